Source: an optimization exercise on an open RTL-to-GDS flow (aim: small area). Production flows keep margins and buffers that such runs may drop.
RTL that was checked went through simulation tests only; none was proved equivalent to the original.
The runs stand in the order in which they began. Some may have run side by side, so a run need not build on the results above it, and the first need not be the original design.
Some runs may be left out. An edit can pass the tests and still lose a function that they never use.
Only the layout flow was run in runs 1 to 3; the RTL was not checked for function there.

==> flow/design.v <==
module fir_filter(
    input               		clk,
    input               		n_rst,
    input  		signed	[7:0] 	din,    
    output reg 	signed 	[7:0] 	dout 
);
localparam signed B0 = -24;
localparam signed B1 = -21;
localparam signed B2 =   0;
localparam signed B3 =  37;
localparam signed B4 =  80;
localparam signed B5 = 114;
localparam signed B6 = 127;
reg signed [7:0] din_d;
reg signed [7:0] din_d1;
reg signed [7:0] din_d2;
reg signed [7:0] din_d3;
reg signed [7:0] din_d4;
reg signed [7:0] din_d5;
reg signed [7:0] din_d6;
reg signed [7:0] din_d7;
reg signed [7:0] din_d8;
reg signed [7:0] din_d9;
reg signed [7:0] din_d10;
reg signed [7:0] din_d11;
reg signed [7:0] din_d12;
wire signed [8:0] sum_w0;
wire signed [8:0] sum_w1;
wire signed [8:0] sum_w2;
wire signed [8:0] sum_w3;
wire signed [8:0] sum_w4;
wire signed [8:0] sum_w5;
wire signed [8:0] sum_w6;
wire signed [16:0] mul_0;
wire signed [16:0] mul_1;
wire signed [16:0] mul_2;
wire signed [16:0] mul_3;
wire signed [16:0] mul_4;
wire signed [16:0] mul_5;
wire signed [16:0] mul_6;
reg signed [16:0] mul_0d;
reg signed [16:0] mul_1d;
reg signed [16:0] mul_2d;
reg signed [16:0] mul_3d;
reg signed [16:0] mul_4d;
reg signed [16:0] mul_5d;
reg signed [16:0] mul_6d;
wire signed [17:0] sum_w00;
wire signed [17:0] sum_w01;
wire signed [17:0] sum_w02;
wire signed [17:0] sum_w03;
reg signed [17:0] sum_w00d;
reg signed [17:0] sum_w01d;
reg signed [17:0] sum_w02d;
reg signed [17:0] sum_w03d;
wire signed [18:0] sum_w000;
wire signed [18:0] sum_w001;
wire signed [19:0] sum_all;
wire signed [7:0] sum_finish;
always @(posedge clk or negedge n_rst) begin
	if (!n_rst) begin 
		din_d <= 8'h0;
	end
	else begin 
		din_d <= din;
	end
end
always @(posedge clk or negedge n_rst) begin
    if (!n_rst) begin 
        dout <= 8'sd0;
	end
    else begin 
        dout <= sum_finish;
	end
end
always @(posedge clk or negedge n_rst) begin
    if (!n_rst) begin
        din_d1  <= 8'sd0; 
        din_d2  <= 8'sd0; 
        din_d3  <= 8'sd0; 
        din_d4  <= 8'sd0;
        din_d5  <= 8'sd0; 
        din_d6  <= 8'sd0; 
        din_d7  <= 8'sd0; 
        din_d8  <= 8'sd0;
        din_d9  <= 8'sd0; 
        din_d10 <= 8'sd0; 
        din_d11 <= 8'sd0; 
        din_d12 <= 8'sd0;
    end else begin
        din_d1  <= din_d;
        din_d2  <= din_d1;
        din_d3  <= din_d2;
        din_d4  <= din_d3;
        din_d5  <= din_d4;
        din_d6  <= din_d5;
        din_d7  <= din_d6;
        din_d8  <= din_d7;
        din_d9  <= din_d8;
        din_d10 <= din_d9;
        din_d11 <= din_d10;
        din_d12 <= din_d11;
    end
end
assign sum_w0 = $signed(din_d) + $signed(din_d12);
assign sum_w1 = $signed(din_d1) + $signed(din_d11);
assign sum_w2 = $signed(din_d2) + $signed(din_d10);
assign sum_w3 = $signed(din_d3) + $signed(din_d9);
assign sum_w4 = $signed(din_d4) + $signed(din_d8);
assign sum_w5 = $signed(din_d5) + $signed(din_d7);
assign sum_w6 = {din_d6[7], din_d6};   
assign mul_0 = $signed(B0) * $signed(sum_w0);
assign mul_1 = $signed(B1) * $signed(sum_w1);
assign mul_2 = $signed(B2) * $signed(sum_w2);
assign mul_3 = $signed(B3) * $signed(sum_w3);
assign mul_4 = $signed(B4) * $signed(sum_w4);
assign mul_5 = $signed(B5) * $signed(sum_w5);
assign mul_6 = $signed(B6) * $signed(sum_w6);
always @(posedge clk or negedge n_rst) begin
    if (!n_rst) begin 
        mul_0d <= 17'sd0;
        mul_1d <= 17'sd0;
        mul_2d <= 17'sd0;
        mul_3d <= 17'sd0;
        mul_4d <= 17'sd0;
        mul_5d <= 17'sd0;
        mul_6d <= 17'sd0;
    end 
	else begin 
        mul_0d <= mul_0;
        mul_1d <= mul_1;
        mul_2d <= mul_2;
        mul_3d <= mul_3;
        mul_4d <= mul_4;
        mul_5d <= mul_5;
        mul_6d <= mul_6;
    end
end
assign sum_w00 = $signed(mul_0d) + $signed(mul_1d); 
assign sum_w01 = $signed(mul_2d) + $signed(mul_3d); 
assign sum_w02 = $signed(mul_4d) + $signed(mul_5d);
assign sum_w03 = $signed(mul_6d);
always @(posedge clk or negedge n_rst) begin
    if (!n_rst) begin
        sum_w00d <= 18'sd0;
        sum_w01d <= 18'sd0;
        sum_w02d <= 18'sd0;
        sum_w03d <= 18'sd0;
    end 
	else begin
        sum_w00d <= sum_w00;
        sum_w01d <= sum_w01;
        sum_w02d <= sum_w02;
        sum_w03d <= sum_w03;
    end
end
assign sum_w000 = $signed(sum_w00d) + $signed(sum_w01d); 
assign sum_w001 = $signed(sum_w02d) + $signed(sum_w03d);
assign sum_all = $signed(sum_w000) + $signed(sum_w001);
assign sum_finish =	((sum_all[19]) && (sum_all[18:16] != 3'b111))? 8'h81 : 
 					((!sum_all[19]) && (sum_all[18:16] != 3'b000))? 8'h7F : sum_all[16:9];
endmodule
==> flow/run.sh <==
#!/bin/bash
# synth_recipe.tcl (not shown) runs the flow's synth.tcl, then flattens the netlist and writes it again
# the make line also repeats each setting of config.mk as NAME=value (left out here)
make -C /OpenROAD-flow-scripts/flow DESIGN_CONFIG=/design/flow/config.mk WORK_HOME=/design/flow/orfs CLKGATE_MAP_FILE= SYNTH_SCRIPT=/design/flow/synth_recipe.tcl finish
==> flow/config.mk <==
export PLATFORM = sky130hd
export DESIGN_NAME = fir_filter
export DESIGN_NICKNAME = fir_filter
export VERILOG_FILES = /design/flow/design.v
export SDC_FILE = /design/flow/constraint.sdc
export NUM_CORES = 4
export LEC_CHECK = 0
export CAP_MARGIN = 20
export CORE_MARGIN = 2
export CORE_UTILIZATION = 40
export SLEW_MARGIN = 20
==> flow/constraint.sdc <==
create_clock -name core_clock -period 6.0 [get_ports {clk}]
set_input_delay 1.2000 -clock core_clock [delete_from_list [all_inputs] [get_ports {clk}]]
set_output_delay 1.2000 -clock core_clock [all_outputs]
set_load 0.01 [all_outputs]
==> run notes, run 1 <==
Total Nets Final=1805; area of placed instances=0.0169 mm^2; vias per cell=4.62; Ports=18; clock period minus worst slack=5.46 ns; Resized cells post-CTS=0; headroom to the max-slew limit=0.397; GRT Util Overall=0.142; DRC Markers=0; max cap viols=0; cts hold-fix bufs=0; RSZ-0062 raised after global routing=false; total negative setup slack=0 ns; Die X=204 um; die area=0.0417 mm^2; Initial Utilization=0.405; Worst-Margin Slew=0.904 ns; Worst R2R Path Depth=22; sequential area share after synthesis=0.410; Synth cell types=47; CP max FO=4; Worst Skew=0.0117 ns; worst r2r dst=mul_1d[14]; Hold WC Path Type=register to register; most frequent cells in the layout=ha_1 (277), dfrtp_1 (263), inv_1 (255), xnor2_1 (91), a21oi_1 (86); clock latency (worst-skew pair)=0.56 ns; number of port buffers=17; DRT Pass-1 Iters=4; Core ar.=0.0396 mm^2; synthesized flop and latch total=263; Area Overhead vs Synth=12.3%; H-tree levels=1; largest net degree at the start of global routing=142; Worst-path clk slew=0.06 ns; FF-to-FF Start=din_d1[0]; share of cells above drive strength 1=0.0474; Setup Crit Path Kind=register to register; post-route cell area=0.0180 mm^2; post-layout util=0.455; Async S/R FF share, synth=1.00; global placement routability congestion=0.820; Post-synth EDFFs=0; Max clock buf depth=3; DR WL/cell=13.9 um; Final Cycle Share=0.910; first-pass GRT wire length=47.7 mm; top_reg_cell synth=dfrtp_1; final setup vio count=0; # rows=73; clock sinks=263; Syn Area/Cell=11.6 um^2; status=no timing/DRC/antenna violations; Gate Count Post-Synth=1382; die height=204 um; vias in the first global route=9897; Yosys top cell area share=0.410; Startpoint Class=register; most common cell after layout, fill and taps aside=ha_1; final-report max-slew violation count=0; Arr. time, crit path=5.92 ns; Min Hold Slack=0.342 ns; Vias=9147; Root Buffer=clkbuf_16; dpl hpwl=22.2 mm; YS warnings=1; post-route ant nets=0; initial antenna violation count=0; post-CTS setup buffer count=0; CTS tree=yes; 1st-iter DRT viols=231; hold path endpoint=din_d11[5]; Achievable Freq=0.183 GHz; CP required=6.47 ns; main area contributors after synthesis=dfrtp_1 (41%), ha_1 (22%), fa_1 (10%); fillers=3620; TritonCTS buffer count=29; total gr overflow=0; Hold Crit Depth=0; leading area contributor after synthesis=dfrtp_1; Post-Syn Area=0.0160 mm^2; Hold Vio Cnt, Final=0; Worst R2R Setup Slack=0.54 ns; final WL=27.5 mm; hold path startpoint=din_d10[5]; CP Capture Type=register; syn nets=1753
## logic make-up after synthesis
logic type / synth area share
and+or+nand+nor: 0.0424
adders and majority gates: 0.321
xor gates and xnor gates: 0.0677
muxes: 0.00226
buffers and inverters: 0.0597
DFF: 0.410
AOI/OAI and AO/OA: 0.0968
## area by class of cell
cell class                      instances  area, um^2  share of cell area
Timing Repair Buffer                   21         218              0.0121
Clock buffer                           35         788              0.0437
Multi-Input combinational cell        864        8500               0.472
Tap cell                              525         657              0.0365
Antenna cell                            1        2.50            0.000139
Sequential cell                       263        6580               0.365
Inverter                              255         957              0.0531
Clock inverter                         17         312              0.0173
## flip-flops by register name, summed over array words and instances (netlist names)
name      count
din_d         8
din_d1        8
din_d10       8
din_d11       8
din_d12       8
din_d2        8
din_d3        8
din_d4        8
din_d5        8
din_d6        8
din_d7        8
din_d8        8
din_d9        8
dout          8
mul_0d       12
mul_1d       15
mul_3d       16
mul_4d       13
mul_5d       16
mul_6d       15
sum_w00d     16
sum_w01d     16
sum_w02d     17
sum_w03d     15
## metrics by stage
step / setup WS (ns) / std cells
6_report: 0.543 / 1981
5_1_grt: 0.116 / 1980
4_1_cts: 0.549 / 1980
3_5_place_dp: 0.576 / 1928
3_3_place_gp: 0.724 / 1928
2_1_floorplan: 0.833 / 1382
## cell usage after synthesis (18+ instances only)
cell / count
dfrtp_1: 263
xnor2_1: 91
a21oi_1: 86
o21bai_1: 32
xor2_1: 33
inv_1: 255
a21o_1: 41
nor2_1: 42
nand2_1: 23
fa_1: 84
o21ai_0: 34
ha_1: 277
nor3_1: 18
## metal layers
| layer | up-vias | wire, um | global-route usage |
|---|---|---|---|
| met2 | 72 | 12500 | 0.239 |
| li1 | 4647 | - | - |
| met3 | 45 | 653 | 0.0164 |
| met1 | 4383 | 13600 | 0.192 |
| met5 | - | 0 | 0 |
| met4 | 0 | 771 | 0.0427 |
## critical path, stage by stage, from the launching register on
cell,delay (ns)
dfrtp_1,0.38
ha_1,0.24
fa_1,0.40
a21oi_1,0.17
nor2_1,0.05
nor2_1,0.16
o21bai_1,0.08
a21oi_1,0.21
xnor2_1,0.24
ha_1,0.32
fa_1,0.47
fa_1,0.49
ha_1,0.31
ha_1,0.34
a21o_1,0.19
a21oi_1,0.23
o21bai_1,0.10
a21oi_1,0.24
o21bai_1,0.10
a21oi_1,0.24
o21bai_1,0.09
a21oi_1,0.18
xnor2_1,0.15
## worst max-delay path by stage
| stage | startpoint | endpoint | slack, ns | depth (start not counted) |
|---|---|---|---|---|
| 2_1_floorplan | din_d3[0] | mul_3d[15] | 0.83 | 23 |
| 3_3_place_gp | din_d1[0] | mul_1d[14] | 0.72 | 22 |
| 3_5_place_dp | din_d1[0] | mul_1d[14] | 0.58 | 22 |
| 4_1_cts | din_d1[0] | mul_1d[14] | 0.55 | 22 |
| 5_1_grt | din_d1[0] | mul_1d[14] | 0.12 | 22 |
| 6_report | din_d1[0] | mul_1d[14] | 0.54 | 22 |
Power of run 1 is not shown: default switching activity piles up to over one toggle a cycle in this logic, so the estimate is an artifact.
==> run 2, diff against run 1 <==
==> flow/design.v (replaced) <==
module fir_filter(
    input              clk,
    input              n_rst,
    input  signed [7:0] din,
    output reg signed [7:0] dout
);
reg [7:0] d0;
reg [7:0] d1;
reg [7:0] d2;
reg [7:0] d3;
reg [7:0] d4;
reg [7:0] d5;
reg [7:0] d6;
reg [7:0] d7;
reg [7:0] d8;
reg [7:0] d9;
reg [7:0] d10;
reg [7:0] d11;
reg [7:0] d12;
reg [7:0] d13;
reg [7:0] d14;
always @(posedge clk or negedge n_rst) begin
    if (!n_rst) begin
        d0 <= 8'd0;
        d1 <= 8'd0;
        d2 <= 8'd0;
        d3 <= 8'd0;
        d4 <= 8'd0;
        d5 <= 8'd0;
        d6 <= 8'd0;
        d7 <= 8'd0;
        d8 <= 8'd0;
        d9 <= 8'd0;
        d10 <= 8'd0;
        d11 <= 8'd0;
        d12 <= 8'd0;
        d13 <= 8'd0;
        d14 <= 8'd0;
    end else begin
        d0 <= din;
        d1 <= d0;
        d2 <= d1;
        d3 <= d2;
        d4 <= d3;
        d5 <= d4;
        d6 <= d5;
        d7 <= d6;
        d8 <= d7;
        d9 <= d8;
        d10 <= d9;
        d11 <= d10;
        d12 <= d11;
        d13 <= d12;
        d14 <= d13;
    end
end
wire s1;
wire c2;
assign s1 = d2[0] ^ d14[0];
assign c2 = d2[0] & d14[0];
wire s3;
wire c4;
assign s3 = d2[1] ^ d14[1] ^ c2;
assign c4 = (d2[1] & d14[1]) | (c2 & (d2[1] ^ d14[1]));
wire s5;
wire c6;
assign s5 = d2[2] ^ d14[2] ^ c4;
assign c6 = (d2[2] & d14[2]) | (c4 & (d2[2] ^ d14[2]));
wire s7;
wire c8;
assign s7 = d2[3] ^ d14[3] ^ c6;
assign c8 = (d2[3] & d14[3]) | (c6 & (d2[3] ^ d14[3]));
wire s9;
wire c10;
assign s9 = d2[4] ^ d14[4] ^ c8;
assign c10 = (d2[4] & d14[4]) | (c8 & (d2[4] ^ d14[4]));
wire s11;
wire c12;
assign s11 = d2[5] ^ d14[5] ^ c10;
assign c12 = (d2[5] & d14[5]) | (c10 & (d2[5] ^ d14[5]));
wire s13;
wire c14;
assign s13 = d2[6] ^ d14[6] ^ c12;
assign c14 = (d2[6] & d14[6]) | (c12 & (d2[6] ^ d14[6]));
wire s15;
wire c16;
assign s15 = ~d2[7] ^ ~d14[7] ^ c14;
assign c16 = (~d2[7] & ~d14[7]) | (c14 & (~d2[7] ^ ~d14[7]));
wire s17;
wire c18;
assign s17 = d3[0] ^ d13[0];
assign c18 = d3[0] & d13[0];
wire s19;
wire c20;
assign s19 = d3[1] ^ d13[1] ^ c18;
assign c20 = (d3[1] & d13[1]) | (c18 & (d3[1] ^ d13[1]));
wire s21;
wire c22;
assign s21 = d3[2] ^ d13[2] ^ c20;
assign c22 = (d3[2] & d13[2]) | (c20 & (d3[2] ^ d13[2]));
wire s23;
wire c24;
assign s23 = d3[3] ^ d13[3] ^ c22;
assign c24 = (d3[3] & d13[3]) | (c22 & (d3[3] ^ d13[3]));
wire s25;
wire c26;
assign s25 = d3[4] ^ d13[4] ^ c24;
assign c26 = (d3[4] & d13[4]) | (c24 & (d3[4] ^ d13[4]));
wire s27;
wire c28;
assign s27 = d3[5] ^ d13[5] ^ c26;
assign c28 = (d3[5] & d13[5]) | (c26 & (d3[5] ^ d13[5]));
wire s29;
wire c30;
assign s29 = d3[6] ^ d13[6] ^ c28;
assign c30 = (d3[6] & d13[6]) | (c28 & (d3[6] ^ d13[6]));
wire s31;
wire c32;
assign s31 = ~d3[7] ^ ~d13[7] ^ c30;
assign c32 = (~d3[7] & ~d13[7]) | (c30 & (~d3[7] ^ ~d13[7]));
wire s33;
wire c34;
assign s33 = d5[0] ^ d11[0];
assign c34 = d5[0] & d11[0];
wire s35;
wire c36;
assign s35 = d5[1] ^ d11[1] ^ c34;
assign c36 = (d5[1] & d11[1]) | (c34 & (d5[1] ^ d11[1]));
wire s37;
wire c38;
assign s37 = d5[2] ^ d11[2] ^ c36;
assign c38 = (d5[2] & d11[2]) | (c36 & (d5[2] ^ d11[2]));
wire s39;
wire c40;
assign s39 = d5[3] ^ d11[3] ^ c38;
assign c40 = (d5[3] & d11[3]) | (c38 & (d5[3] ^ d11[3]));
wire s41;
wire c42;
assign s41 = d5[4] ^ d11[4] ^ c40;
assign c42 = (d5[4] & d11[4]) | (c40 & (d5[4] ^ d11[4]));
wire s43;
wire c44;
assign s43 = d5[5] ^ d11[5] ^ c42;
assign c44 = (d5[5] & d11[5]) | (c42 & (d5[5] ^ d11[5]));
wire s45;
wire c46;
assign s45 = d5[6] ^ d11[6] ^ c44;
assign c46 = (d5[6] & d11[6]) | (c44 & (d5[6] ^ d11[6]));
wire s47;
wire c48;
assign s47 = ~d5[7] ^ ~d11[7] ^ c46;
assign c48 = (~d5[7] & ~d11[7]) | (c46 & (~d5[7] ^ ~d11[7]));
wire s49;
wire c50;
assign s49 = d6[0] ^ d10[0];
assign c50 = d6[0] & d10[0];
wire s51;
wire c52;
assign s51 = d6[1] ^ d10[1] ^ c50;
assign c52 = (d6[1] & d10[1]) | (c50 & (d6[1] ^ d10[1]));
wire s53;
wire c54;
assign s53 = d6[2] ^ d10[2] ^ c52;
assign c54 = (d6[2] & d10[2]) | (c52 & (d6[2] ^ d10[2]));
wire s55;
wire c56;
assign s55 = d6[3] ^ d10[3] ^ c54;
assign c56 = (d6[3] & d10[3]) | (c54 & (d6[3] ^ d10[3]));
wire s57;
wire c58;
assign s57 = d6[4] ^ d10[4] ^ c56;
assign c58 = (d6[4] & d10[4]) | (c56 & (d6[4] ^ d10[4]));
wire s59;
wire c60;
assign s59 = d6[5] ^ d10[5] ^ c58;
assign c60 = (d6[5] & d10[5]) | (c58 & (d6[5] ^ d10[5]));
wire s61;
wire c62;
assign s61 = d6[6] ^ d10[6] ^ c60;
assign c62 = (d6[6] & d10[6]) | (c60 & (d6[6] ^ d10[6]));
wire s63;
wire c64;
assign s63 = ~d6[7] ^ ~d10[7] ^ c62;
assign c64 = (~d6[7] & ~d10[7]) | (c62 & (~d6[7] ^ ~d10[7]));
wire s65;
wire c66;
assign s65 = d7[0] ^ d9[0];
assign c66 = d7[0] & d9[0];
wire s67;
wire c68;
assign s67 = d7[1] ^ d9[1] ^ c66;
assign c68 = (d7[1] & d9[1]) | (c66 & (d7[1] ^ d9[1]));
wire s69;
wire c70;
assign s69 = d7[2] ^ d9[2] ^ c68;
assign c70 = (d7[2] & d9[2]) | (c68 & (d7[2] ^ d9[2]));
wire s71;
wire c72;
assign s71 = d7[3] ^ d9[3] ^ c70;
assign c72 = (d7[3] & d9[3]) | (c70 & (d7[3] ^ d9[3]));
wire s73;
wire c74;
assign s73 = d7[4] ^ d9[4] ^ c72;
assign c74 = (d7[4] & d9[4]) | (c72 & (d7[4] ^ d9[4]));
wire s75;
wire c76;
assign s75 = d7[5] ^ d9[5] ^ c74;
assign c76 = (d7[5] & d9[5]) | (c74 & (d7[5] ^ d9[5]));
wire s77;
wire c78;
assign s77 = d7[6] ^ d9[6] ^ c76;
assign c78 = (d7[6] & d9[6]) | (c76 & (d7[6] ^ d9[6]));
wire s79;
wire c80;
assign s79 = ~d7[7] ^ ~d9[7] ^ c78;
assign c80 = (~d7[7] & ~d9[7]) | (c78 & (~d7[7] ^ ~d9[7]));
wire s81;
wire c82;
assign s81 = ~d8[0] ^ ~s17 ^ s33;
assign c82 = (~d8[0] & ~s17) | (s33 & (~d8[0] ^ ~s17));
wire s83;
wire c84;
assign s83 = ~d8[1] ^ 1'b1 ^ s65;
assign c84 = (~d8[1] & 1'b1) | (s65 & (~d8[1] ^ 1'b1));
wire s85;
wire c86;
assign s85 = ~s19 ^ s35 ^ c82;
assign c86 = (~s19 & s35) | (c82 & (~s19 ^ s35));
wire s87;
wire c88;
assign s87 = s83 ^ s85;
assign c88 = s83 & s85;
wire s89;
wire c90;
assign s89 = ~d8[2] ^ 1'b1 ^ ~s17;
assign c90 = (~d8[2] & 1'b1) | (~s17 & (~d8[2] ^ 1'b1));
wire s91;
wire c92;
assign s91 = s33 ^ s67 ^ c84;
assign c92 = (s33 & s67) | (c84 & (s33 ^ s67));
wire s93;
wire c94;
assign s93 = s89 ^ ~s21 ^ s37;
assign c94 = (s89 & ~s21) | (s37 & (s89 ^ ~s21));
wire s95;
wire c96;
assign s95 = c86 ^ s91 ^ c88;
assign c96 = (c86 & s91) | (c88 & (c86 ^ s91));
wire s97;
wire c98;
assign s97 = s93 ^ s95;
assign c98 = s93 & s95;
wire s99;
wire c100;
assign s99 = ~d8[3] ^ s1 ^ ~s19;
assign c100 = (~d8[3] & s1) | (~s19 & (~d8[3] ^ s1));
wire s101;
wire c102;
assign s101 = s35 ^ c90 ^ s69;
assign c102 = (s35 & c90) | (s69 & (s35 ^ c90));
wire s103;
wire c104;
assign s103 = c92 ^ s99 ^ ~s23;
assign c104 = (c92 & s99) | (~s23 & (c92 ^ s99));
wire s105;
wire c106;
assign s105 = s39 ^ c94 ^ s101;
assign c106 = (s39 & c94) | (s101 & (s39 ^ c94));
wire s107;
wire c108;
assign s107 = c96 ^ s103 ^ s105;
assign c108 = (c96 & s103) | (s105 & (c96 ^ s103));
wire s109;
wire c110;
assign s109 = c98 ^ s107;
assign c110 = c98 & s107;
wire s111;
wire c112;
assign s111 = ~d8[4] ^ ~s17 ^ s49;
assign c112 = (~d8[4] & ~s17) | (s49 & (~d8[4] ^ ~s17));
wire s113;
wire c114;
assign s113 = ~s65 ^ s3 ^ s111;
assign c114 = (~s65 & s3) | (s111 & (~s65 ^ s3));
wire s115;
wire c116;
assign s115 = ~s21 ^ s37 ^ c100;
assign c116 = (~s21 & s37) | (c100 & (~s21 ^ s37));
wire s117;
wire c118;
assign s117 = s113 ^ s71 ^ c102;
assign c118 = (s113 & s71) | (c102 & (s113 ^ s71));
wire s119;
wire c120;
assign s119 = s115 ^ c104 ^ ~s25;
assign c120 = (s115 & c104) | (~s25 & (s115 ^ c104));
wire s121;
wire c122;
assign s121 = s41 ^ s117 ^ c106;
assign c122 = (s41 & s117) | (c106 & (s41 ^ s117));
wire s123;
wire c124;
assign s123 = s119 ^ c108 ^ s121;
assign c124 = (s119 & c108) | (s121 & (s119 ^ c108));
wire s125;
wire c126;
assign s125 = c110 ^ s123;
assign c126 = c110 & s123;
wire s127;
wire c128;
assign s127 = ~d8[5] ^ ~s1 ^ s33;
assign c128 = (~d8[5] & ~s1) | (s33 & (~d8[5] ^ ~s1));
wire s129;
wire c130;
assign s129 = ~s19 ^ s51 ^ ~s67;
assign c130 = (~s19 & s51) | (~s67 & (~s19 ^ s51));
wire s131;
wire c132;
assign s131 = c112 ^ s127 ^ s5;
assign c132 = (c112 & s127) | (s5 & (c112 ^ s127));
wire s133;
wire c134;
assign s133 = c114 ^ s129 ^ ~s23;
assign c134 = (c114 & s129) | (~s23 & (c114 ^ s129));
wire s135;
wire c136;
assign s135 = s39 ^ c116 ^ s131;
assign c136 = (s39 & c116) | (s131 & (s39 ^ c116));
wire s137;
wire c138;
assign s137 = c118 ^ s73 ^ s133;
assign c138 = (c118 & s73) | (s133 & (c118 ^ s73));
wire s139;
wire c140;
assign s139 = s135 ^ ~s27 ^ s43;
assign c140 = (s135 & ~s27) | (s43 & (s135 ^ ~s27));
wire s141;
wire c142;
assign s141 = c120 ^ c122 ^ s137;
assign c142 = (c120 & c122) | (s137 & (c120 ^ c122));
wire s143;
wire c144;
assign s143 = s139 ^ c124 ^ s141;
assign c144 = (s139 & c124) | (s141 & (s139 ^ c124));
wire s145;
wire c146;
assign s145 = c126 ^ s143;
assign c146 = c126 & s143;
wire s147;
wire c148;
assign s147 = ~d8[6] ^ 1'b1 ^ s49;
assign c148 = (~d8[6] & 1'b1) | (s49 & (~d8[6] ^ 1'b1));
wire s149;
wire c150;
assign s149 = ~s3 ^ s35 ^ c128;
assign c150 = (~s3 & s35) | (c128 & (~s3 ^ s35));
wire s151;
wire c152;
assign s151 = s147 ^ ~s21 ^ s53;
assign c152 = (s147 & ~s21) | (s53 & (s147 ^ ~s21));
wire s153;
wire c154;
assign s153 = ~s69 ^ c130 ^ s149;
assign c154 = (~s69 & c130) | (s149 & (~s69 ^ c130));
wire s155;
wire c156;
assign s155 = s7 ^ c132 ^ s151;
assign c156 = (s7 & c132) | (s151 & (s7 ^ c132));
wire s157;
wire c158;
assign s157 = s153 ^ c134 ^ ~s25;
assign c158 = (s153 & c134) | (~s25 & (s153 ^ c134));
wire s159;
wire c160;
assign s159 = s41 ^ c136 ^ s155;
assign c160 = (s41 & c136) | (s155 & (s41 ^ c136));
wire s161;
wire c162;
assign s161 = s75 ^ c138 ^ s157;
assign c162 = (s75 & c138) | (s157 & (s75 ^ c138));
wire s163;
wire c164;
assign s163 = s159 ^ ~s29 ^ s45;
assign c164 = (s159 & ~s29) | (s45 & (s159 ^ ~s29));
wire s165;
wire c166;
assign s165 = c140 ^ c142 ^ s161;
assign c166 = (c140 & c142) | (s161 & (c140 ^ c142));
wire s167;
wire c168;
assign s167 = s163 ^ c144 ^ s165;
assign c168 = (s163 & c144) | (s165 & (s163 ^ c144));
wire s169;
wire c170;
assign s169 = c146 ^ s167;
assign c170 = c146 & s167;
wire s171;
wire c172;
assign s171 = d8[0] ^ d8[7] ^ 1'b1;
assign c172 = (d8[0] & d8[7]) | (1'b1 & (d8[0] ^ d8[7]));
wire s173;
wire c174;
assign s173 = s65 ^ s171 ^ s51;
assign c174 = (s65 & s171) | (s51 & (s65 ^ s171));
wire s175;
wire c176;
assign s175 = c148 ^ ~s5 ^ s37;
assign c176 = (c148 & ~s5) | (s37 & (c148 ^ ~s5));
wire s177;
wire c178;
assign s177 = c150 ^ s173 ^ ~s23;
assign c178 = (c150 & s173) | (~s23 & (c150 ^ s173));
wire s179;
wire c180;
assign s179 = s55 ^ ~s71 ^ c152;
assign c180 = (s55 & ~s71) | (c152 & (s55 ^ ~s71));
wire s181;
wire c182;
assign s181 = c154 ^ s175 ^ s9;
assign c182 = (c154 & s175) | (s9 & (c154 ^ s175));
wire s183;
wire c184;
assign s183 = s177 ^ s179 ^ c156;
assign c184 = (s177 & s179) | (c156 & (s177 ^ s179));
wire s185;
wire c186;
assign s185 = ~s27 ^ s43 ^ c158;
assign c186 = (~s27 & s43) | (c158 & (~s27 ^ s43));
wire s187;
wire c188;
assign s187 = s181 ^ c160 ^ s183;
assign c188 = (s181 & c160) | (s183 & (s181 ^ c160));
wire s189;
wire c190;
assign s189 = s77 ^ c162 ^ s185;
assign c190 = (s77 & c162) | (s185 & (s77 ^ c162));
wire s191;
wire c192;
assign s191 = s187 ^ ~s31 ^ s47;
assign c192 = (s187 & ~s31) | (s47 & (s187 ^ ~s31));
wire s193;
wire c194;
assign s193 = c164 ^ c166 ^ s189;
assign c194 = (c164 & c166) | (s189 & (c164 ^ c166));
wire s195;
wire c196;
assign s195 = s191 ^ c168 ^ s193;
assign c196 = (s191 & c168) | (s193 & (s191 ^ c168));
wire s197;
wire c198;
assign s197 = c170 ^ s195;
assign c198 = c170 & s195;
wire s199;
wire c200;
assign s199 = d8[1] ^ 1'b1 ^ c172;
assign c200 = (d8[1] & 1'b1) | (c172 & (d8[1] ^ 1'b1));
wire s201;
wire c202;
assign s201 = s67 ^ s199 ^ s53;
assign c202 = (s67 & s199) | (s53 & (s67 ^ s199));
wire s203;
wire c204;
assign s203 = c174 ^ ~s7 ^ s39;
assign c204 = (c174 & ~s7) | (s39 & (c174 ^ ~s7));
wire s205;
wire c206;
assign s205 = c176 ^ s201 ^ c178;
assign c206 = (c176 & s201) | (c178 & (c176 ^ s201));
wire s207;
wire c208;
assign s207 = c180 ^ ~s25 ^ s57;
assign c208 = (c180 & ~s25) | (s57 & (c180 ^ ~s25));
wire s209;
wire c210;
assign s209 = ~s73 ^ s203 ^ s11;
assign c210 = (~s73 & s203) | (s11 & (~s73 ^ s203));
wire s211;
wire c212;
assign s211 = c182 ^ c184 ^ s205;
assign c212 = (c182 & c184) | (s205 & (c182 ^ c184));
wire s213;
wire c214;
assign s213 = s207 ^ ~s29 ^ s45;
assign c214 = (s207 & ~s29) | (s45 & (s207 ^ ~s29));
wire s215;
wire c216;
assign s215 = c186 ^ s209 ^ c188;
assign c216 = (c186 & s209) | (c188 & (c186 ^ s209));
wire s217;
wire c218;
assign s217 = s211 ^ ~c32 ^ c48;
assign c218 = (s211 & ~c32) | (c48 & (s211 ^ ~c32));
wire s219;
wire c220;
assign s219 = s79 ^ c190 ^ s213;
assign c220 = (s79 & c190) | (s213 & (s79 ^ c190));
wire s221;
wire c222;
assign s221 = s215 ^ c192 ^ s217;
assign c222 = (s215 & c192) | (s217 & (s215 ^ c192));
wire s223;
wire c224;
assign s223 = c194 ^ s219 ^ s221;
assign c224 = (c194 & s219) | (s221 & (c194 ^ s219));
wire s225;
wire c226;
assign s225 = c196 ^ c198 ^ s223;
assign c226 = (c196 & c198) | (s223 & (c196 ^ c198));
wire s227;
wire c228;
assign s227 = d8[2] ^ 1'b1 ^ c200;
assign c228 = (d8[2] & 1'b1) | (c200 & (d8[2] ^ 1'b1));
wire s229;
wire c230;
assign s229 = s69 ^ s227 ^ s55;
assign c230 = (s69 & s227) | (s55 & (s69 ^ s227));
wire s231;
wire c232;
assign s231 = c202 ^ c204 ^ ~s9;
assign c232 = (c202 & c204) | (~s9 & (c202 ^ c204));
wire s233;
wire c234;
assign s233 = s41 ^ s229 ^ c206;
assign c234 = (s41 & s229) | (c206 & (s41 ^ s229));
wire s235;
wire c236;
assign s235 = ~s27 ^ s59 ^ ~s75;
assign c236 = (~s27 & s59) | (~s75 & (~s27 ^ s59));
wire s237;
wire c238;
assign s237 = c208 ^ s231 ^ s13;
assign c238 = (c208 & s231) | (s13 & (c208 ^ s231));
wire s239;
wire c240;
assign s239 = c210 ^ c212 ^ s233;
assign c240 = (c210 & c212) | (s233 & (c210 ^ c212));
wire s241;
wire c242;
assign s241 = s235 ^ c80 ^ ~s31;
assign c242 = (s235 & c80) | (~s31 & (s235 ^ c80));
wire s243;
wire c244;
assign s243 = s47 ^ c214 ^ s237;
assign c244 = (s47 & c214) | (s237 & (s47 ^ c214));
wire s245;
wire c246;
assign s245 = c216 ^ s239 ^ c218;
assign c246 = (c216 & s239) | (c218 & (c216 ^ s239));
wire s247;
wire c248;
assign s247 = c220 ^ s241 ^ s243;
assign c248 = (c220 & s241) | (s243 & (c220 ^ s241));
wire s249;
wire c250;
assign s249 = c222 ^ s245 ^ s247;
assign c250 = (c222 & s245) | (s247 & (c222 ^ s245));
wire s251;
wire c252;
assign s251 = c224 ^ s249 ^ c226;
assign c252 = (c224 & s249) | (c226 & (c224 ^ s249));
wire s253;
wire c254;
assign s253 = d8[3] ^ c228 ^ s71;
assign c254 = (d8[3] & c228) | (s71 & (d8[3] ^ c228));
wire s255;
wire c256;
assign s255 = c230 ^ s57 ^ s253;
assign c256 = (c230 & s57) | (s253 & (c230 ^ s57));
wire s257;
wire c258;
assign s257 = ~s11 ^ s43 ^ c232;
assign c258 = (~s11 & s43) | (c232 & (~s11 ^ s43));
wire s259;
wire c260;
assign s259 = s255 ^ c234 ^ ~s29;
assign c260 = (s255 & c234) | (~s29 & (s255 ^ c234));
wire s261;
wire c262;
assign s261 = s61 ^ ~s77 ^ c236;
assign c262 = (s61 & ~s77) | (c236 & (s61 ^ ~s77));
wire s263;
wire c264;
assign s263 = s257 ^ ~c32 ^ c48;
assign c264 = (s257 & ~c32) | (c48 & (s257 ^ ~c32));
wire s265;
wire c266;
assign s265 = s15 ^ c238 ^ c240;
assign c266 = (s15 & c238) | (c240 & (s15 ^ c238));
wire s267;
wire c268;
assign s267 = s259 ^ s261 ^ c242;
assign c268 = (s259 & s261) | (c242 & (s259 ^ s261));
wire s269;
wire c270;
assign s269 = s263 ^ c244 ^ s265;
assign c270 = (s263 & c244) | (s265 & (s263 ^ c244));
wire s271;
wire c272;
assign s271 = c246 ^ s267 ^ c248;
assign c272 = (c246 & s267) | (c248 & (c246 ^ s267));
wire s273;
wire c274;
assign s273 = s269 ^ c250 ^ s271;
assign c274 = (s269 & c250) | (s271 & (s269 ^ c250));
wire s275;
wire c276;
assign s275 = c252 ^ s273;
assign c276 = c252 & s273;
wire s277;
wire c278;
assign s277 = d8[4] ^ 1'b1 ^ c254;
assign c278 = (d8[4] & 1'b1) | (c254 & (d8[4] ^ 1'b1));
wire s279;
wire c280;
assign s279 = s73 ^ s59 ^ c256;
assign c280 = (s73 & s59) | (c256 & (s73 ^ s59));
wire s281;
wire c282;
assign s281 = s277 ^ ~s13 ^ s45;
assign c282 = (s277 & ~s13) | (s45 & (s277 ^ ~s13));
wire s283;
wire c284;
assign s283 = c258 ^ s279 ^ c16;
assign c284 = (c258 & s279) | (c16 & (c258 ^ s279));
wire s285;
wire c286;
assign s285 = ~s31 ^ s63 ^ ~s79;
assign c286 = (~s31 & s63) | (~s79 & (~s31 ^ s63));
wire s287;
wire c288;
assign s287 = c260 ^ c262 ^ s281;
assign c288 = (c260 & c262) | (s281 & (c260 ^ c262));
wire s289;
wire c290;
assign s289 = c264 ^ s283 ^ c266;
assign c290 = (c264 & s283) | (c266 & (c264 ^ s283));
wire s291;
wire c292;
assign s291 = s285 ^ s287 ^ c268;
assign c292 = (s285 & s287) | (c268 & (s285 ^ s287));
wire s293;
wire c294;
assign s293 = c270 ^ s289 ^ s291;
assign c294 = (c270 & s289) | (s291 & (c270 ^ s289));
wire s295;
wire c296;
assign s295 = c272 ^ s293 ^ c274;
assign c296 = (c272 & s293) | (c274 & (c272 ^ s293));
wire s297;
wire c298;
assign s297 = c276 ^ s295;
assign c298 = c276 & s295;
wire s299;
wire c300;
assign s299 = d8[5] ^ 1'b1 ^ c278;
assign c300 = (d8[5] & 1'b1) | (c278 & (d8[5] ^ 1'b1));
wire s301;
wire c302;
assign s301 = s75 ^ s61 ^ c280;
assign c302 = (s75 & s61) | (c280 & (s75 ^ s61));
wire s303;
wire c304;
assign s303 = s299 ^ ~c32 ^ c64;
assign c304 = (s299 & ~c32) | (c64 & (s299 ^ ~c32));
wire s305;
wire c306;
assign s305 = ~c80 ^ ~s15 ^ s47;
assign c306 = (~c80 & ~s15) | (s47 & (~c80 ^ ~s15));
wire s307;
wire c308;
assign s307 = c282 ^ s301 ^ c284;
assign c308 = (c282 & s301) | (c284 & (c282 ^ s301));
wire s309;
wire c310;
assign s309 = c286 ^ s303 ^ c288;
assign c310 = (c286 & s303) | (c288 & (c286 ^ s303));
wire s311;
wire c312;
assign s311 = s305 ^ s307 ^ c290;
assign c312 = (s305 & s307) | (c290 & (s305 ^ s307));
wire s313;
wire c314;
assign s313 = s309 ^ c292 ^ s311;
assign c314 = (s309 & c292) | (s311 & (s309 ^ c292));
wire s315;
wire c316;
assign s315 = c294 ^ s313 ^ c296;
assign c316 = (c294 & s313) | (c296 & (c294 ^ s313));
wire s317;
wire c318;
assign s317 = c298 ^ s315;
assign c318 = c298 & s315;
wire s319;
wire c320;
assign s319 = d8[6] ^ 1'b1 ^ c300;
assign c320 = (d8[6] & 1'b1) | (c300 & (d8[6] ^ 1'b1));
wire s321;
wire c322;
assign s321 = s77 ^ ~c16 ^ c48;
assign c322 = (s77 & ~c16) | (c48 & (s77 ^ ~c16));
wire s323;
wire c324;
assign s323 = s63 ^ c302 ^ s319;
assign c324 = (s63 & c302) | (s319 & (s63 ^ c302));
wire s325;
wire c326;
assign s325 = c304 ^ c306 ^ s321;
assign c326 = (c304 & c306) | (s321 & (c304 ^ c306));
wire s327;
wire c328;
assign s327 = s323 ^ c308 ^ c310;
assign c328 = (s323 & c308) | (c310 & (s323 ^ c308));
wire s329;
wire c330;
assign s329 = s325 ^ c312 ^ s327;
assign c330 = (s325 & c312) | (s327 & (s325 ^ c312));
wire s331;
wire c332;
assign s331 = c314 ^ s329 ^ c316;
assign c332 = (c314 & s329) | (c316 & (c314 ^ s329));
wire s333;
wire c334;
assign s333 = c318 ^ s331;
assign c334 = c318 & s331;
wire s335;
wire c336;
assign s335 = ~d8[7] ^ 1'b1 ^ c64;
assign c336 = (~d8[7] & 1'b1) | (c64 & (~d8[7] ^ 1'b1));
wire s337;
wire c338;
assign s337 = c320 ^ s79 ^ c322;
assign c338 = (c320 & s79) | (c322 & (c320 ^ s79));
wire s339;
wire c340;
assign s339 = s335 ^ c324 ^ c326;
assign c340 = (s335 & c324) | (c326 & (s335 ^ c324));
wire s341;
wire c342;
assign s341 = s337 ^ s339 ^ c328;
assign c342 = (s337 & s339) | (c328 & (s337 ^ s339));
wire s343;
wire c344;
assign s343 = c330 ^ s341 ^ c332;
assign c344 = (c330 & s341) | (c332 & (c330 ^ s341));
wire s345;
wire c346;
assign s345 = c334 ^ s343;
assign c346 = c334 & s343;
wire s347;
wire c348;
assign s347 = c80 ^ c336 ^ c338;
assign c348 = (c80 & c336) | (c338 & (c80 ^ c336));
wire s349;
wire c350;
assign s349 = c340 ^ s347 ^ c342;
assign c350 = (c340 & s347) | (c342 & (c340 ^ s347));
wire s351;
wire c352;
assign s351 = s349 ^ c344 ^ c346;
assign c352 = (s349 & c344) | (c346 & (s349 ^ c344));
wire s353;
wire c354;
assign s353 = c348 ^ c350 ^ c352;
assign c354 = (c348 & c350) | (c352 & (c348 ^ c350));
wire s355;
wire c356;
assign s355 = 1'b1 ^ c354;
assign c356 = 1'b1 & c354;
wire [17:0] S = {s355, s353, s351, s345, s333, s317, s297, s275, s251, s225, s197, s169, s145, s125, s109, s97, s87, s81};
wire ovf = S[17] ^ S[16];
wire [7:0] sat = {S[17], ovf ? {6{~S[17]}} : S[15:10], ovf | S[9]};
always @(posedge clk or negedge n_rst) begin
    if (!n_rst) dout <= 8'sd0;
    else        dout <= sat;
end
endmodule
--- a/flow/config.mk
+++ b/flow/config.mk
@@ -5,6 +5,7 @@
 export SDC_FILE = /design/flow/constraint.sdc
 export NUM_CORES = 4
 export LEC_CHECK = 0
+export ABC_AREA = 1
 export CAP_MARGIN = 20
 export CORE_MARGIN = 2
 export CORE_UTILIZATION = 40
==> run 2 against run 1 <==
Now fails the layout checks on setup timing. Critical endpoint is now dout[6]. Worst hold slack improved by 0.0045 ns. Flip-flop and latch count decreased by 135. Largest cell class unchanged. Critical path type unchanged. Highest routed layer unchanged. Core utilization increased by 4.5 points. Routed wire length decreased by 54%. Global-route usage increased by 0.98 points.
==> run notes, run 2 <==
total gr overflow=0 (unchanged); clock latency (worst-skew pair)=0.42 ns (-0.14 ns); vias in the first global route=4360 (-56%); first-pass GRT wire length=22.0 mm (-54%); Die X=139 um (-32%); TritonCTS buffer count=17 (-41%); Total Nets Final=797 (-56%); leading area contributor after synthesis=dfrtp_1; Syn Area/Cell=14.2 um^2 (+22%); Post-Syn Area=0.00726 mm^2 (-55%); largest net degree at the start of global routing=70 (-51%); main area contributors after synthesis=dfrtp_1 (44%), fa_1 (41%), inv_1 (10%); cts hold-fix bufs=0 (unchanged); hold path startpoint=d1[2]; Achievable Freq=0.126 GHz (-31%); CP top delay family=adder cells; fillers=1554 (-57%); YS warnings=1 (unchanged); Root Buffer=clkbuf_16; DR WL/cell=14.6 um (+5.2%); Synth top cells by count=inv_1 (195), fa_1 (148), dfrtp_1 (128); antenna cells=0 (-1); Setup Crit Path Kind=register to register; Initial Utilization=0.406 (+0.000861); cell with the most instances after synthesis=inv_1; share of cells above drive strength 1=0.254 (+0.207); Max clock buf depth=2 (-1); Worst-path clk slew=0.06 ns (about the same); syn nets=691 (-61%); final setup vio count=8 (+8); Synth cell types=11 (-77%); headroom to the max-slew limit=0.440 (+0.0429); 1st-iter DRT viols=163 (-29%); worst r2r dst=dout[6]; post-route ant nets=0 (unchanged); number of port buffers=17 (unchanged); Worst-Margin Slew=0.839 ns (-0.0644 ns); Buf/Inv on CP=6 (+6); post-route cell area=0.00895 mm^2 (-50%); status=complete, but fails checks; CP max FO=7 (+3); clock period minus worst slack=7.92 ns (+2.47 ns); CP Capture Type=register; final-report max-slew violation count=0 (unchanged); # rows=49 (-33%); Violated Checks=setup timing; max cap viols=0 (unchanged); CTS tree=yes; Area Overhead vs Synth=23.2%; vias per cell=4.15 (-10%); most frequent cells in the layout=inv_1 (181), dfrtp_1 (128), fa_1 (115), buf_4 (71), fa_2 (33); CP required=6.30 ns (-0.17 ns); Placed Cells=823 (-57%); most common cell after layout, fill and taps aside=inv_1; top_reg_cell synth=dfrtp_1; CP dominant cell by count=fa_2; Gate Count Post-Synth=511 (-63%); Final Cycle Share=1.32 (+0.411); Hold Vio Cnt, Final=0 (unchanged); DRC Markers=0 (unchanged); Async S/R FF share, synth=1.00 (unchanged); Hold WC Path Type=register to register; Core ar.=0.0179 mm^2 (-55%); crit-path max cell delay=0.52 ns (+0.03 ns); Worst R2R Path Depth=26 (+18%); clock sinks=128 (-51%); dpl hpwl=10.5 mm (-53%); Ports=18 (unchanged); initial antenna violation count=0 (unchanged); Worst R2R Setup Slack=-1.92 ns (-2.47 ns); area of placed instances=0.00827 mm^2 (-51%); RSZ-0062 raised after global routing=true; Yosys top cell area share=0.441 (+0.0309); sequential area share after synthesis=0.441 (+0.0309); synthesized flop and latch total=128 (-51%); DRT Pass-1 Iters=4 (unchanged); Post-synth EDFFs=0 (unchanged); Arr. time, crit path=8.22 ns (+2.30 ns); Hold Crit Depth=0 (unchanged); hold path endpoint=d2[2]; Slowest cell on crit path=fa_2; GRT Util Overall=0.152 (+0.00984); global placement routability congestion=0.851 (+3.7%); Startpoint Class=register; slack of the critical path=-1.92 ns (-2.47 ns); FF-to-FF Start=d10[0]; Worst Skew=0.0101 ns (-0.00165 ns); final WL=12.6 mm (-54%); final cell count without fillers=859 (-57%); H-tree levels=4 (+3); die height=139 um (-32%); Vias=3563 (-61%); die area=0.0192 mm^2 (-54%)
run 2: cell types whose count changed after synthesis, moves of 16 or more:
| cell | before | now |
|---|---|---|
| xnor2_1 | 91 | 0 |
| dfrtp_1 | 263 | 128 |
| xor2_1 | 33 | 0 |
| ha_1 | 277 | 22 |
| a21oi_1 | 86 | 7 |
| nor2_1 | 42 | 4 |
| nor2b_1 | 16 | 0 |
| fa_1 | 84 | 148 |
| inv_1 | 255 | 195 |
| o21ai_0 | 34 | 0 |
| o21bai_1 | 32 | 0 |
| nand2_1 | 23 | 3 |
| a21o_1 | 41 | 1 |
| nor3_1 | 18 | 0 |
run 2: stage by stage:
step | util | worst slack [ns] | hold WS (ns) | setup TNS, ns
2_1_floorplan | - | -1.69 | 0.331 | -13.20
3_3_place_gp | 0.462 | -1.95 | 0.332 | -15.19
3_5_place_dp | 0.462 | -2.08 | 0.335 | -16.09
4_1_cts | 0.498 | -1.99 | 0.347 | -15.45
5_1_grt | 0.500 | -2.19 | 0.349 | -16.96
6_report | 0.500 | -1.92 | 0.346 | -14.88
run 2: worst max path at each step:
stage	start	end	slack, ns	cells past startpoint
floorplan	d3[0]	dout[1]	-1.69	26
global placement	d2[0]	dout[1]	-1.95	29
detailed placement	d2[0]	dout[1]	-2.08	29
CTS	d10[0]	dout[6]	-1.99	26
global route	d5[0]	dout[6]	-2.19	27
finish	d10[0]	dout[6]	-1.92	26
run 2: final cells by class:
type	instances	area, um^2	share of cell area
Clock buffer	17	425	0.0476
Clock inverter	15	160	0.0179
Inverter	195	732	0.0818
Multi-Input combinational cell	188	3450	0.385
Sequential cell	128	3200	0.358
Tap cell	229	287	0.0320
Timing Repair Buffer	87	693	0.0775
run 2: kinds of logic after synthesis:
family,Yosys count,share of synthesized area
buf+inv,195,0.101
fa+ha+maj,170,0.446
flops,128,0.441
simple gates,10,0.00603
compound gates,8,0.00586
run 2: what timing repair did:
item,CTS,global route
resized for setup,16,13
setup buffers,4,0
setup endpoints to repair,8,8
pin swaps,15,3
hold endpoints to repair,0,0
run 2: layer usage:
layer / wire length (um) / GRT usage
met1: 5880 / 0.213
met4: 269 / 0.0633
met3: 344 / 0.0376
met5: 0 / 0
met2: 6070 / 0.229
Power of run 2 is left out for the same reason.
==> run 3, diff against run 2 <==
--- a/flow/config.mk
+++ b/flow/config.mk
@@ -8,5 +8,6 @@
 export ABC_AREA = 1
 export CAP_MARGIN = 20
 export CORE_MARGIN = 2
-export CORE_UTILIZATION = 40
+export CORE_UTILIZATION = 60
+export CTS_BUF_LIST = sky130_fd_sc_hd__clkbuf_2 sky130_fd_sc_hd__clkbuf_4
 export SLEW_MARGIN = 20
==> run 3 against run 2 <==
Routed wire length fell by 1.4%. Synthesized cell count unchanged. Critical path depth stayed put. Worst hold slack barely moved. Flip-flop and latch count is the same. Fmax is 0.98% lower. Via count fell by 0.65%. Sequential share of layout area grew 2.0 points. The layout still fails its checks (setup timing). Largest cell class unchanged. Setup slack got worse by 0.079 ns. Core utilization is 21 points higher. Die area down 32%.
==> run notes, run 3 <==
status=complete, but fails checks; Violated Checks=setup timing; cell with the most instances after synthesis=inv_1; Post-Synth Simple-Gate Area=0.00603 (unchanged); area share of fa/ha/maj cells after synthesis=0.446 (unchanged); Achievable Freq=0.125 GHz (-0.98%); post-route ant nets=0 (unchanged); H-tree levels=4 (unchanged); DRC Markers=0 (unchanged); YS warnings=1 (unchanged); Area Overhead vs Synth=16.8%; hold path endpoint=d2[7]; clock period minus worst slack=8.00 ns (+0.0787 ns); Worst R2R Setup Slack=-2.00 ns (-0.08 ns); DRT Pass-1 Iters=4 (unchanged); Total Nets Final=792 (-0.63%); Gate Count Post-Synth=511 (unchanged); Syn Area/Cell=14.2 um^2 (unchanged); GRT Util Overall=0.223 (+0.0717); area of placed instances=0.00813 mm^2 (-1.8%); Yosys top cell area share=0.441 (unchanged); CTS tree=yes; post-route cell area=0.00848 mm^2 (-5.2%); global placement routability congestion=0.863 (+1.4%); Worst-Margin Slew=0.972 ns (+0.132 ns); share of cells above drive strength 1=0.230 (-0.0236); slack of the critical path=-2.00 ns (-0.0787 ns); Initial Utilization=0.609 (+0.204); multiplexer area fraction after synthesis=0 (unchanged); largest net degree at the start of global routing=77 (+10%); synthesized-area fraction occupied by xor and xnor cells=0 (unchanged); synthesized flop and latch total=128 (unchanged); RSZ-0062 raised after global routing=true; vias per cell=4.59 (+11%); Final Cycle Share=1.33 (+0.0131); Vias=3540 (-0.65%); main combinational cell family by area after synthesis=adder cells; die area=0.0130 mm^2 (-32%); CP dominant cell by count=fa_2; Synth top cells by count=inv_1 (195), fa_1 (148), dfrtp_1 (128); number of port buffers=17 (unchanged); main area contributors after synthesis=dfrtp_1 (44%), fa_1 (41%), inv_1 (10%); Synth cell types=11 (unchanged); max cap viols=0 (unchanged); die height=114 um (-18%); Post-synth EDFFs=0 (unchanged); Post-Syn Area=0.00726 mm^2 (unchanged); leading area contributor after synthesis=dfrtp_1; Hold Crit Depth=0 (unchanged); Die X=114 um (-18%); compound-gate portion of the synthesized area=0.00586 (unchanged); headroom to the max-slew limit=0.352 (-0.0883); most common cell after layout, fill and taps aside=inv_1; Async S/R FF share, synth=1.00 (unchanged); dpl hpwl=10.4 mm (-0.70%); Startpoint Class=register; first-pass GRT wire length=20.8 mm (-5.3%); Worst R2R Path Depth=26 (unchanged); CP Capture Type=register; cts hold-fix bufs=0 (unchanged); Hold WC Path Type=register to register; CP required=6.41 ns (+0.11 ns); crit-path max cell delay=0.56 ns (+0.04 ns); 1st-iter DRT viols=174 (+6.7%); initial antenna violation count=0 (unchanged); DR WL/cell=16.0 um (+9.7%); Max clock buf depth=2 (unchanged); final-report max-slew violation count=0 (unchanged); Root Buffer=clkbuf_4; Core ar.=0.0119 mm^2 (-33%); vias in the first global route=4071 (-6.6%); sequential area share after synthesis=0.441 (unchanged); Min Hold Slack=0.347 ns (+0.000197 ns); CP top delay family=adder cells; total gr overflow=0 (unchanged); Buf/Inv on CP=5 (-1); Hold Vio Cnt, Final=0 (unchanged); CP max FO=7 (unchanged); clock sinks=128 (unchanged); most frequent cells in the layout=inv_1 (183), dfrtp_1 (128), fa_1 (117), buf_4 (64), fa_2 (31); final WL=12.4 mm (-1.4%); TritonCTS buffer count=17 (unchanged); Worst Skew=0.0155 ns (+0.00542 ns); clock latency (worst-skew pair)=0.52 ns (+0.10 ns); Slowest cell on crit path=fa_2; Worst-path clk slew=0.11 ns (+0.05 ns); top_reg_cell synth=dfrtp_1; total negative setup slack=-15.66 ns (-0.785 ns); Arr. time, crit path=8.41 ns (+0.19 ns); hold path startpoint=d1[7]; worst r2r dst=dout[4]; Setup Crit Path Kind=register to register; # rows=40 (-18%); Ports=18 (unchanged); antenna cells=0 (unchanged); syn nets=691 (unchanged); FF-to-FF Start=d13[0]; final setup vio count=8 (unchanged)
run 3: cell counts after synthesis:
No cell type changed its count.
run 3: worst max path at each step:
| stage | startpoint | end | slack, ns | cells after the start |
|---|---|---|---|---|
| 6_report | d13[0] | dout[4] | -2.00 | 26 |
| 5_1_grt | d5[0] | dout[1] | -2.26 | 30 |
| 4_1_cts | d13[0] | dout[6] | -2.00 | 26 |
| 3_5_place_dp | d13[0] | dout[3] | -2.09 | 28 |
| 3_3_place_gp | d2[0] | dout[1] | -2.00 | 29 |
| 2_1_floorplan | d3[0] | dout[1] | -1.69 | 26 |
run 3: layout make-up:
class,count,area [um^2]
clock inverter,15,141
tap,147,184
sequential,128,3200
timing repair buffer,82,663
fill,862,3430
multi-input combinational,188,3430
clock buffer,17,128
inverter,195,732
run 3: cells by family after synthesis:
kind of cell / after synthesis
simple gates: 10
fa+ha+maj: 170
flops: 128
compound gates: 8
buf+inv: 195
run 3: per-stage QoR:
stage	cells	worst slack, ns	util
5_1_grt	772	-2.26	0.712
2_1_floorplan	511	-1.69	-
6_report	772	-2.00	0.712
3_5_place_dp	735	-2.09	0.682
4_1_cts	769	-2.00	0.709
3_3_place_gp	735	-2.00	0.682
run 3: timing repair:
action | 4_1_cts | 5_1_grt
resized for setup | 15 | 9
pin swaps | 9 | 3
gates cloned | 0 | 0
setup endpoints to repair | 8 | 8
setup buffers | 2 | 3
run 3: metal layers:
metal | part of all wire | GRT usage | wire length, um | vias to the layer above
met5 | 0 | 0 | 0 | -
met4 | 0.0096 | 0.0561 | 119 | 0
met3 | 0.036 | 0.0494 | 451 | 11
met2 | 0.46 | 0.328 | 5750 | 49
met1 | 0.49 | 0.350 | 6060 | 1885
li1 | - | - | - | 1595
run 3: worst reg2reg max path: stages (launching register included):
cell and delay [ns]:
dfrtp_1 0.42, ha_2 0.19, fa_2 0.39, fa_2 0.37
inv_2 0.07, fa_2 0.50, fa_2 0.56, inv_2 0.04
fa_2 0.33, fa_2 0.35, fa_2 0.34, fa_2 0.34
fa_2 0.34, fa_1 0.45, fa_2 0.35, fa_2 0.35
fa_2 0.35, fa_2 0.34, fa_1 0.42, inv_1 0.06
ha_1 0.14, inv_2 0.04, fa_2 0.33, inv_2 0.07
fa_2 0.48, nor2_4 0.20, a21oi_1 0.07
Power of run 3 is left out for the same reason.
==> run 4, diff against run 3 <==
==> flow/design.v (replaced) <==
module fir_filter(
    input              clk,
    input              n_rst,
    input  signed [7:0] din,
    output reg signed [7:0] dout
);
reg [7:0] d0;
reg [7:0] d1;
reg [7:0] d2;
reg [7:0] d3;
reg [7:0] d4;
reg [7:0] d5;
reg [7:0] d6;
reg [7:0] d7;
reg [7:0] d8;
reg [7:0] d9;
reg [7:0] d10;
reg [7:0] d11;
reg [7:0] d12;
reg [7:0] d13;
reg [16:0] m;
wire n1, n2, n3, n4, n5, n6, n7, n8, n9, n10, n11, n12, n13, n14, n15, n16, n17, n18, n19, n20, n21, n22, n23, n24, n25, n26, n27, n28, n29, n30, n31, n32, n33, n34, n35, n36, n37, n38, n39, n40, n41, n42, n43, n44, n45, n46, n47, n48, n49, n50, n51, n52, n53, n54, n55, n56, n57, n58, n59, n60, n61, n62, n63, n64, n65, n66, n67, n68, n69, n70, n71, n72, n73, n74, n75, n76, n77, n78, n79, n80, n81, n82, n83, n84, n85, n86, n87, n88, n89, n90, n91, n92, n93, n94, n95, n96, n97, n98, n99, n100, n101, n102, n103, n104, n105, n106, n107, n108, n109, n110, n111, n112, n113, n114, n115, n116, n117, n118, n119, n120, n121, n122, n123, n124, n125, n126, n127, n128, n129, n130, n131, n132, n133, n134, n135, n136, n137, n138, n139, n140, n141, n142, n143, n144, n145, n146, n147, n148, n149, n150, n151, n152, n153, n154, n155, n156, n157, n158, n159, n160, n161, n162, n163, n164, n165, n166, n167, n168, n169, n170, n171, n172, n173, n174, n175, n176, n177, n178, n179, n180, n181, n182, n183, n184, n185, n186, n187, n188, n189, n190, n191, n192, n193, n194, n195, n196, n197, n198, n199, n200, n201, n202, n203, n204, n205, n206, n207, n208, n209, n210, n211, n212, n213, n214, n215, n216, n217, n218, n219, n220, n221, n222, n223, n224, n225, n226, n227, n228, n229, n230, n231, n232, n233, n234, n235, n236, n237, n238, n239, n240, n241, n242, n243, n244, n245, n246, n247, n248, n249, n250, n251, n252, n253, n254, n255, n256, n257, n258, n259, n260, n261, n262, n263, n264, n265, n266, n267, n268, n269, n270, n271, n272, n273, n274, n275, n276, n277, n278, n279, n280, n281, n282, n283, n284, n285, n286, n287, n288, n289, n290, n291, n292, n293, n294, n295, n296, n297, n298, n299, n300, n301, n302, n303, n304, n305, n306, n307, n308, n309, n310, n311, n312, n313, n314, n315, n316, n317, n318, n319, n320, n321, n322, n323, n324, n325, n326, n327, n328, n329, n330, n331, n332, n333, n334, n335, n336, n337, n338, n339, n340, n341, n342, n343, n344, n345, n346, n347, n348, n349, n350, n351, n352, n353, n354, n355, n356, n357, n358, n359, n360, n361, n362, n363, n364, n365, n366, n367, n368, n369, n370, n371, n372, n373, n374, n375, n376, n377, n378, n379, n380, n382, n384, n386, n388, n390, n392, n394, n396, n398, n399, n400, n401, n402, n403, n404, n405, n406, n407, n408, n409, n410, n411, n412, n413, n414, n415, n416, n417, n418, n419, n420, n421, n422, n423, n424;
assign n1 = d1[0] ^ d13[0];
assign n2 = d1[0] & d13[0];
assign n3 = d1[1] ^ d13[1] ^ n2;
assign n4 = (d1[1] & d13[1]) | (n2 & (d1[1] ^ d13[1]));
assign n5 = d1[2] ^ d13[2] ^ n4;
assign n6 = (d1[2] & d13[2]) | (n4 & (d1[2] ^ d13[2]));
assign n7 = d1[3] ^ d13[3] ^ n6;
assign n8 = (d1[3] & d13[3]) | (n6 & (d1[3] ^ d13[3]));
assign n9 = d1[4] ^ d13[4];
assign n10 = d1[4] & d13[4];
assign n11 = d1[5] ^ d13[5] ^ n10;
assign n12 = (d1[5] & d13[5]) | (n10 & (d1[5] ^ d13[5]));
assign n13 = d1[6] ^ d13[6] ^ n12;
assign n14 = (d1[6] & d13[6]) | (n12 & (d1[6] ^ d13[6]));
assign n15 = d1[7] ^ d13[7] ^ n14;
assign n16 = (d1[7] & d13[7]) | (n14 & (d1[7] ^ d13[7]));
assign n17 = d2[0] ^ d12[0];
assign n18 = d2[0] & d12[0];
assign n19 = d2[1] ^ d12[1] ^ n18;
assign n20 = (d2[1] & d12[1]) | (n18 & (d2[1] ^ d12[1]));
assign n21 = d2[2] ^ d12[2] ^ n20;
assign n22 = (d2[2] & d12[2]) | (n20 & (d2[2] ^ d12[2]));
assign n23 = d2[3] ^ d12[3] ^ n22;
assign n24 = (d2[3] & d12[3]) | (n22 & (d2[3] ^ d12[3]));
assign n25 = d2[4] ^ d12[4];
assign n26 = d2[4] & d12[4];
assign n27 = d2[5] ^ d12[5] ^ n26;
assign n28 = (d2[5] & d12[5]) | (n26 & (d2[5] ^ d12[5]));
assign n29 = d2[6] ^ d12[6] ^ n28;
assign n30 = (d2[6] & d12[6]) | (n28 & (d2[6] ^ d12[6]));
assign n31 = d2[7] ^ d12[7] ^ n30;
assign n32 = (d2[7] & d12[7]) | (n30 & (d2[7] ^ d12[7]));
assign n33 = d4[0] ^ d10[0];
assign n34 = d4[0] & d10[0];
assign n35 = d4[1] ^ d10[1] ^ n34;
assign n36 = (d4[1] & d10[1]) | (n34 & (d4[1] ^ d10[1]));
assign n37 = d4[2] ^ d10[2] ^ n36;
assign n38 = (d4[2] & d10[2]) | (n36 & (d4[2] ^ d10[2]));
assign n39 = d4[3] ^ d10[3] ^ n38;
assign n40 = (d4[3] & d10[3]) | (n38 & (d4[3] ^ d10[3]));
assign n41 = d4[4] ^ d10[4];
assign n42 = d4[4] & d10[4];
assign n43 = d4[5] ^ d10[5] ^ n42;
assign n44 = (d4[5] & d10[5]) | (n42 & (d4[5] ^ d10[5]));
assign n45 = d4[6] ^ d10[6] ^ n44;
assign n46 = (d4[6] & d10[6]) | (n44 & (d4[6] ^ d10[6]));
assign n47 = d4[7] ^ d10[7] ^ n46;
assign n48 = (d4[7] & d10[7]) | (n46 & (d4[7] ^ d10[7]));
assign n49 = d5[0] ^ d9[0];
assign n50 = d5[0] & d9[0];
assign n51 = d5[1] ^ d9[1] ^ n50;
assign n52 = (d5[1] & d9[1]) | (n50 & (d5[1] ^ d9[1]));
assign n53 = d5[2] ^ d9[2] ^ n52;
assign n54 = (d5[2] & d9[2]) | (n52 & (d5[2] ^ d9[2]));
assign n55 = d5[3] ^ d9[3] ^ n54;
assign n56 = (d5[3] & d9[3]) | (n54 & (d5[3] ^ d9[3]));
assign n57 = d5[4] ^ d9[4];
assign n58 = d5[4] & d9[4];
assign n59 = d5[5] ^ d9[5] ^ n58;
assign n60 = (d5[5] & d9[5]) | (n58 & (d5[5] ^ d9[5]));
assign n61 = d5[6] ^ d9[6] ^ n60;
assign n62 = (d5[6] & d9[6]) | (n60 & (d5[6] ^ d9[6]));
assign n63 = d5[7] ^ d9[7] ^ n62;
assign n64 = (d5[7] & d9[7]) | (n62 & (d5[7] ^ d9[7]));
assign n65 = d6[0] ^ d8[0];
assign n66 = d6[0] & d8[0];
assign n67 = d6[1] ^ d8[1] ^ n66;
assign n68 = (d6[1] & d8[1]) | (n66 & (d6[1] ^ d8[1]));
assign n69 = d6[2] ^ d8[2] ^ n68;
assign n70 = (d6[2] & d8[2]) | (n68 & (d6[2] ^ d8[2]));
assign n71 = d6[3] ^ d8[3] ^ n70;
assign n72 = (d6[3] & d8[3]) | (n70 & (d6[3] ^ d8[3]));
assign n73 = d6[4] ^ d8[4];
assign n74 = d6[4] & d8[4];
assign n75 = d6[5] ^ d8[5] ^ n74;
assign n76 = (d6[5] & d8[5]) | (n74 & (d6[5] ^ d8[5]));
assign n77 = d6[6] ^ d8[6] ^ n76;
assign n78 = (d6[6] & d8[6]) | (n76 & (d6[6] ^ d8[6]));
assign n79 = d6[7] ^ d8[7] ^ n78;
assign n80 = (d6[7] & d8[7]) | (n78 & (d6[7] ^ d8[7]));
assign n81 = ~n1;
assign n82 = ~n3;
assign n83 = ~n5;
assign n84 = ~n7;
assign n85 = ~n8;
assign n86 = ~n11;
assign n87 = ~n13;
assign n88 = ~n15;
assign n89 = ~n16;
assign n90 = ~n9;
assign n91 = ~n17;
assign n92 = ~n19;
assign n93 = ~n21;
assign n94 = ~n23;
assign n95 = ~n24;
assign n96 = ~n27;
assign n97 = ~n29;
assign n98 = ~n31;
assign n99 = ~n32;
assign n100 = ~n25;
assign n101 = ~n65;
assign n102 = ~n67;
assign n103 = ~n69;
assign n104 = ~n71;
assign n105 = ~n72;
assign n106 = ~n75;
assign n107 = ~n77;
assign n108 = ~n79;
assign n109 = ~n80;
assign n110 = ~n73;
assign n111 = ~d7[0];
assign n112 = ~d7[1];
assign n113 = ~d7[2];
assign n114 = ~d7[3];
assign n115 = ~d7[4];
assign n116 = ~d7[5];
assign n117 = ~d7[6];
assign n118 = ~d7[7];
assign n119 = n111 ^ n33;
assign n120 = n111 & n33;
assign n121 = ~(n112 ^ n65);
assign n122 = n112 | n65;
assign n123 = n120 ^ n121 ^ n35;
assign n124 = (n120 & n121) | (n35 & (n120 ^ n121));
assign n125 = ~(n113 ^ n33);
assign n126 = n113 | n33;
assign n127 = n91 ^ n122 ^ n125;
assign n128 = (n91 & n122) | (n125 & (n91 ^ n122));
assign n129 = n67 ^ n127 ^ n124;
assign n130 = (n67 & n127) | (n124 & (n67 ^ n127));
assign n131 = n37 ^ n93;
assign n132 = n37 & n93;
assign n133 = n114 ^ n1 ^ n126;
assign n134 = (n114 & n1) | (n126 & (n114 ^ n1));
assign n135 = n35 ^ n92 ^ n128;
assign n136 = (n35 & n92) | (n128 & (n35 ^ n92));
assign n137 = n133 ^ n69 ^ n132;
assign n138 = (n133 & n69) | (n132 & (n133 ^ n69));
assign n139 = n135 ^ n130 ^ n39;
assign n140 = (n135 & n130) | (n39 & (n135 ^ n130));
assign n141 = n94 ^ n137;
assign n142 = n94 & n137;
assign n143 = ~(n115 ^ n41);
assign n144 = n115 | n41;
assign n145 = n49 ^ n91 ^ n100;
assign n146 = (n49 & n91) | (n100 & (n49 ^ n91));
assign n147 = n101 ^ n143 ^ n3;
assign n148 = (n101 & n143) | (n3 & (n101 ^ n143));
assign n149 = n145 ^ n134 ^ n37;
assign n150 = (n145 & n134) | (n37 & (n145 ^ n134));
assign n151 = n147 ^ n93 ^ n136;
assign n152 = (n147 & n93) | (n136 & (n147 ^ n93));
assign n153 = n40 ^ n71 ^ n95;
assign n154 = (n40 & n71) | (n95 & (n40 ^ n71));
assign n155 = n149 ^ n138 ^ n151;
assign n156 = (n149 & n138) | (n151 & (n149 ^ n138));
assign n157 = n140 ^ n153 ^ n142;
assign n158 = (n140 & n153) | (n142 & (n140 ^ n153));
assign n159 = ~(n116 ^ n33);
assign n160 = n116 | n33;
assign n161 = n73 ^ n81 ^ n144;
assign n162 = (n73 & n81) | (n144 & (n73 ^ n81));
assign n163 = n159 ^ n43 ^ n51;
assign n164 = (n159 & n43) | (n51 & (n159 ^ n43));
assign n165 = n92 ^ n96 ^ n102;
assign n166 = (n92 & n96) | (n102 & (n92 ^ n96));
assign n167 = n146 ^ n161 ^ n148;
assign n168 = (n146 & n161) | (n148 & (n146 ^ n161));
assign n169 = n5 ^ n163 ^ n165;
assign n170 = (n5 & n163) | (n165 & (n5 ^ n163));
assign n171 = n72 ^ n39 ^ n150;
assign n172 = (n72 & n39) | (n150 & (n72 ^ n39));
assign n173 = n167 ^ n94 ^ n152;
assign n174 = (n167 & n94) | (n152 & (n167 ^ n94));
assign n175 = n169 ^ n154 ^ n171;
assign n176 = (n169 & n154) | (n171 & (n169 ^ n154));
assign n177 = n156 ^ n173 ^ n175;
assign n178 = (n156 & n173) | (n175 & (n156 ^ n173));
assign n179 = ~(n117 ^ n41);
assign n180 = n117 | n41;
assign n181 = n49 ^ n100 ^ n160;
assign n182 = (n49 & n100) | (n160 & (n49 ^ n100));
assign n183 = n179 ^ n35 ^ n75;
assign n184 = (n179 & n35) | (n75 & (n179 ^ n35));
assign n185 = n82 ^ n162 ^ n181;
assign n186 = (n82 & n162) | (n181 & (n82 ^ n162));
assign n187 = n164 ^ n45 ^ n53;
assign n188 = (n164 & n45) | (n53 & (n164 ^ n45));
assign n189 = n183 ^ n93 ^ n97;
assign n190 = (n183 & n93) | (n97 & (n183 ^ n93));
assign n191 = n103 ^ n166 ^ n40;
assign n192 = (n103 & n166) | (n40 & (n103 ^ n166));
assign n193 = n185 ^ n168 ^ n7;
assign n194 = (n185 & n168) | (n7 & (n185 ^ n168));
assign n195 = n95 ^ n187 ^ n189;
assign n196 = (n95 & n187) | (n189 & (n95 ^ n187));
assign n197 = n170 ^ n172 ^ n191;
assign n198 = (n170 & n172) | (n191 & (n170 ^ n172));
assign n199 = n193 ^ n174 ^ n195;
assign n200 = (n193 & n174) | (n195 & (n193 ^ n174));
assign n201 = n176 ^ n197 ^ n199;
assign n202 = (n176 & n197) | (n199 & (n176 ^ n197));
assign n203 = d7[0] ^ n118 ^ n9;
assign n204 = (d7[0] & n118) | (n9 & (d7[0] ^ n118));
assign n205 = n65 ^ n180 ^ n43;
assign n206 = (n65 & n180) | (n43 & (n65 ^ n180));
assign n207 = n51 ^ n203 ^ n96;
assign n208 = (n51 & n203) | (n96 & (n51 ^ n203));
assign n209 = n182 ^ n184 ^ n37;
assign n210 = (n182 & n184) | (n37 & (n182 ^ n184));
assign n211 = n77 ^ n205 ^ n83;
assign n212 = (n77 & n205) | (n83 & (n77 ^ n205));
assign n213 = n207 ^ n186 ^ n8;
assign n214 = (n207 & n186) | (n8 & (n207 ^ n186));
assign n215 = n47 ^ n55 ^ n188;
assign n216 = (n47 & n55) | (n188 & (n47 ^ n55));
assign n217 = n209 ^ n94 ^ n98;
assign n218 = (n209 & n94) | (n98 & (n209 ^ n94));
assign n219 = n104 ^ n190 ^ n211;
assign n220 = (n104 & n190) | (n211 & (n104 ^ n190));
assign n221 = n192 ^ n194 ^ n213;
assign n222 = (n192 & n194) | (n213 & (n192 ^ n194));
assign n223 = n215 ^ n196 ^ n217;
assign n224 = (n215 & n196) | (n217 & (n215 ^ n196));
assign n225 = n219 ^ n198 ^ n221;
assign n226 = (n219 & n198) | (n221 & (n219 ^ n198));
assign n227 = n200 ^ n223 ^ n225;
assign n228 = (n200 & n223) | (n225 & (n200 ^ n223));
assign n229 = ~(d7[1] ^ n57);
assign n230 = d7[1] | n57;
assign n231 = n100 ^ n110 ^ n229;
assign n232 = (n100 & n110) | (n229 & (n100 ^ n110));
assign n233 = n11 ^ n67 ^ n204;
assign n234 = (n11 & n67) | (n204 & (n11 ^ n67));
assign n235 = n231 ^ n206 ^ n45;
assign n236 = (n231 & n206) | (n45 & (n231 ^ n206));
assign n237 = n53 ^ n233 ^ n97;
assign n238 = (n53 & n233) | (n97 & (n53 ^ n233));
assign n239 = n208 ^ n48 ^ n56;
assign n240 = (n208 & n48) | (n56 & (n208 ^ n48));
assign n241 = n39 ^ n79 ^ n210;
assign n242 = (n39 & n79) | (n210 & (n39 ^ n79));
assign n243 = n95 ^ n99 ^ n105;
assign n244 = (n95 & n99) | (n105 & (n95 ^ n99));
assign n245 = n235 ^ n84 ^ n212;
assign n246 = (n235 & n84) | (n212 & (n235 ^ n84));
assign n247 = n237 ^ n214 ^ n216;
assign n248 = (n237 & n214) | (n216 & (n237 ^ n214));
assign n249 = n239 ^ n241 ^ n218;
assign n250 = (n239 & n241) | (n218 & (n239 ^ n241));
assign n251 = n243 ^ n220 ^ n245;
assign n252 = (n243 & n220) | (n245 & (n243 ^ n220));
assign n253 = n222 ^ n247 ^ n224;
assign n254 = (n222 & n247) | (n224 & (n222 ^ n247));
assign n255 = n249 ^ n251 ^ n226;
assign n256 = (n249 & n251) | (n226 & (n249 ^ n251));
assign n257 = n253 ^ n228;
assign n258 = n253 & n228;
assign n259 = ~(d7[2] ^ n41);
assign n260 = d7[2] | n41;
assign n261 = n90 ^ n230 ^ n259;
assign n262 = (n90 & n230) | (n259 & (n90 ^ n230));
assign n263 = n59 ^ n96 ^ n106;
assign n264 = (n59 & n96) | (n106 & (n59 ^ n96));
assign n265 = n232 ^ n261 ^ n13;
assign n266 = (n232 & n261) | (n13 & (n232 ^ n261));
assign n267 = n69 ^ n234 ^ n263;
assign n268 = (n69 & n234) | (n263 & (n69 ^ n234));
assign n269 = n40 ^ n80 ^ n47;
assign n270 = (n40 & n80) | (n47 & (n40 ^ n80));
assign n271 = n55 ^ n236 ^ n85;
assign n272 = (n55 & n236) | (n85 & (n55 ^ n236));
assign n273 = n265 ^ n98 ^ n238;
assign n274 = (n265 & n98) | (n238 & (n265 ^ n98));
assign n275 = n267 ^ n240 ^ n242;
assign n276 = (n267 & n240) | (n242 & (n267 ^ n240));
assign n277 = n244 ^ n269 ^ n246;
assign n278 = (n244 & n269) | (n246 & (n244 ^ n269));
assign n279 = n271 ^ n273 ^ n248;
assign n280 = (n271 & n273) | (n248 & (n271 ^ n273));
assign n281 = n275 ^ n250 ^ n252;
assign n282 = (n275 & n250) | (n252 & (n275 ^ n250));
assign n283 = n277 ^ n279 ^ n254;
assign n284 = (n277 & n279) | (n254 & (n277 ^ n279));
assign n285 = n281 ^ n256 ^ n283;
assign n286 = (n281 & n256) | (n283 & (n281 ^ n256));
assign n287 = ~(d7[3] ^ n57);
assign n288 = d7[3] | n57;
assign n289 = n260 ^ n287 ^ n43;
assign n290 = (n260 & n287) | (n43 & (n260 ^ n287));
assign n291 = n86 ^ n262 ^ n61;
assign n292 = (n86 & n262) | (n61 & (n86 ^ n262));
assign n293 = n289 ^ n97 ^ n107;
assign n294 = (n289 & n97) | (n107 & (n289 ^ n97));
assign n295 = n264 ^ n48 ^ n56;
assign n296 = (n264 & n48) | (n56 & (n264 ^ n48));
assign n297 = n15 ^ n71 ^ n266;
assign n298 = (n15 & n71) | (n266 & (n15 ^ n71));
assign n299 = n99 ^ n291 ^ n293;
assign n300 = (n99 & n291) | (n293 & (n99 ^ n291));
assign n301 = n268 ^ n270 ^ n295;
assign n302 = (n268 & n270) | (n295 & (n268 ^ n270));
assign n303 = n272 ^ n297 ^ n274;
assign n304 = (n272 & n297) | (n274 & (n272 ^ n297));
assign n305 = n299 ^ n276 ^ n301;
assign n306 = (n299 & n276) | (n301 & (n299 ^ n276));
assign n307 = n278 ^ n303 ^ n280;
assign n308 = (n278 & n303) | (n280 & (n278 ^ n303));
assign n309 = n305 ^ n282 ^ n307;
assign n310 = (n305 & n282) | (n307 & (n305 ^ n282));
assign n311 = n284 ^ n309;
assign n312 = n284 & n309;
assign n313 = d7[4] ^ n73 ^ n288;
assign n314 = (d7[4] & n73) | (n288 & (d7[4] ^ n73));
assign n315 = n59 ^ n313 ^ n290;
assign n316 = (n59 & n313) | (n290 & (n59 ^ n313));
assign n317 = n45 ^ n87 ^ n16;
assign n318 = (n45 & n87) | (n16 & (n45 ^ n87));
assign n319 = n72 ^ n63 ^ n292;
assign n320 = (n72 & n63) | (n292 & (n72 ^ n63));
assign n321 = n315 ^ n98 ^ n108;
assign n322 = (n315 & n98) | (n108 & (n315 ^ n98));
assign n323 = n294 ^ n296 ^ n298;
assign n324 = (n294 & n296) | (n298 & (n294 ^ n296));
assign n325 = n317 ^ n319 ^ n300;
assign n326 = (n317 & n319) | (n300 & (n317 ^ n319));
assign n327 = n321 ^ n302 ^ n323;
assign n328 = (n321 & n302) | (n323 & (n321 ^ n302));
assign n329 = n304 ^ n325 ^ n306;
assign n330 = (n304 & n325) | (n306 & (n304 ^ n325));
assign n331 = n327 ^ n308 ^ n329;
assign n332 = (n327 & n308) | (n329 & (n327 ^ n308));
assign n333 = n310 ^ n331;
assign n334 = n310 & n331;
assign n335 = ~(d7[5] ^ n75);
assign n336 = d7[5] | n75;
assign n337 = n314 ^ n335 ^ n61;
assign n338 = (n314 & n335) | (n61 & (n314 ^ n335));
assign n339 = n64 ^ n316 ^ n47;
assign n340 = (n64 & n316) | (n47 & (n64 ^ n316));
assign n341 = n99 ^ n109 ^ n337;
assign n342 = (n99 & n109) | (n337 & (n99 ^ n109));
assign n343 = n88 ^ n318 ^ n320;
assign n344 = (n88 & n318) | (n320 & (n88 ^ n318));
assign n345 = n339 ^ n322 ^ n341;
assign n346 = (n339 & n322) | (n341 & (n339 ^ n322));
assign n347 = n324 ^ n343 ^ n326;
assign n348 = (n324 & n343) | (n326 & (n324 ^ n343));
assign n349 = n345 ^ n328 ^ n347;
assign n350 = (n345 & n328) | (n347 & (n345 ^ n328));
assign n351 = n330 ^ n349 ^ n332;
assign n352 = (n330 & n349) | (n332 & (n330 ^ n349));
assign n353 = ~(d7[6] ^ n336);
assign n354 = d7[6] | n336;
assign n355 = n77 ^ n353 ^ n48;
assign n356 = (n77 & n353) | (n48 & (n77 ^ n353));
assign n357 = n63 ^ n338 ^ n89;
assign n358 = (n63 & n338) | (n89 & (n63 ^ n338));
assign n359 = n340 ^ n355 ^ n342;
assign n360 = (n340 & n355) | (n342 & (n340 ^ n355));
assign n361 = n357 ^ n344 ^ n346;
assign n362 = (n357 & n344) | (n346 & (n357 ^ n344));
assign n363 = n359 ^ n348 ^ n361;
assign n364 = (n359 & n348) | (n361 & (n359 ^ n348));
assign n365 = n350 ^ n363;
assign n366 = n350 & n363;
assign n367 = ~(d7[7] ^ n354);
assign n368 = d7[7] | n354;
assign n369 = n367 ^ n64 ^ n79;
assign n370 = (n367 & n64) | (n79 & (n367 ^ n64));
assign n371 = n356 ^ n358 ^ n369;
assign n372 = (n356 & n358) | (n369 & (n356 ^ n358));
assign n373 = n360 ^ n371 ^ n362;
assign n374 = (n360 & n371) | (n362 & (n360 ^ n371));
assign n375 = n364 ^ n373;
assign n376 = n364 & n373;
assign n377 = n368 ^ n80 ^ n370;
assign n378 = (n368 & n80) | (n370 & (n368 ^ n80));
assign n379 = n372 ^ n377 ^ n374;
assign n380 = (n372 & n377) | (n374 & (n372 ^ n377));
assign n382 = n91 & n119;
assign n384 = (n382 & n92) | (n123 & (n382 ^ n92));
assign n386 = (n131 & n129) | (n384 & (n131 ^ n129));
assign n388 = (n139 & n386) | (n141 & (n139 ^ n386));
assign n390 = (n155 & n157) | (n388 & (n155 ^ n157));
assign n392 = (n158 & n177) | (n390 & (n158 ^ n177));
assign n394 = (n178 & n201) | (n392 & (n178 ^ n201));
assign n396 = (n202 & n227) | (n394 & (n202 ^ n227));
assign n398 = (n255 & n257) | (n396 & (n255 ^ n257));
assign n399 = m[0] ^ m[1] ^ m[2];
assign n400 = (m[0] & m[1]) | (m[2] & (m[0] ^ m[1]));
assign n401 = m[3] ^ m[4] ^ n400;
assign n402 = (m[3] & m[4]) | (n400 & (m[3] ^ m[4]));
assign n403 = m[5] ^ m[6] ^ n402;
assign n404 = (m[5] & m[6]) | (n402 & (m[5] ^ m[6]));
assign n405 = m[7] ^ m[8] ^ n404;
assign n406 = (m[7] & m[8]) | (n404 & (m[7] ^ m[8]));
assign n407 = m[9] ^ m[10] ^ n406;
assign n408 = (m[9] & m[10]) | (n406 & (m[9] ^ m[10]));
assign n409 = m[11] ^ m[12] ^ n408;
assign n410 = (m[11] & m[12]) | (n408 & (m[11] ^ m[12]));
assign n411 = m[13] ^ m[14] ^ n410;
assign n412 = (m[13] & m[14]) | (n410 & (m[13] ^ m[14]));
assign n413 = m[15] ^ m[16] ^ n412;
assign n414 = (m[15] & m[16]) | (n412 & (m[15] ^ m[16]));
assign n415 = ~n414;
assign n416 = n415 ^ n413;
assign n417 = n416 ? n413 : n401;
assign n418 = n416 ? n413 : n403;
assign n419 = n416 ? n413 : n405;
assign n420 = n416 ? n413 : n407;
assign n421 = n416 ? n413 : n409;
assign n422 = n416 ? n413 : n411;
assign n423 = n416 | n399;
assign n424 = ~din[7];
always @(posedge clk or negedge n_rst) begin
    if (!n_rst) begin
        d0 <= 8'h80;
        d1 <= 8'h80;
        d2 <= 8'h80;
        d3 <= 8'h80;
        d4 <= 8'h80;
        d5 <= 8'h80;
        d6 <= 8'h80;
        d7 <= 8'h80;
        d8 <= 8'h80;
        d9 <= 8'h80;
        d10 <= 8'h80;
        d11 <= 8'h80;
        d12 <= 8'h80;
        d13 <= 8'h80;
        m <= 17'h18000;
        dout <= 8'sd0;
    end else begin
        d0[0] <= din[0];
        d0[1] <= din[1];
        d0[2] <= din[2];
        d0[3] <= din[3];
        d0[4] <= din[4];
        d0[5] <= din[5];
        d0[6] <= din[6];
        d0[7] <= n424;
        d1[0] <= d0[0];
        d1[1] <= d0[1];
        d1[2] <= d0[2];
        d1[3] <= d0[3];
        d1[4] <= d0[4];
        d1[5] <= d0[5];
        d1[6] <= d0[6];
        d1[7] <= d0[7];
        d2[0] <= d1[0];
        d2[1] <= d1[1];
        d2[2] <= d1[2];
        d2[3] <= d1[3];
        d2[4] <= d1[4];
        d2[5] <= d1[5];
        d2[6] <= d1[6];
        d2[7] <= d1[7];
        d3[0] <= d2[0];
        d3[1] <= d2[1];
        d3[2] <= d2[2];
        d3[3] <= d2[3];
        d3[4] <= d2[4];
        d3[5] <= d2[5];
        d3[6] <= d2[6];
        d3[7] <= d2[7];
        d4[0] <= d3[0];
        d4[1] <= d3[1];
        d4[2] <= d3[2];
        d4[3] <= d3[3];
        d4[4] <= d3[4];
        d4[5] <= d3[5];
        d4[6] <= d3[6];
        d4[7] <= d3[7];
        d5[0] <= d4[0];
        d5[1] <= d4[1];
        d5[2] <= d4[2];
        d5[3] <= d4[3];
        d5[4] <= d4[4];
        d5[5] <= d4[5];
        d5[6] <= d4[6];
        d5[7] <= d4[7];
        d6[0] <= d5[0];
        d6[1] <= d5[1];
        d6[2] <= d5[2];
        d6[3] <= d5[3];
        d6[4] <= d5[4];
        d6[5] <= d5[5];
        d6[6] <= d5[6];
        d6[7] <= d5[7];
        d7[0] <= d6[0];
        d7[1] <= d6[1];
        d7[2] <= d6[2];
        d7[3] <= d6[3];
        d7[4] <= d6[4];
        d7[5] <= d6[5];
        d7[6] <= d6[6];
        d7[7] <= d6[7];
        d8[0] <= d7[0];
        d8[1] <= d7[1];
        d8[2] <= d7[2];
        d8[3] <= d7[3];
        d8[4] <= d7[4];
        d8[5] <= d7[5];
        d8[6] <= d7[6];
        d8[7] <= d7[7];
        d9[0] <= d8[0];
        d9[1] <= d8[1];
        d9[2] <= d8[2];
        d9[3] <= d8[3];
        d9[4] <= d8[4];
        d9[5] <= d8[5];
        d9[6] <= d8[6];
        d9[7] <= d8[7];
        d10[0] <= d9[0];
        d10[1] <= d9[1];
        d10[2] <= d9[2];
        d10[3] <= d9[3];
        d10[4] <= d9[4];
        d10[5] <= d9[5];
        d10[6] <= d9[6];
        d10[7] <= d9[7];
        d11[0] <= d10[0];
        d11[1] <= d10[1];
        d11[2] <= d10[2];
        d11[3] <= d10[3];
        d11[4] <= d10[4];
        d11[5] <= d10[5];
        d11[6] <= d10[6];
        d11[7] <= d10[7];
        d12[0] <= d11[0];
        d12[1] <= d11[1];
        d12[2] <= d11[2];
        d12[3] <= d11[3];
        d12[4] <= d11[4];
        d12[5] <= d11[5];
        d12[6] <= d11[6];
        d12[7] <= d11[7];
        d13[0] <= d12[0];
        d13[1] <= d12[1];
        d13[2] <= d12[2];
        d13[3] <= d12[3];
        d13[4] <= d12[4];
        d13[5] <= d12[5];
        d13[6] <= d12[6];
        d13[7] <= d12[7];
        m[0] <= n258;
        m[1] <= n285;
        m[2] <= n398;
        m[3] <= n286;
        m[4] <= n311;
        m[5] <= n312;
        m[6] <= n333;
        m[7] <= n334;
        m[8] <= n351;
        m[9] <= n352;
        m[10] <= n365;
        m[11] <= n366;
        m[12] <= n375;
        m[13] <= n376;
        m[14] <= n379;
        m[15] <= n378;
        m[16] <= n380;
        dout[0] <= n423;
        dout[1] <= n417;
        dout[2] <= n418;
        dout[3] <= n419;
        dout[4] <= n420;
        dout[5] <= n421;
        dout[6] <= n422;
        dout[7] <= n415;
    end
end
endmodule
==> flow/config.mk (replaced) <==
export PLATFORM = sky130hd
export DESIGN_NAME = fir_filter
export DESIGN_NICKNAME = fir_filter
export VERILOG_FILES = /design/flow/design.v
export SDC_FILE = /design/flow/constraint.sdc
export NUM_CORES = 4
export LEC_CHECK = 0
export CAP_MARGIN = 20
export CORE_MARGIN = 2
export CORE_UTILIZATION = 40
export SLEW_MARGIN = 20
==> run 4 against run 3 <==
Now clean on timing, DRC and antenna. Worst hold slack got worse by 0.00076 ns. Design area rose by 6.0%. Clock-buffer cell count did not move. Routed wire length rose by 5.7%. Die area rose by 61%. First-iteration DRC count fell by 28%. Fmax rose by 65%. Register-to-register slack improved by 3.2 ns. Via count rose by 3.2%. Sequential share of layout area rose by 0.60 points. Core utilization fell by 25 points. Clock skew fell by 0.0019 ns.
==> run notes, run 4 <==
Max clock buf depth=2 (unchanged); Achievable Freq=0.206 GHz (+65%); Setup Crit Path Kind=register to register; cts hold-fix bufs=0 (unchanged); Die X=144 um (+27%); RSZ-0062 raised after global routing=false; Synth cell types=17 (+6); most common cell after layout, fill and taps aside=inv_1; GRT Util Overall=0.146 (-0.0775); Largest register FFs=17; met2 usage=0.239 (-0.0891); Worst-path clk slew=0.06 ns (-0.05 ns); leading area contributor after synthesis=dfrtp_1; sequential area share after synthesis=0.437 (-0.00439); Reg with most FFs=m; clock period minus worst slack=4.84 ns (-3.16 ns); DR WL/cell=14.9 um (-7.4%); post-CTS setup buffer count=0 (-2); area share of fa/ha/maj cells after synthesis=0.446 (about the same); met3 GRT Util=0.0351 (-0.0143); Global Route met1 Usage=0.194 (-0.156); dpl hpwl=10.9 mm (+4.4%); Slowest cell on crit path=fa_1; Arr. time, crit path=5.14 ns (-3.27 ns); max cap viols=0 (unchanged); CP dominant cell by count=fa_1; Resized cells post-CTS=0 (-15); global placement routability congestion=0.860 (-0.29%); clock latency (worst-skew pair)=0.43 ns (-0.09 ns); share of cells above drive strength 1=0.0812 (-0.149); CP max FO=2 (-5); number of port buffers=17 (unchanged); CP required=6.30 ns (-0.11 ns); Total Nets Final=800 (+1.0%); Post-synth EDFFs=0 (unchanged); first-pass GRT wire length=21.9 mm (+5.2%); grt peak-use layer=met2; Root Buffer=clkbuf_16; Syn Area/Cell=13.9 um^2 (-1.8%); headroom to the max-slew limit=0.434 (+0.0818); Hold Vio Cnt, Final=0 (unchanged); clock sinks=137 (+7.0%); Async S/R FF share, synth=1.00 (unchanged); CP Capture Type=register; top_reg_cell synth=dfrtp_1; most frequent cells in the layout=inv_1 (222), fa_1 (149), dfrtp_1 (121), ha_1 (38), clkbuf_16 (17); Area Overhead vs Synth=13.8%; # rows=51 (+28%); Core ar.=0.0194 mm^2 (+63%); Yosys top cell area share=0.384 (-0.0576); Post-Syn Area=0.00789 mm^2 (+8.7%); die area=0.0209 mm^2 (+61%); die height=144 um (+27%); vias in the first global route=4294 (+5.5%); Initial Utilization=0.407 (-0.203); Final Cycle Share=0.807 (-0.526); initial antenna violation count=0 (unchanged); Worst-Margin Slew=0.849 ns (-0.123 ns); vias per cell=4.15 (-9.6%); H-tree levels=4 (unchanged); status=no timing/DRC/antenna violations; crit-path max cell delay=0.62 ns (+0.06 ns); final-report max-slew violation count=0 (unchanged); Worst Skew=0.0136 ns (-0.00192 ns); DRC Markers=0 (unchanged); synthesized-area fraction occupied by xor and xnor cells=0.00222 (+0.00222); largest net degree at the start of global routing=71 (-7.8%); cell with the most instances after synthesis=inv_1; 1st-iter DRT viols=126 (-28%); Hold WC Path Type=register to register; multiplexer area fraction after synthesis=0 (unchanged); Synth top cells by count=inv_1 (222), fa_1 (149), dfrtp_1 (121); Post-Synth Simple-Gate Area=0.00269 (-0.00334); final WL=13.1 mm (+5.7%); final setup vio count=0 (-8); post-route ant nets=0 (unchanged); compound-gate portion of the synthesized area=0.00697 (+0.00111); syn nets=763 (+10%); total negative setup slack=0 ns (+15.66 ns); antenna cells=0 (unchanged); DRT Pass-1 Iters=4 (unchanged); total gr overflow=0 (unchanged); Vias=3653 (+3.2%); CTS tree=yes; crit path cell chain=inv_1 -> fa_1 -> fa_1 -> fa_1 -> inv_1 -> fa_1 -> fa_1 -> fa_1 -> inv_1 -> fa_1 -> inv_1 -> ha_1 -> a2111oi_1 -> o21bai_1; Startpoint Class=register; Ports=18 (unchanged); main area contributors after synthesis=dfrtp_1 (38%), fa_1 (38%), inv_1 (11%); synthesized flop and latch total=137 (+7.0%); YS warnings=1 (unchanged); TritonCTS buffer count=17 (unchanged); Gate Count Post-Synth=566 (+11%); main combinational cell family by area after synthesis=adder cells
run 4: changes by cell type after synthesis, sizes merged, moves of 4 or more:
| cell | before | now |
|---|---|---|
| inv | 195 | 222 |
| nand2 | 4 | 0 |
| nor2 | 5 | 1 |
| maj3 | 0 | 6 |
| ha | 22 | 38 |
| a21oi | 7 | 2 |
| dfstp | 0 | 16 |
| dfrtp | 128 | 121 |
run 4: cell families after synthesis:
family / count (synthesis)
buf+inv: 222
fa+ha+maj: 193
flops: 137
compound gates: 8
simple gates: 4
xor+xnor: 2
run 4: final timing paths:
check | start | endpoint | slack [ns] | cells past startpoint
max | d4[1] | m[2] | 1.16 | 14
min reg2reg | d0[0] | d1[0] | 0.35 | 0
min in group asynchronous | n_rst | d1[4] | 0.75 | 1
max in group asynchronous | n_rst | d11[1] | 3.98 | 2
max reg2reg | d4[1] | m[2] | 1.16 | 14
min | d0[0] | d1[0] | 0.35 | 0
run 4: layer usage:
layer,vias up,part of all wire
li1,1631,-
met1,1979,0.44
met2,26,0.52
met3,17,0.020
met4,0,0.018
met5,-,0
run 4: worst max-delay path: cells and delay by family, from the launching register on:
family	cells	cell delay [ns]
buf+inv	4	0.30
fa+ha+maj	8	3.52
flops	1	0.41
compound gates	2	0.47
run 4: metrics by stage:
step | cells | setup slack (ns) | hold WS [ns] | utilization | instance area [um^2]
after floorplan | 566 | 1.48 | 0.331 | - | 7890
after global routing | 881 | 0.897 | 0.356 | 0.463 | 8990
after global placement | 849 | 1.15 | 0.331 | 0.433 | 8400
after CTS | 881 | 1.05 | 0.348 | 0.463 | 8990
after detailed placement | 849 | 1.09 | 0.335 | 0.433 | 8400
final | 881 | 1.16 | 0.346 | 0.463 | 8990
run 4: layout make-up:
cell class,instances,area (um^2)
fill,1749,10400
multi-input combinational,207,3610
sequential,137,3450
inverter,222,833
clock buffer,17,425
tap,265,332
timing repair buffer,18,179
clock inverter,15,156
Power of run 4 is not shown: the default activity estimate is doubtful for this run.

==> port drivers added, routing unchanged <==
The results above use ideal ports. As a check the final layouts listed here were re-extracted and re-timed, cells and wires unchanged. Step 1 (the two cells are an assumption about what drives the block):
set clk [get_ports {clk}]
set_driving_cell -lib_cell sky130_fd_sc_hd__clkbuf_16 $clk
set_driving_cell -lib_cell sky130_fd_sc_hd__buf_2 [delete_from_list [all_inputs] $clk]
Step 2, shift: input delay + t, output delay - t, t = (earliest + latest rising clock arrival at the registers) / 2. This alone moves slack from input paths to output paths. Three values: ideal, step 1, step 2; two values: the first two.
run	t, ns	setup slack, ns	worst setup path after step 2	worst register clock-pin slew, ns	worst slew at a driven data input, ns
run 1	0.601	0.543 / 0.543 / 0.543	register to register	0.07 / 0.07	0.05
run 2	0.457	-1.922 / -1.922 / -1.922	register to register	0.06 / 0.06	0.03
run 3	0.548	-2.001 / -2.001 / -2.001	register to register	0.12 / 0.12	0.03
run 4	0.463	1.157 / 1.157 / 1.157	register to register	0.07 / 0.07	0.04
